This is an optimization exercise on Yosys and OpenROAD, whose aim is a short achievable clock period and few clock cycles, not a production implementation. At most, simulation tests tie the RTL to the original design; equivalence was not proved. Order is by start time. A run may have started before the one above it ended, and the first run may already hold edits. Some runs may be left out. An edit can pass the tests and still lose a function that they never use. Function not checked in run 2: the RTL went through the layout flow alone. Power figures rest on the tool's default switching activity, not on a simulated workload.

File: flow/config.mk
export PLATFORM = sky130hd
export DESIGN_NAME = zpc_mips
export DESIGN_NICKNAME = zpc_mips
export VERILOG_FILES = /design/flow/design.v
export SDC_FILE = /design/flow/constraint.sdc
export NUM_CORES = 4
export LEC_CHECK = 0
export CAP_MARGIN = 20
export CORE_MARGIN = 2
export CORE_UTILIZATION = 40
export SLEW_MARGIN = 20
File: flow/constraint.sdc
create_clock -name core_clock -period 11.0 [get_ports {clk}]
set_input_delay 2.2000 -clock core_clock [delete_from_list [all_inputs] [get_ports {clk}]]
set_output_delay 2.2000 -clock core_clock [all_outputs]
set_load 0.01 [all_outputs]
File: flow/design.v
module GND(output G);
  assign G = 1'b0;
endmodule
module VCC(output P);
  assign P = 1'b1;
endmodule
module INV(input I, output O);
  assign O = ~I;
endmodule
module AND2(input I0, input I1, output O);
  assign O = I0 & I1;
endmodule
module OR2(input I0, input I1, output O);
  assign O = I0 | I1;
endmodule
module XOR2(input I0, input I1, output O);
  assign O = I0 ^ I1;
endmodule
`timescale 1ns / 1ps
module ADC32(
	input [31:0] A,
	input [31:0] B,
	input C0,
	output [32:0] S
    );
	assign S = A + B + C0;
endmodule
`timescale 1ns / 1ps
module xor32(
input [31:0]A,
input [31:0]B,
output [31:0]res 
    );
assign res = A^B;
endmodule
`timescale 1ns / 1ps
module nor32(
input [31:0]A,
input [31:0]B,
output [31:0]res 
    );
assign res = ~(A|B);
endmodule
`timescale 1ns / 1ps
module srl32(
input [31:0]A,
input [31:0]B,
output [31:0]res 
    );
	 assign res = A >> 1;
endmodule
`timescale 1ns / 1ps
module or_bit_32(
	input [31:0] A,
	output o
    );
	assign o = ~|A;
endmodule
`timescale 1ns / 1ps
module   SignalExt_32 (input S, 
							  output [31:0]So 
							  ); 
			assign So = {32{S}}; 
endmodule
`timescale 1ns / 1ps
module or32(
input [31:0]A,
input [31:0]B,
output [31:0]res 
    );
assign res = A | B;
endmodule
`timescale 1ns / 1ps
module and32(
input [31:0]A,
input [31:0]B,
output [31:0]res    );
assign	 res = A & B;
endmodule
`timescale 1ns / 1ps
module mux8to1_32(
 input [31:0] x0,
 input [31:0] x1,
 input [31:0] x2,
 input [31:0] x3,
 input [31:0] x4,
 input [31:0] x5,
 input [31:0] x6,
 input [31:0] x7,
 input [2:0] sel,
 output reg [31:0] o 
    );
	always @(*)
		case(sel)
		3'h0: o = x0;
		3'h1: o = x1;
		3'h2: o = x2;
		3'h3: o = x3;
		3'h4: o = x4;
		3'h5: o = x5;
		3'h6: o = x6;
		3'h7: o = x7;
		endcase
endmodule
`timescale 1ns / 1ps
module mux4to1_5(
	input [1:0] sel,
	input [4:0] a,
	input [4:0] b,
	input [4:0] c,
	input [4:0] d,
	output reg [4:0] o
    );
	 always @(*) begin
	 case (sel)
	 2'b00: o = a;
	 2'b01: o = b;
	 2'b10: o = c;
	 2'b11: o = d;
	 endcase
	 end
endmodule
`timescale 1ns / 1ps
module mux4to1_32(
	input [1:0] sel,
	input [31:0] a,
	input [31:0] b,
	input [31:0] c,
	input [31:0] d,
	output reg [31:0] o
    );
	 always @(*) begin
	 case (sel)
	 2'b00: o = a;
	 2'b01: o = b;
	 2'b10: o = c;
	 2'b11: o = d;
	 endcase
	 end
endmodule
`timescale 1ns / 1ps
module mux2to1_32(
	input [31:0] a,
	input [31:0] b,
	input sel,
	output [31:0] o
    );
	 assign o = sel ? b : a;
endmodule
`timescale 1ns / 1ps
module Ext_32(imm_16, Imm_32);
input [15:0] imm_16;
output [31:0] Imm_32;
assign Imm_32 = {{16{imm_16[15]}}, imm_16};
endmodule
`timescale 1ns / 1ps
module Ext_32_Unsigned(imm_16,imm_32);
input [15:0] imm_16;
output [31:0] imm_32;
assign imm_32 = {{16{1'b0}}, imm_16};
endmodule
`timescale 1ns / 1ps
module PC_Minus_4(input [31:0] PC_Next, output [31:0] PC_Previous
    );
assign PC_Previous=PC_Next-32'h4;
endmodule
`timescale 1ns / 1ps
module REG32(input clk,
             input rst,
             input CE,
				 input [31:0]D,
             output reg[31:0]Q
);
  always @(posedge clk or posedge rst)
   if (rst==1) Q<=0;
   else if (CE) Q<=D;
endmodule
`timescale 1ns / 1ps
module Regs(input clk, rst, L_S,
input [4:0] R_addr_A, R_addr_B, Wt_addr,
input [31:0] Wt_data,
output [31:0] rdata_A, rdata_B
);
reg[31:0] register [1:31];  
integer i;
assign rdata_A= (R_addr_A== 0) ? 0 : register[R_addr_A]; 
assign rdata_B= (R_addr_B== 0) ? 0 : register[R_addr_B];  
always @(posedge clk or posedge rst)
begin if (rst==1) for (i=1; i<32; i=i+1) register[i] <= 0; 
else if ((Wt_addr!= 0) && (L_S == 1))
register[Wt_addr] <= Wt_data;  
end
endmodule
`timescale 1ns / 1ps
module CoPorcessor0(input clk, rst, we,
input [4:0] R_addr,Wt_addr,
input [31:0] Wt_data,
output [31:0] rdata
);
reg[31:0] register [0:31];  
integer i;
assign rdata=register[R_addr]; 
always @(posedge clk or posedge rst)
begin if (rst==1) for (i=0; i<32; i=i+1) register[i] <= 0; 
else if (we == 1)
register[Wt_addr] <= Wt_data;  
end
endmodule
`timescale 1ns / 1ps
module ctrl(input INT_KBD,
				input INT_CNT,
				input clk,
            input reset,
				input zero,
				input overflow,
				input MIO_ready,
				input [31:0] Inst_in,
				output reg MemRead,
				output reg MemWrite,
				output reg CPU_MIO,
				output reg IorD,
				output reg IRWrite,
				output reg RegWrite,
				output reg ALUSrcA,
				output reg PCWrite,
				output reg PCWriteCond,
				output reg Branch,
				output reg Unsigned,
				output reg CP0Write,
				output reg [1:0] CP0Dst,
				output reg [2:0] Cause,
				output reg [2:0] DatatoCP0,
				output reg [1:0] RegDst,
				output reg [2:0] MemtoReg,
				output reg [1:0] ALUSrcB,
				output reg [1:0] CP0Src,
				output reg [2:0] PCSource,
				output reg [2:0] ALU_operation,
				output reg [4:0] state_out,
				output reg Intr,
				output reg Int_status
    );
	 parameter IF = 5'b00000, ID=5'b00001, EX_R= 5'b00010, EX_Mem=5'b00011, EX_I= 5'b00100,
    WB_Lui=5'b00101, EX_beq=5'b00110, EX_bne= 5'b00111, EX_jr= 5'b01000, EX_jal=5'b01001,
    EX_j= 5'b01010, MEM_RD=5'b01011, MEM_WD= 5'b01100, WB_R= 5'b01101, WB_I=5'b01110, WB_LW=5'b01111, 
	 CP0_RD=5'b10000,CP0_WD=5'b10001,INT_WEPC=5'b10010,INT_WCAUSE=5'b10011,INT_WSHIFT=5'b10100,INT_JHANDLER=5'b10101,INT_RET=5'b10110,Error=5'b11111;
    parameter AND=3'b000, OR=3'b001, ADD=3'b010, SUB=3'b110, NOR=3'b100, SLT=3'b111, XOR=3'b011, SRL=3'b101;
    wire [5:0] opcode;
	 wire [4:0] rs;
	 wire [5:0] funct;
	 reg INT_SYS;
	 reg INT_UNIMPL;
	 assign opcode[5:0]=Inst_in[31:26];
	 assign rs[4:0]=Inst_in[25:21];
	 assign funct[5:0]=Inst_in[5:0];
    always @ (posedge clk or posedge reset)
    if (reset==1) 
	  begin  
		{PCWrite, PCWriteCond, IorD, MemRead, MemWrite, IRWrite, MemtoReg, PCSource, ALUSrcB, ALUSrcA, RegWrite, RegDst, CPU_MIO}<=19'h4A021; {CP0Write, CP0Dst, Cause, DatatoCP0}<=9'h000; Branch<=0; Unsigned<=0; ALU_operation<=ADD; state_out<= IF; Int_status=0; INT_SYS<=0; INT_UNIMPL<=0; Intr<=1;
	  end 
    else if((INT_KBD|INT_CNT)&&state_out==IF&&Int_status==0)
	  begin
		 {PCWrite, PCWriteCond, IorD, MemRead, MemWrite, IRWrite, MemtoReg, PCSource, ALUSrcB, ALUSrcA, RegWrite, RegDst, CPU_MIO}<=19'h00000; {CP0Write, CP0Dst, Cause, DatatoCP0}<=9'h145; Branch<=0; Unsigned<=0; ALU_operation<=ADD; state_out<=INT_WEPC; Int_status=1; Intr<=1; 
	  end
	 else
     case(state_out)
      IF: begin 
		     if(MIO_ready) 
			   begin
             {PCWrite, PCWriteCond, IorD, MemRead, MemWrite, IRWrite, MemtoReg, PCSource, ALUSrcB, ALUSrcA, RegWrite, RegDst, CPU_MIO}<=19'h00060; {CP0Write, CP0Dst, Cause, DatatoCP0}<=9'h000; Branch<=0; Unsigned<=0; ALU_operation<=ADD; state_out<= ID; INT_SYS<=1'b0; INT_UNIMPL<=1'b0; Intr<=1;end
           else 
			   begin 
				 {PCWrite, PCWriteCond, IorD, MemRead, MemWrite, IRWrite, MemtoReg, PCSource, ALUSrcB, ALUSrcA, RegWrite, RegDst, CPU_MIO}<=19'h4A021; {CP0Write, CP0Dst, Cause, DatatoCP0}<=9'h000; Branch<=0; Unsigned<=0; ALU_operation<=ADD; state_out<=IF; Intr<=1;
				end
          end
      ID: begin
				   case(opcode)
					  6'h0: 
					   begin 
					    case(funct)
							6'h8: begin {PCWrite, PCWriteCond, IorD, MemRead, MemWrite, IRWrite, MemtoReg, PCSource, ALUSrcB, ALUSrcA, RegWrite, RegDst, CPU_MIO}<=19'h40010; {CP0Write, CP0Dst, Cause, DatatoCP0}<=9'h000; Branch<=0; Unsigned<=0; ALU_operation<=ADD;state_out<=EX_jr; end  
							6'hc: begin {PCWrite, PCWriteCond, IorD, MemRead, MemWrite, IRWrite, MemtoReg, PCSource, ALUSrcB, ALUSrcA, RegWrite, RegDst, CPU_MIO}<=19'h00000; {CP0Write, CP0Dst, Cause, DatatoCP0}<=9'h144; Branch<=0; Unsigned<=0; ALU_operation<=ADD;state_out<=INT_WEPC; Int_status=1;INT_SYS<=1'b1; end  
						   default:
							 begin
							 {PCWrite, PCWriteCond, IorD, MemRead, MemWrite, IRWrite, MemtoReg, PCSource, ALUSrcB, ALUSrcA, RegWrite, RegDst, CPU_MIO}<=19'h00010; {CP0Write, CP0Dst, Cause, DatatoCP0}<=9'h000; Unsigned<=0; Branch<=0; 
							   case(funct)
							    6'b100000:	 ALU_operation<= ADD; 
                         6'b100010:  ALU_operation<= SUB; 
                         6'b100100:  ALU_operation<= AND; 
                         6'b100101:  ALU_operation<= OR; 
                         6'b101010:  ALU_operation<= SLT; 
                         6'b100111:  ALU_operation<= NOR; 
                         6'b000010:  ALU_operation<= SRL; 
                         6'b010110:  ALU_operation<= XOR; 
							  endcase
							  state_out<=EX_R;    
							 end
						 endcase
						end
					  6'h23: begin
							{PCWrite, PCWriteCond, IorD, MemRead, MemWrite, IRWrite, MemtoReg, PCSource, ALUSrcB, ALUSrcA, RegWrite, RegDst, CPU_MIO}<=19'h00050; {CP0Write, CP0Dst, Cause, DatatoCP0}<=9'h000; Branch<=0; Unsigned<=0; ALU_operation<=ADD;state_out<=EX_Mem; 
								end
					  6'h2b: begin
							{PCWrite, PCWriteCond, IorD, MemRead, MemWrite, IRWrite, MemtoReg, PCSource, ALUSrcB, ALUSrcA, RegWrite, RegDst, CPU_MIO}<=19'h00050; {CP0Write, CP0Dst, Cause, DatatoCP0}<=9'h000; Branch<=0; Unsigned<=0; ALU_operation<=ADD;state_out<=EX_Mem; 
								end
					  6'h4: begin 
							{PCWrite, PCWriteCond, IorD, MemRead, MemWrite, IRWrite, MemtoReg, PCSource, ALUSrcB, ALUSrcA, RegWrite, RegDst, CPU_MIO}<=19'h20090; {CP0Write, CP0Dst, Cause, DatatoCP0}<=9'h000; Branch<=1; Unsigned<=0; ALU_operation<=SUB;state_out<=EX_beq;  
								end
					  6'h5: begin 
							{PCWrite, PCWriteCond, IorD, MemRead, MemWrite, IRWrite, MemtoReg, PCSource, ALUSrcB, ALUSrcA, RegWrite, RegDst, CPU_MIO}<=19'h20090; {CP0Write, CP0Dst, Cause, DatatoCP0}<=9'h000; Branch<=0; Unsigned<=0; ALU_operation<=SUB;state_out<=EX_bne;  
								end
					  6'h2: begin 
							{PCWrite, PCWriteCond, IorD, MemRead, MemWrite, IRWrite, MemtoReg, PCSource, ALUSrcB, ALUSrcA, RegWrite, RegDst, CPU_MIO}<=19'h40160; {CP0Write, CP0Dst, Cause, DatatoCP0}<=9'h000; Branch<=0; Unsigned<=0; ALU_operation<=ADD; state_out<=EX_j;   
								end
					  6'h3:  begin 
							{PCWrite, PCWriteCond, IorD, MemRead, MemWrite, IRWrite, MemtoReg, PCSource, ALUSrcB, ALUSrcA, RegWrite, RegDst, CPU_MIO}<=19'h40d6c; {CP0Write, CP0Dst, Cause, DatatoCP0}<=9'h000; Branch<=0; Unsigned<=0; ALU_operation<=ADD;state_out<=EX_jal;  
								end
					  6'ha: begin 
							{PCWrite, PCWriteCond, IorD, MemRead, MemWrite, IRWrite, MemtoReg, PCSource, ALUSrcB, ALUSrcA, RegWrite, RegDst, CPU_MIO}<=19'h00050; {CP0Write, CP0Dst, Cause, DatatoCP0}<=9'h000; Branch<=0; Unsigned<=0; ALU_operation<= SLT;state_out<=EX_I;    
								end
					  6'h8:  begin 
							{PCWrite, PCWriteCond, IorD, MemRead, MemWrite, IRWrite, MemtoReg, PCSource, ALUSrcB, ALUSrcA, RegWrite, RegDst, CPU_MIO}<=19'h00050; {CP0Write, CP0Dst, Cause, DatatoCP0}<=9'h000; Branch<=0; Unsigned<=0; ALU_operation<= ADD;state_out<=EX_I;    
								end
					  6'h9:  begin 
							{PCWrite, PCWriteCond, IorD, MemRead, MemWrite, IRWrite, MemtoReg, PCSource, ALUSrcB, ALUSrcA, RegWrite, RegDst, CPU_MIO}<=19'h00050; {CP0Write, CP0Dst, Cause, DatatoCP0}<=9'h000; Branch<=0; Unsigned<=1; ALU_operation<= ADD;state_out<=EX_I;    
								end
					  6'h10: case(rs)
									5'h0:begin 
										{PCWrite, PCWriteCond, IorD, MemRead, MemWrite, IRWrite, MemtoReg, PCSource, ALUSrcB, ALUSrcA, RegWrite, RegDst, CPU_MIO}<=19'h01008; {CP0Write, CP0Dst, Cause, DatatoCP0}<=9'h000; Unsigned<=0; Branch<=0; ALU_operation<= ADD;state_out<=CP0_RD;  
											end
									5'h4:begin 
										{PCWrite, PCWriteCond, IorD, MemRead, MemWrite, IRWrite, MemtoReg, PCSource, ALUSrcB, ALUSrcA, RegWrite, RegDst, CPU_MIO}<=19'h00000; {CP0Write, CP0Dst, Cause, DatatoCP0}<=9'h100; Unsigned<=0; Branch<=0; ALU_operation<= ADD;state_out<=CP0_WD;  
											end
									default:
									   case(funct)
											6'h18:begin
											{PCWrite, PCWriteCond, IorD, MemRead, MemWrite, IRWrite, MemtoReg, PCSource, ALUSrcB, ALUSrcA, RegWrite, RegDst, CPU_MIO}<=19'h40200; {CP0Write, CP0Dst, Cause, DatatoCP0}<=9'h040; Unsigned<=0; Branch<=0; ALU_operation<= ADD;state_out<=INT_RET; Intr<=0;  
													 end
											default:begin
											{PCWrite, PCWriteCond, IorD, MemRead, MemWrite, IRWrite, MemtoReg, PCSource, ALUSrcB, ALUSrcA, RegWrite, RegDst, CPU_MIO}<=19'h00000; {CP0Write, CP0Dst, Cause, DatatoCP0}<=9'h144; Branch<=0; Unsigned<=0; ALU_operation<=ADD;state_out<=INT_WEPC; INT_UNIMPL<=1'b1;
														end
										endcase							
								endcase
					  6'hc: begin 
							{PCWrite, PCWriteCond, IorD, MemRead, MemWrite, IRWrite, MemtoReg, PCSource, ALUSrcB, ALUSrcA, RegWrite, RegDst, CPU_MIO}<=19'h00050; {CP0Write, CP0Dst, Cause, DatatoCP0}<=9'h000; Branch<=0; Unsigned<=0; ALU_operation<= AND;state_out<=EX_I;    
								end
					  6'hd: begin 
							{PCWrite, PCWriteCond, IorD, MemRead, MemWrite, IRWrite, MemtoReg, PCSource, ALUSrcB, ALUSrcA, RegWrite, RegDst, CPU_MIO}<=19'h00050; {CP0Write, CP0Dst, Cause, DatatoCP0}<=9'h000; Branch<=0; Unsigned<=0; ALU_operation<= OR;state_out<=EX_I;    
								end
					  6'he: begin 
							{PCWrite, PCWriteCond, IorD, MemRead, MemWrite, IRWrite, MemtoReg, PCSource, ALUSrcB, ALUSrcA, RegWrite, RegDst, CPU_MIO}<=19'h00050; {CP0Write, CP0Dst, Cause, DatatoCP0}<=9'h000; Branch<=0; Unsigned<=0; ALU_operation<= XOR;state_out<=EX_I;    
								end
					  6'hf: begin 
							{PCWrite, PCWriteCond, IorD, MemRead, MemWrite, IRWrite, MemtoReg, PCSource, ALUSrcB, ALUSrcA, RegWrite, RegDst, CPU_MIO}<=19'h00050; {CP0Write, CP0Dst, Cause, DatatoCP0}<=9'h000; Branch<=0; Unsigned<=0; ALU_operation<= ADD;state_out<=EX_I; 
								end
					  default: state_out<=IF;  
					  endcase        						
		    end
		EX_R: begin
				   {PCWrite, PCWriteCond, IorD, MemRead, MemWrite, IRWrite, MemtoReg, PCSource, ALUSrcB, ALUSrcA, RegWrite, RegDst, CPU_MIO}<=19'h0001a; {CP0Write, CP0Dst, Cause, DatatoCP0}<=9'h000; Branch<=0; Unsigned<=0; ALU_operation<=ADD; state_out<=WB_R;
		      end
	   EX_Mem: begin
					 case(opcode)
					 6'h23:  begin 
								{PCWrite, PCWriteCond, IorD, MemRead, MemWrite, IRWrite, MemtoReg, PCSource, ALUSrcB, ALUSrcA, RegWrite, RegDst, CPU_MIO}<=19'h18051; {CP0Write, CP0Dst, Cause, DatatoCP0}<=9'h000; Branch<=0; Unsigned<=0; ALU_operation<=ADD;state_out<=MEM_RD; 
								end
					 6'h2b:  begin
								{PCWrite, PCWriteCond, IorD, MemRead, MemWrite, IRWrite, MemtoReg, PCSource, ALUSrcB, ALUSrcA, RegWrite, RegDst, CPU_MIO}<=19'h14051; {CP0Write, CP0Dst, Cause, DatatoCP0}<=9'h000; Branch<=0; Unsigned<=0; ALU_operation<=ADD;state_out<=MEM_WD; 
								end
					 endcase
					end
		EX_I: begin 
		       case(opcode)
				 6'hf:begin {PCWrite, PCWriteCond, IorD, MemRead, MemWrite, IRWrite, MemtoReg, PCSource, ALUSrcB, ALUSrcA, RegWrite, RegDst, CPU_MIO}<=19'h00868; {CP0Write, CP0Dst, Cause, DatatoCP0}<=9'h000; Branch<=0; Unsigned<=0; ALU_operation<= ADD;state_out<=WB_Lui; end
				 default:begin{PCWrite, PCWriteCond, IorD, MemRead, MemWrite, IRWrite, MemtoReg, PCSource, ALUSrcB, ALUSrcA, RegWrite, RegDst, CPU_MIO}<=19'h00058; {CP0Write, CP0Dst, Cause, DatatoCP0}<=9'h000; Branch<=0; Unsigned<=0; ALU_operation<=ADD;state_out<=WB_I; end
				 endcase
				end
	   EX_beq: begin {PCWrite, PCWriteCond, IorD, MemRead, MemWrite, IRWrite, MemtoReg, PCSource, ALUSrcB, ALUSrcA, RegWrite, RegDst, CPU_MIO}<=19'h4A021; {CP0Write, CP0Dst, Cause, DatatoCP0}<=9'h000; Branch<=0; Unsigned<=0; ALU_operation<=ADD; state_out<=IF; end
		EX_bne: begin {PCWrite, PCWriteCond, IorD, MemRead, MemWrite, IRWrite, MemtoReg, PCSource, ALUSrcB, ALUSrcA, RegWrite, RegDst, CPU_MIO}<=19'h4A021; {CP0Write, CP0Dst, Cause, DatatoCP0}<=9'h000; Branch<=0; Unsigned<=0; ALU_operation<=ADD; state_out<=IF; end
		EX_jr: begin {PCWrite, PCWriteCond, IorD, MemRead, MemWrite, IRWrite, MemtoReg, PCSource, ALUSrcB, ALUSrcA, RegWrite, RegDst, CPU_MIO}<=19'h4A021; {CP0Write, CP0Dst, Cause, DatatoCP0}<=9'h000; Branch<=0; Unsigned<=0; ALU_operation<=ADD; state_out<=IF; end
		EX_jal: begin {PCWrite, PCWriteCond, IorD, MemRead, MemWrite, IRWrite, MemtoReg, PCSource, ALUSrcB, ALUSrcA, RegWrite, RegDst, CPU_MIO}<=19'h4A021; {CP0Write, CP0Dst, Cause, DatatoCP0}<=9'h000; Branch<=0; Unsigned<=0; ALU_operation<=ADD; state_out<=IF; end
		EX_j: begin {PCWrite, PCWriteCond, IorD, MemRead, MemWrite, IRWrite, MemtoReg, PCSource, ALUSrcB, ALUSrcA, RegWrite, RegDst, CPU_MIO}<=19'h4A021; {CP0Write, CP0Dst, Cause, DatatoCP0}<=9'h000; Branch<=0; Unsigned<=0; ALU_operation<=ADD; state_out<=IF; end
		MEM_RD: begin {PCWrite, PCWriteCond, IorD, MemRead, MemWrite, IRWrite, MemtoReg, PCSource, ALUSrcB, ALUSrcA, RegWrite, RegDst, CPU_MIO}<=19'h00408; {CP0Write, CP0Dst, Cause, DatatoCP0}<=9'h000; Branch<=0; Unsigned<=0; ALU_operation<=ADD; state_out<=WB_LW; end 
		MEM_WD: begin {PCWrite, PCWriteCond, IorD, MemRead, MemWrite, IRWrite, MemtoReg, PCSource, ALUSrcB, ALUSrcA, RegWrite, RegDst, CPU_MIO}<=19'h4A021; {CP0Write, CP0Dst, Cause, DatatoCP0}<=9'h000; Branch<=0; Unsigned<=0; ALU_operation<=ADD; state_out<=IF; end
		CP0_RD: begin {PCWrite, PCWriteCond, IorD, MemRead, MemWrite, IRWrite, MemtoReg, PCSource, ALUSrcB, ALUSrcA, RegWrite, RegDst, CPU_MIO}<=19'h4A021; {CP0Write, CP0Dst, Cause, DatatoCP0}<=9'h000; Branch<=0; Unsigned<=0; ALU_operation<=ADD; state_out<=IF; end
		CP0_WD: begin {PCWrite, PCWriteCond, IorD, MemRead, MemWrite, IRWrite, MemtoReg, PCSource, ALUSrcB, ALUSrcA, RegWrite, RegDst, CPU_MIO}<=19'h4A021; {CP0Write, CP0Dst, Cause, DatatoCP0}<=9'h000; Branch<=0; Unsigned<=0; ALU_operation<=ADD; state_out<=IF; end
		WB_LW: begin {PCWrite, PCWriteCond, IorD, MemRead, MemWrite, IRWrite, MemtoReg, PCSource, ALUSrcB, ALUSrcA, RegWrite, RegDst, CPU_MIO}<=19'h4A021; {CP0Write, CP0Dst, Cause, DatatoCP0}<=9'h000; Branch<=0; Unsigned<=0; ALU_operation<=ADD; state_out<=IF; end
		WB_R: begin {PCWrite, PCWriteCond, IorD, MemRead, MemWrite, IRWrite, MemtoReg, PCSource, ALUSrcB, ALUSrcA, RegWrite, RegDst, CPU_MIO}<=19'h4A021; {CP0Write, CP0Dst, Cause, DatatoCP0}<=9'h000; Branch<=0; Unsigned<=0; ALU_operation<=ADD; state_out<=IF; end
		WB_I: begin {PCWrite, PCWriteCond, IorD, MemRead, MemWrite, IRWrite, MemtoReg, PCSource, ALUSrcB, ALUSrcA, RegWrite, RegDst, CPU_MIO}<=19'h4A021; {CP0Write, CP0Dst, Cause, DatatoCP0}<=9'h000; Branch<=0; Unsigned<=0; ALU_operation<=ADD; state_out<=IF; end
		WB_Lui: begin {PCWrite, PCWriteCond, IorD, MemRead, MemWrite, IRWrite, MemtoReg, PCSource, ALUSrcB, ALUSrcA, RegWrite, RegDst, CPU_MIO}<=19'h4A021; {CP0Write, CP0Dst, Cause, DatatoCP0}<=9'h000; Branch<=0; Unsigned<=0; ALU_operation<=ADD; state_out<=IF; end
		INT_WEPC: begin 
						{PCWrite, PCWriteCond, IorD, MemRead, MemWrite, IRWrite, MemtoReg, PCSource, ALUSrcB, ALUSrcA, RegWrite, RegDst, CPU_MIO}<=19'h00000; state_out<=INT_WCAUSE;
						if(INT_KBD) {CP0Write, CP0Dst, Cause, DatatoCP0}<=9'h181;
						else if(INT_CNT) {CP0Write, CP0Dst, Cause, DatatoCP0}<=9'h1a1;
						else if(INT_SYS) begin {CP0Write, CP0Dst, Cause, DatatoCP0}<=9'h189; INT_SYS<=1'b0; end 
						else if(INT_UNIMPL) begin {CP0Write, CP0Dst, Cause, DatatoCP0}<=9'h191; INT_UNIMPL<=1'b0; end
						else if(overflow) {CP0Write, CP0Dst, Cause, DatatoCP0}<=9'h199;
						else {CP0Write, CP0Dst, Cause, DatatoCP0}<=9'h000;
				    end
		INT_WCAUSE: begin {PCWrite, PCWriteCond, IorD, MemRead, MemWrite, IRWrite, MemtoReg, PCSource, ALUSrcB, ALUSrcA, RegWrite, RegDst, CPU_MIO}<=19'h00000; {CP0Write, CP0Dst, Cause, DatatoCP0}<=9'h1c1; state_out<=INT_WSHIFT;end
		INT_WSHIFT: begin {PCWrite, PCWriteCond, IorD, MemRead, MemWrite, IRWrite, MemtoReg, PCSource, ALUSrcB, ALUSrcA, RegWrite, RegDst, CPU_MIO}<=19'h40280; {CP0Write, CP0Dst, Cause, DatatoCP0}<=9'h000; state_out<=INT_JHANDLER;end
		INT_JHANDLER: begin {PCWrite, PCWriteCond, IorD, MemRead, MemWrite, IRWrite, MemtoReg, PCSource, ALUSrcB, ALUSrcA, RegWrite, RegDst, CPU_MIO}<=19'h4A021; {CP0Write, CP0Dst, Cause, DatatoCP0}<=9'h000; Branch<=0; Unsigned<=0; ALU_operation<=ADD; state_out<=IF;end
		INT_RET: begin {PCWrite, PCWriteCond, IorD, MemRead, MemWrite, IRWrite, MemtoReg, PCSource, ALUSrcB, ALUSrcA, RegWrite, RegDst, CPU_MIO}<=19'h4A021; {CP0Write, CP0Dst, Cause, DatatoCP0}<=9'h000; Branch<=0; Unsigned<=0; ALU_operation<=ADD; state_out<=IF; Int_status=0; Intr<=1;end
		Error: begin {PCWrite, PCWriteCond, IorD, MemRead, MemWrite, IRWrite, MemtoReg, PCSource, ALUSrcB, ALUSrcA, RegWrite, RegDst, CPU_MIO}<=19'h00000; {CP0Write, CP0Dst, Cause, DatatoCP0}<=9'h144; Branch<=0; Unsigned<=0; ALU_operation<=ADD;state_out<=INT_WEPC; INT_UNIMPL<=1'b1; Intr<=1; end 
		endcase
endmodule
`timescale 1ns / 1ps
module alu_MUSER_Muliti_CPU(A, 
                            ALU_operation, 
                            B, 
                            overflow, 
                            res, 
                            zero);
    input [31:0] A;
    input [2:0] ALU_operation;
    input [31:0] B;
   output overflow;
   assign overflow = 1'b0;
   output [31:0] res;
   output zero;
   wire N0;
   wire [32:0] S;
   wire [31:0] XLXN;
   wire [31:0] XLXN_11;
   wire [31:0] XLXN_19;
   wire [31:0] XLXN_21;
   wire [31:0] XLXN_22;
   wire [31:0] XLXN_28;
   wire [31:0] XLXN_30;
   wire [31:0] res_DUMMY;
   assign res[31:0] = res_DUMMY[31:0];
   ADC32  XLXI_4 (.A(A[31:0]), 
                 .B(XLXN_11[31:0]), 
                 .C0(ALU_operation[2]), 
                 .S(S[32:0]));
   xor32  XLXI_5 (.A(A[31:0]), 
                 .B(B[31:0]), 
                 .res(XLXN_28[31:0]));
   nor32  XLXI_6 (.A(A[31:0]), 
                 .B(B[31:0]), 
                 .res(XLXN[31:0]));
   srl32  XLXI_7 (.A(A[31:0]), 
                 .B(B[31:0]), 
                 .res(XLXN_30[31:0]));
   or_bit_32  XLXI_8 (.A(res_DUMMY[31:0]), 
                     .o(zero));
   xor32  XLXI_9 (.A(XLXN_19[31:0]), 
                 .B(B[31:0]), 
                 .res(XLXN_11[31:0]));
   SignalExt_32  XLXI_10 (.S(ALU_operation[2]), 
                         .So(XLXN_19[31:0]));
   or32  XLXI_18 (.A(A[31:0]), 
                 .B(B[31:0]), 
                 .res(XLXN_22[31:0]));
   and32  XLXI_19 (.A(A[31:0]), 
                  .B(B[31:0]), 
                  .res(XLXN_21[31:0]));
   mux8to1_32  XLXI_20 (.sel(ALU_operation[2:0]), 
                       .x0(XLXN_21[31:0]), 
                       .x1(XLXN_22[31:0]), 
                       .x2(S[31:0]), 
                       .x3(XLXN_28[31:0]), 
                       .x4(XLXN[31:0]), 
                       .x5(XLXN_30[31:0]), 
                       .x6(S[31:0]), 
                       .x7({N0, N0, N0, N0, N0, N0, N0, N0, N0, N0, N0, N0, N0, 
         N0, N0, N0, N0, N0, N0, N0, N0, N0, N0, N0, N0, N0, N0, N0, N0, N0, 
         N0, S[32]}), 
                       .o(res_DUMMY[31:0]));
   GND  XLXI_21 (.G(N0));
endmodule
`timescale 1ns / 1ps
module Data_path_MUSER_Muliti_CPU(ALUSrcA, 
                                  ALUSrcB, 
                                  ALU_operation, 
                                  Branch, 
                                  Cause, 
                                  clk, 
                                  CP0Dst, 
                                  CP0Write, 
                                  DatatoCP0, 
                                  data2CPU, 
                                  IorD, 
                                  IRWrite, 
                                  MemtoReg, 
                                  MIO_ready, 
                                  PCSource, 
                                  PCWrite, 
                                  PCWriteCond, 
                                  RegDst, 
                                  RegWrite, 
                                  reset, 
                                  Unsigned, 
                                  data_out, 
                                  Inst, 
                                  M_addr, 
                                  overflow, 
                                  PC_Current, 
                                  zero);
    input ALUSrcA;
    input [1:0] ALUSrcB;
    input [2:0] ALU_operation;
    input Branch;
    input [2:0] Cause;
    input clk;
    input [1:0] CP0Dst;
    input CP0Write;
    input [2:0] DatatoCP0;
    input [31:0] data2CPU;
    input IorD;
    input IRWrite;
    input [2:0] MemtoReg;
    input MIO_ready;
    input [2:0] PCSource;
    input PCWrite;
    input PCWriteCond;
    input [1:0] RegDst;
    input RegWrite;
    input reset;
    input Unsigned;
   output [31:0] data_out;
   output [31:0] Inst;
   output [31:0] M_addr;
   output overflow;
   output [31:0] PC_Current;
   output zero;
   wire [31:0] ALU_Out;
   wire [4:0] CP0_addr;
   wire [31:0] CP0_out;
   wire [31:0] CP0_WData;
   wire [31:0] Data_in;
   wire [31:0] Imm_32;
   wire N0;
   wire [31:0] PC_Previous;
   wire V5;
   wire [4:0] Wt_addr;
   wire [31:0] Wt_data;
   wire [31:0] XLXN_41;
   wire [31:0] XLXN_42;
   wire [31:0] XLXN_48;
   wire [31:0] XLXN_49;
   wire XLXN_56;
   wire XLXN_61;
   wire XLXN_62;
   wire XLXN_65;
   wire XLXN_70;
   wire [31:0] XLXN_75;
   wire [31:0] XLXN_103;
   wire [31:0] XLXN_104;
   wire [31:0] PC_Current_DUMMY;
   wire zero_DUMMY;
   wire [31:0] Inst_DUMMY;
   wire [31:0] data_out_DUMMY;
   assign data_out[31:0] = data_out_DUMMY[31:0];
   assign Inst[31:0] = Inst_DUMMY[31:0];
   assign PC_Current[31:0] = PC_Current_DUMMY[31:0];
   assign zero = zero_DUMMY;
   REG32  ALUOut (.CE(V5), 
                 .clk(clk), 
                 .D(XLXN_42[31:0]), 
                 .rst(N0), 
                 .Q(ALU_Out[31:0]));
   Ext_32  EXT (.imm_16(Inst_DUMMY[15:0]), 
               .Imm_32(XLXN_104[31:0]));
   REG32  IR (.CE(IRWrite), 
             .clk(clk), 
             .D(data2CPU[31:0]), 
             .rst(N0), 
             .Q(Inst_DUMMY[31:0]));
   REG32  MDR (.CE(V5), 
              .clk(clk), 
              .D(data2CPU[31:0]), 
              .rst(N0), 
              .Q(Data_in[31:0]));
   mux4to1_5  mux2 (.a(Inst_DUMMY[20:16]), 
                   .b(Inst_DUMMY[15:11]), 
                   .c({V5, V5, V5, V5, V5}), 
                   .d({N0, N0, N0, N0, N0}), 
                   .sel(RegDst[1:0]), 
                   .o(Wt_addr[4:0]));
   mux4to1_32  mux3 (.a(data_out_DUMMY[31:0]), 
                    .b({N0, N0, N0, N0, N0, N0, N0, N0, N0, N0, N0, N0, N0, N0, 
         N0, N0, N0, N0, N0, N0, N0, N0, N0, N0, N0, N0, N0, N0, N0, V5, N0, 
         N0}), 
                    .c(Imm_32[31:0]), 
                    .d({Imm_32[29:0], N0, N0}), 
                    .sel(ALUSrcB[1:0]), 
                    .o(XLXN_41[31:0]));
   mux2to1_32  mux4 (.a(PC_Current_DUMMY[31:0]), 
                    .b(XLXN_48[31:0]), 
                    .sel(ALUSrcA), 
                    .o(XLXN_49[31:0]));
   mux2to1_32  mux6 (.a(PC_Current_DUMMY[31:0]), 
                    .b(ALU_Out[31:0]), 
                    .sel(IorD), 
                    .o(M_addr[31:0]));
   REG32  PC (.CE(XLXN_70), 
             .clk(clk), 
             .D(XLXN_75[31:0]), 
             .rst(reset), 
             .Q(PC_Current_DUMMY[31:0]));
   alu_MUSER_Muliti_CPU  U1 (.A(XLXN_49[31:0]), 
                            .ALU_operation(ALU_operation[2:0]), 
                            .B(XLXN_41[31:0]), 
                            .overflow(overflow), 
                            .res(XLXN_42[31:0]), 
                            .zero(zero_DUMMY));
   Regs  U2 (.clk(clk), 
            .L_S(RegWrite), 
            .rst(reset), 
            .R_addr_A(Inst_DUMMY[25:21]), 
            .R_addr_B(Inst_DUMMY[20:16]), 
            .Wt_addr(Wt_addr[4:0]), 
            .Wt_data(Wt_data[31:0]), 
            .rdata_A(XLXN_48[31:0]), 
            .rdata_B(data_out_DUMMY[31:0]));
   XOR2  XLXI_21 (.I0(zero_DUMMY), 
                 .I1(Branch), 
                 .O(XLXN_56));
   INV  XLXI_22 (.I(XLXN_56), 
                .O(XLXN_61));
   AND2  XLXI_23 (.I0(XLXN_61), 
                 .I1(PCWriteCond), 
                 .O(XLXN_62));
   OR2  XLXI_24 (.I0(XLXN_62), 
                .I1(PCWrite), 
                .O(XLXN_65));
   AND2  XLXI_25 (.I0(XLXN_65), 
                 .I1(MIO_ready), 
                 .O(XLXN_70));
   GND  XLXI_26 (.G(N0));
   VCC  XLXI_27 (.P(V5));
   Ext_32_Unsigned  XLXI_29 (.imm_16(Inst_DUMMY[15:0]), 
                            .imm_32(XLXN_103[31:0]));
   mux2to1_32  XLXI_30 (.a(XLXN_104[31:0]), 
                       .b(XLXN_103[31:0]), 
                       .sel(Unsigned), 
                       .o(Imm_32[31:0]));
   mux8to1_32  XLXI_33 (.sel(MemtoReg[2:0]), 
                       .x0(ALU_Out[31:0]), 
                       .x1(Data_in[31:0]), 
                       .x2({Inst_DUMMY[15:0], N0, N0, N0, N0, N0, N0, N0, N0, 
         N0, N0, N0, N0, N0, N0, N0, N0}), 
                       .x3(PC_Current_DUMMY[31:0]), 
                       .x4(CP0_out[31:0]), 
                       .x5(32'h0),
                       .x6(32'h0),
                       .x7(32'h0),
                       .o(Wt_data[31:0]));
   mux8to1_32  XLXI_35 (.sel(PCSource[2:0]), 
                       .x0(XLXN_42[31:0]), 
                       .x1(ALU_Out[31:0]), 
                       .x2({PC_Current_DUMMY[31:28], Inst_DUMMY[25:0], N0, 
         N0}), 
                       .x3(ALU_Out[31:0]), 
                       .x4(CP0_out[31:0]), 
                       .x5({N0, N0, N0, N0, N0, N0, N0, N0, N0, N0, N0, N0, N0, 
         N0, N0, N0, N0, N0, N0, N0, N0, N0, N0, N0, N0, N0, V5, N0, V5, N0, 
         N0, N0}), 
                       .x6(32'h0),
                       .x7(32'h0),
                       .o(XLXN_75[31:0]));
   mux4to1_5  XLXI_42 (.a(Inst_DUMMY[15:11]), 
                      .b({N0, V5, V5, N0, N0}), 
                      .c({N0, V5, V5, N0, V5}), 
                      .d({N0, V5, V5, V5, N0}), 
                      .sel(CP0Dst[1:0]), 
                      .o(CP0_addr[4:0]));
   CoPorcessor0  XLXI_57 (.clk(clk), 
                         .rst(reset), 
                         .R_addr(CP0_addr[4:0]), 
                         .we(CP0Write), 
                         .Wt_addr(CP0_addr[4:0]), 
                         .Wt_data(CP0_WData[31:0]), 
                         .rdata(CP0_out[31:0]));
   mux8to1_32  XLXI_61 (.sel(DatatoCP0[2:0]), 
                       .x0(data_out_DUMMY[31:0]), 
                       .x1({N0, N0, N0, N0, N0, N0, N0, N0, N0, N0, N0, N0, N0, 
         N0, N0, N0, N0, N0, N0, N0, N0, N0, N0, N0, N0, N0, N0, N0, N0, 
         Cause[2:0]}), 
                       .x2({CP0_out[31:1], V5}), 
                       .x3({N0, N0, N0, N0, CP0_out[31:4]}), 
                       .x4(PC_Current_DUMMY[31:0]), 
                       .x5(PC_Previous[31:0]), 
                       .x6(32'h0),
                       .x7(32'h0),
                       .o(CP0_WData[31:0]));
   PC_Minus_4  XLXI_62 (.PC_Next(PC_Current_DUMMY[31:0]), 
                       .PC_Previous(PC_Previous[31:0]));
endmodule
`timescale 1ns / 1ps
module Muliti_CPU(clk, 
                  Data_in, 
                  INT_CNT, 
                  INT_KBD, 
                  MIO_ready, 
                  reset, 
                  Addr_out, 
                  CPU_MIO, 
                  Data_out, 
                  inst_out, 
                  Intr, 
                  INT_STATE, 
                  mem_w, 
                  PC_out, 
                  state);
    input clk;
    input [31:0] Data_in;
    input INT_CNT;
    input INT_KBD;
    input MIO_ready;
    input reset;
   output [31:0] Addr_out;
   output CPU_MIO;
   output [31:0] Data_out;
   output [31:0] inst_out;
   output Intr;
   output INT_STATE;
   output mem_w;
   output [31:0] PC_out;
   output [4:0] state;
   wire ALUSrcA;
   wire [1:0] ALUSrcB;
   wire [2:0] ALU_operation;
   wire Branch;
   wire [2:0] Cause;
   wire [1:0] CP0Dst;
   wire CP0Write;
   wire [2:0] DatatoCP0;
   wire IorD;
   wire IRWrite;
   wire MemRead;
   wire [2:0] MemtoReg;
   wire MemWrite;
   wire neg_MemRead;
   wire overflow;
   wire PCWrite;
   wire PCWriteCond;
   wire [2:0] PC_Source;
   wire [1:0] RegDst;
   wire RegWrite;
   wire Unsigned;
   wire zero;
   wire [31:0] inst_out_DUMMY;
   assign inst_out[31:0] = inst_out_DUMMY[31:0];
   ctrl  U1_1 (.clk(clk), 
              .Inst_in(inst_out_DUMMY[31:0]), 
              .INT_CNT(INT_CNT), 
              .INT_KBD(INT_KBD), 
              .MIO_ready(MIO_ready), 
              .overflow(overflow), 
              .reset(reset), 
              .zero(zero), 
              .ALUSrcA(ALUSrcA), 
              .ALUSrcB(ALUSrcB[1:0]), 
              .ALU_operation(ALU_operation[2:0]), 
              .Branch(Branch), 
              .Cause(Cause[2:0]), 
              .CPU_MIO(CPU_MIO), 
              .CP0Dst(CP0Dst[1:0]), 
              .CP0Write(CP0Write), 
              .DatatoCP0(DatatoCP0[2:0]), 
              .Intr(Intr), 
              .Int_status(INT_STATE), 
              .IorD(IorD), 
              .IRWrite(IRWrite), 
              .MemRead(MemRead), 
              .MemtoReg(MemtoReg[2:0]), 
              .MemWrite(MemWrite), 
              .PCSource(PC_Source[2:0]), 
              .PCWrite(PCWrite), 
              .PCWriteCond(PCWriteCond), 
              .RegDst(RegDst[1:0]), 
              .RegWrite(RegWrite), 
              .state_out(state[4:0]), 
              .Unsigned(Unsigned));
   Data_path_MUSER_Muliti_CPU  U1_2 (.ALUSrcA(ALUSrcA), 
                   .ALUSrcB(ALUSrcB[1:0]), 
                   .ALU_operation(ALU_operation[2:0]), 
                   .Branch(Branch), 
                   .Cause(Cause[2:0]), 
                   .clk(clk), 
                   .CP0Dst(CP0Dst[1:0]), 
                   .CP0Write(CP0Write), 
                   .DatatoCP0(DatatoCP0[2:0]), 
                   .data2CPU(Data_in[31:0]), 
                   .IorD(IorD), 
                   .IRWrite(IRWrite), 
                   .MemtoReg(MemtoReg[2:0]), 
                   .MIO_ready(MIO_ready), 
                   .PCSource(PC_Source[2:0]), 
                   .PCWrite(PCWrite), 
                   .PCWriteCond(PCWriteCond), 
                   .RegDst(RegDst[1:0]), 
                   .RegWrite(RegWrite), 
                   .reset(reset), 
                   .Unsigned(Unsigned), 
                   .data_out(Data_out[31:0]), 
                   .Inst(inst_out_DUMMY[31:0]), 
                   .M_addr(Addr_out[31:0]), 
                   .overflow(overflow), 
                   .PC_Current(PC_out[31:0]), 
                   .zero(zero));
   INV  XLXI_4 (.I(MemRead), 
               .O(neg_MemRead));
   AND2  XLXI_5 (.I0(MemWrite), 
                .I1(neg_MemRead), 
                .O(mem_w));
endmodule
`timescale 1ns / 1ps
module zpc_mips(
    input         clk,
    input         reset,
    input  [31:0] Data_in,
    input         INT_KBD,
    input         INT_CNT,
    output [31:0] Addr_out,
    output [31:0] Data_out,
    output        mem_w
);
  wire [31:0] pc_unused;
  wire [31:0] inst_unused;
  wire [4:0]  state_unused;
  wire        mio_unused;
  wire        intr_unused;
  wire        ints_unused;
  Muliti_CPU core (
    .clk(clk),
    .Data_in(Data_in),
    .INT_CNT(INT_CNT),
    .INT_KBD(INT_KBD),
    .MIO_ready(1'b1),
    .reset(reset),
    .Addr_out(Addr_out),
    .CPU_MIO(mio_unused),
    .Data_out(Data_out),
    .inst_out(inst_unused),
    .Intr(intr_unused),
    .INT_STATE(ints_unused),
    .mem_w(mem_w),
    .PC_out(pc_unused),
    .state(state_unused)
  );
endmodule
File: flow/run.sh
#!/bin/bash
# synth_recipe.tcl (not shown) runs the flow's synth.tcl, then flattens the netlist and writes it again
# the make line also repeats each setting of config.mk as NAME=value (left out here)
make -C /OpenROAD-flow-scripts/flow DESIGN_CONFIG=/design/flow/config.mk WORK_HOME=/design/flow/orfs CLKGATE_MAP_FILE= SYNTH_SCRIPT=/design/flow/synth_recipe.tcl finish
==> results of run 1 <==
[power groups by stage]
stage | registers [µW] | clock network, µW | logic (µW)
5_1_grt | 12200 | 8960 | 15300
2_1_floorplan | 11000 | 0 | 7820
6_report | 12100 | 8600 | 14800
3_5_place_dp | 12100 | 0 | 14100
4_1_cts | 12000 | 8640 | 14200
3_3_place_gp | 12100 | 0 | 14000
[state kept, by name, summed over array words and instances (netlist names), 2 cells and up]
signal and cells:
core.U1_1.ALU_operation 3, core.U1_1.state_out 5, core.U1_1.RegDst 2, core.U1_2.PC.Q 32, core.U1_1.Cause 3, core.U1_1.ALUSrcB 2, core.U1_1.MemtoReg 3, core.U1_2.MDR.Q 32
core.U1_1.PCSource 3, core.U1_2.U2.register 992, core.U1_1.DatatoCP0 2, core.U1_1.CP0Dst 2, core.U1_2.XLXI_57.register 1024, core.U1_2.IR.Q 32, core.U1_2.ALUOut.Q 32
[final timing paths]
check,from,to,depth (start not counted)
worst max-delay path,core.U1_2.IR.Q[18]$_DFFE_PP_,core.U1_2.PC.Q[16]$_DFFE_PP0P_,28
worst min-delay path,core.U1_2.XLXI_57.register[0][1]$_DFFE_PP0P_,core.U1_2.XLXI_57.register[0][1]$_DFFE_PP0P_,2
worst max register to register,core.U1_2.IR.Q[18]$_DFFE_PP_,core.U1_2.PC.Q[16]$_DFFE_PP0P_,28
worst min register to register,core.U1_2.XLXI_57.register[0][1]$_DFFE_PP0P_,core.U1_2.XLXI_57.register[0][1]$_DFFE_PP0P_,2
max in group asynchronous,reset,core.U1_2.XLXI_57.register[20][3]$_DFFE_PP0P_,5
min in group asynchronous,reset,core.U1_1.state_out[4]$_DFFE_PP0P_,2
[routing by layer]
layer / vias to the layer above / share of wire
li1: 39460 / -
met1: 49230 / 0.36
met2: 7282 / 0.43
met3: 2567 / 0.11
met4: 20 / 0.10
met5: - / 0.00029
[worst min-delay path: stages (launching register included)]
cell and delay, ps:
sky130_fd_sc_hd__dfrtp_1 330, sky130_fd_sc_hd__nand2_1 40, sky130_fd_sc_hd__o21ai_0 60
[stage by stage]
step | setup slack [ps] | hold slack [ps] | area [µm²] | instances | power, µW
3_3_place_gp | 1225 | 456.8 | 114000 | 13960 | 26160
3_5_place_dp | 1133 | 465.4 | 114000 | 13960 | 26230
6_report | 489.2 | 477.0 | 122400 | 14420 | 35580
2_1_floorplan | -20180 | 442.2 | 107700 | 10870 | 18820
4_1_cts | 1089 | 478.6 | 122300 | 14390 | 34810
5_1_grt | 551.9 | 494.8 | 122400 | 14400 | 36440
[logic make-up (layout without fill, tap and decap cells)]
family          after synthesis  in the layout  share of synthesized area
xor+xnor                     75             75                   0.006100
flops                      2183           2183                     0.5059
simple gates               2918           2918                     0.1207
fa+ha+maj                    98             98                    0.01143
mux                        1018           1018                     0.1054
buf+inv                    1166           1144                    0.04239
compound gates             3409           3409                     0.2081
other cells                   0             24                          0
[cells in the mapped netlist, types with 14 or more instances]
| cell | number | area share |
|---|---|---|
| sky130_fd_sc_hd__mux2_2 | 895 | 0.094 |
| sky130_fd_sc_hd__nor2_1 | 381 | 0.013 |
| sky130_fd_sc_hd__or3_1 | 19 | 0.0011 |
| sky130_fd_sc_hd__clkbuf_1 | 899 | 0.031 |
| sky130_fd_sc_hd__o31ai_1 | 125 | 0.0087 |
| sky130_fd_sc_hd__nor3_1 | 117 | 0.0054 |
| sky130_fd_sc_hd__xor2_1 | 19 | 0.0015 |
| sky130_fd_sc_hd__and3_1 | 112 | 0.0065 |
| sky130_fd_sc_hd__a221oi_1 | 236 | 0.019 |
| sky130_fd_sc_hd__nor4_1 | 47 | 0.0027 |
| sky130_fd_sc_hd__a21o_1 | 34 | 0.0024 |
| sky130_fd_sc_hd__buf_6 | 15 | 0.0016 |
| sky130_fd_sc_hd__xnor2_1 | 56 | 0.0046 |
| sky130_fd_sc_hd__a21oi_1 | 433 | 0.020 |
| sky130_fd_sc_hd__buf_1 | 72 | 0.0025 |
| sky130_fd_sc_hd__a211oi_1 | 36 | 0.0025 |
| sky130_fd_sc_hd__o21ai_0 | 1247 | 0.058 |
| sky130_fd_sc_hd__nand3_1 | 186 | 0.0086 |
| sky130_fd_sc_hd__o22ai_1 | 53 | 0.0031 |
| sky130_fd_sc_hd__nor2b_1 | 27 | 0.0016 |
| sky130_fd_sc_hd__nand2_1 | 1674 | 0.058 |
| sky130_fd_sc_hd__ha_1 | 96 | 0.011 |
| sky130_fd_sc_hd__a2111oi_0 | 36 | 0.0029 |
| sky130_fd_sc_hd__dfxtp_1 | 64 | 0.012 |
| sky130_fd_sc_hd__buf_2 | 22 | 0.0010 |
| sky130_fd_sc_hd__o211ai_1 | 24 | 0.0017 |
| sky130_fd_sc_hd__inv_1 | 137 | 0.0048 |
| sky130_fd_sc_hd__and2_1 | 15 | 0.00087 |
| sky130_fd_sc_hd__edfxtp_1 | 32 | 0.0089 |
| sky130_fd_sc_hd__a22oi_1 | 633 | 0.044 |
| sky130_fd_sc_hd__nand4_1 | 195 | 0.011 |
| sky130_fd_sc_hd__a222oi_1 | 106 | 0.0099 |
| sky130_fd_sc_hd__dfrtp_1 | 2082 | 0.48 |
| sky130_fd_sc_hd__nand2b_1 | 30 | 0.0017 |
| sky130_fd_sc_hd__or2_2 | 20 | 0.0012 |
| sky130_fd_sc_hd__mux2i_1 | 110 | 0.010 |
| sky130_fd_sc_hd__o21a_1 | 25 | 0.0017 |
| sky130_fd_sc_hd__a31oi_1 | 46 | 0.0027 |
| sky130_fd_sc_hd__o221ai_1 | 14 | 0.0011 |
| sky130_fd_sc_hd__a22o_1 | 198 | 0.016 |
[cell type report]
class	instances	area (µm²)
diodes	24	60.06
clock buffers	342	7003
clock inverters	97	1294
fillers	25020	145500
inverters	146	551.8
multi-input cells	7518	49830
flip-flops and latches	2183	54480
well taps	3552	4444
repair buffers	559	4773
==> metrics.md, run 1 <==
| Metric | Value |
|---|---|
| Library cells used by synthesis | 115 |
| Utilization after layout | 0.4570 |
| Sum of buffers and inverters on the critical path | 4 |
| Initial antenna violation count | 32 |
| Nets in the synthesized netlist | 11,000 |
| Number of enable flip-flop cells after synthesis | 32 |
| Max transition margin | 0.1406 |
| Clock latency at the later pin of the worst-skew pair | 970 ps |
| Wire length of the first global-routing pass | 779,600 µm |
| Detailed Routing Iterations Pass 1 | 10 |
| Dpl hpwl | 367,000 µm |
| Post-Synthesis Cells | 10,870 |
| Most frequently used flop master after synthesis | sky130_fd_sc_hd__dfrtp_1 |
| Register-to-register path setup slack | 490 ps |
| Setup fix buffers added after clock tree synthesis | 0 |
| Final wirelength | 568,600 µm |
| Leading cell type in the layout, fill and taps excluded | sky130_fd_sc_hd__dfrtp_1 |
| Die Span Y | 522.8 µm |
| Kind of capture point of the worst setup path | flip-flop |
| Post-detailed-route wirelength per cell | 39.43 µm |
| Count of pins over their slew limit | 0 |
| Clock-pin slew on the worst setup and hold paths | 70 ps |
| Number of nets with antenna violations after detailed routing | 0 |
| Total routing usage reported by global routing | 0.4072 |
| Proportion of power drawn by flip-flops and latches | 0.341 |
| Met1 usage | 0.4872 |
| Peak VDD IR | 0.0002044 V |
| LEAKAGE | 0.05329 µW |
| Via count | 98,560 |
| Clock tree sinks | 2,183 |
| Fin. Hold Viols | 0 |
| GR Util met2 | 0.6047 |
| Comb pwr share | 0.417 |
| Count of hold buffers inserted by post-cts repair | 0 |
| Post-CTS resize count | 0 |
| Congestion Overflow GR | 0 |
| Final TNS setup | 0 ps |
| Chip Width | 522.8 µm |
| Average via count per standard cell | 6.834 |
| Floorplan Core Area | 0.2679 mm² |
| Most frequent CP cell | sky130_fd_sc_hd__a21oi_1 |
| Count of buffers from port buffering | 100 |
| Status | no timing/DRC/antenna violations |
| RSZ-0062 raised after global routing | false |
| Pin count of the biggest net entering global routing | 170 |
| Cell family contributing the most delay on the critical path | compound AO/OA/AOI/OAI gates |
| Tcrit/Tclk final | 0.9555 |
| Clock network power share | 0.242 |
| H-tree Lvls | 4 |
| Int Pwr | 19,290 µW |
| Commonest cells after routing, fill and taps aside | sky130_fd_sc_hd__dfrtp_1, sky130_fd_sc_hd__nand2_1, sky130_fd_sc_hd__o21ai_0 |
| Min Tclk post-route | 10,510 ps |
| Maximum fanout count along the critical path | 25 |
| Area of the mapped netlist | 0.1077 mm² |
| Number of global-route vias before repair | 94,420 |
| Slew of the pin with the lowest slew margin | 1279 ps |
| Number of DRC markers after the initial detailed-route iteration | 14,240 |
| Syn avg cell area | 9.909 µm² |
| Post-layout nets | 10,780 |
| Switch Pwr | 16,290 µW |
| Data required, critical path | 11,810 ps |
| Share of layout cells above drive strength 1 | 0.1904 |
| Total CTS buffers | 242 |
| Async SR Flop Fraction | 0.9560 |
| Sequential area share after synthesis | 0.5059 |
| Flip-flop and latch count after synthesis | 2,183 |
| Cell at the root of the clock tree | sky130_fd_sc_hd__clkbuf_16 |
| I/O pin total | 101 |
| Startpoint Class | flip-flop |
| Switching portion of total power | 0.4578 |
| CP Data Arrival Time | 11,320 ps |
| Maximum count of clock buffers along a single path | 4 |
| Starting density of the core | 0.4019 |
| TritonCTS clock tree | done |
| Die Outline Area | 0.2734 mm² |
| Total setup violations reported at the end of the flow | 0 |
| Gpl congestion | 1.055 |
| Yosys warns | 9 |
| Largest clock skew in the final design | 66.34 ps |
| Busiest grt layer | met2 |
| Floorplan row count | 190 |
| Area growth from synthesis to layout | 13.71% |
| Met3 track utilization from global routing | 0.1261 |
| Critical path class | flip-flop to flip-flop |
| Residual DRC | 0 |
| Max Cap Viol | 0 |
| Stage delay of the slowest cell on the critical path | 920 ps |
| Cell area power density | 290.6 mW/mm² |
| Cell with the biggest individual delay on the critical path | sky130_fd_sc_hd__edfxtp_1 |
| Path class of the lowest-slack min-delay path | flip-flop to flip-flop |
| Fmax | 95.14 MHz |
Testbench counts, summed over its fixed seeds: cycles 98,509.
==> inputs of run 2 (changes only) <==
--- a/flow/design.v
+++ b/flow/design.v
@@ -818,27 +818,214 @@
     output [31:0] Data_out,
     output        mem_w
 );
-  wire [31:0] pc_unused;
-  wire [31:0] inst_unused;
-  wire [4:0]  state_unused;
-  wire        mio_unused;
-  wire        intr_unused;
-  wire        ints_unused;
-  Muliti_CPU core (
-    .clk(clk),
-    .Data_in(Data_in),
-    .INT_CNT(INT_CNT),
-    .INT_KBD(INT_KBD),
-    .MIO_ready(1'b1),
-    .reset(reset),
-    .Addr_out(Addr_out),
-    .CPU_MIO(mio_unused),
-    .Data_out(Data_out),
-    .inst_out(inst_unused),
-    .Intr(intr_unused),
-    .INT_STATE(ints_unused),
-    .mem_w(mem_w),
-    .PC_out(pc_unused),
-    .state(state_unused)
-  );
+  integer k;
+  reg  [31:0] A;         
+  reg  [31:0] Dout;      
+  reg         wr;        
+  reg         bfetch;    
+  reg         bload;     
+  reg  [4:0]  ld_rd;     
+  reg  [31:0] nf;        
+  assign Addr_out = A;
+  assign Data_out = Dout;
+  assign mem_w    = wr;
+  reg  [31:0] rf   [1:31];
+  reg  [31:1] rf_ok;      
+  reg  [31:0] cp0  [0:31];
+  reg  [31:0] c0_ok;      
+  reg         inh;        
+  reg         kbd_r, cnt_r;
+  reg         vd;
+  reg  [31:0] IRd;
+  reg  [31:0] pc4d;
+  wire [5:0]  op  = IRd[31:26];
+  wire [4:0]  rs  = IRd[25:21];
+  wire [4:0]  rt  = IRd[20:16];
+  wire [4:0]  rd  = IRd[15:11];
+  wire [5:0]  fn  = IRd[5:0];
+  wire [15:0] imm = IRd[15:0];
+  wire [31:0] simm = {{16{imm[15]}}, imm};
+  wire [31:0] zimm = {16'h0, imm};
+  wire d_r     = op == 6'h00;
+  wire d_jr    = d_r && fn == 6'h08;
+  wire d_sys   = d_r && fn == 6'h0c;
+  wire d_alur  = d_r && !d_jr && !d_sys;
+  wire d_lw    = op == 6'h23;
+  wire d_sw    = op == 6'h2b;
+  wire d_beq   = op == 6'h04;
+  wire d_bne   = op == 6'h05;
+  wire d_jal   = op == 6'h03;
+  wire d_addi  = op == 6'h08;
+  wire d_addiu = op == 6'h09;
+  wire d_slti  = op == 6'h0a;
+  wire d_andi  = op == 6'h0c;
+  wire d_ori   = op == 6'h0d;
+  wire d_xori  = op == 6'h0e;
+  wire d_lui   = op == 6'h0f;
+  wire d_c0    = op == 6'h10;
+  wire d_mfc0  = d_c0 && rs == 5'd0;
+  wire d_mtc0  = d_c0 && rs == 5'd4;
+  wire d_eret  = d_c0 && rs != 5'd0 && rs != 5'd4 && fn == 6'h18;
+  wire d_unimp = d_c0 && rs != 5'd0 && rs != 5'd4 && fn != 6'h18;
+  wire        d_we = d_alur | d_addi | d_addiu | d_slti | d_andi | d_ori |
+                     d_xori | d_lui | d_mfc0 | d_jal;
+  wire [4:0]  d_wa = d_jal ? 5'd31 : (d_alur ? rd : rt);
+  wire d_s_sub = d_alur && fn == 6'h22;
+  wire d_s_and = (d_alur && fn == 6'h24) || d_andi;
+  wire d_s_or  = (d_alur && fn == 6'h25) || d_ori;
+  wire d_s_nor = d_alur && fn == 6'h27;
+  wire d_s_xor = (d_alur && fn == 6'h16) || d_xori;
+  wire d_s_slt = (d_alur && fn == 6'h2a) || d_slti;
+  wire d_s_srl = d_alur && fn == 6'h02;
+  wire d_s_x   = d_lui || d_jal || d_mfc0;
+  wire d_s_add = !(d_s_sub | d_s_and | d_s_or | d_s_nor | d_s_xor | d_s_slt |
+                   d_s_srl | d_s_x);
+  wire d_br   = d_beq | d_bne;
+  wire d_pred = d_br && (rs == rt ? d_beq : d_bne);
+  wire [31:0] d_btgt = pc4d + {simm[29:0], 2'b00};
+  reg         ve;
+  reg  [31:0] pc4e, opA, opB, opX, btgt;
+  reg  [4:0]  e_rs, e_rt, e_wa, e_rd;
+  reg         e_we, e_xr;
+  reg         e_lw, e_sw, e_mem, e_br, e_beq, e_pred, e_jr, e_sys, e_exc, e_eret, e_mtc0;
+  reg         s_add, s_sub, s_and, s_or, s_nor, s_xor, s_slt, s_srl, s_x;
+  wire stallE   = bload && ld_rd != 5'd0 && (ld_rd == e_rs || ld_rd == e_rt);
+  wire take_int = ve && (kbd_r | cnt_r) && !inh;
+  wire goE      = ve && !stallE && !take_int;
+  wire [31:0] sum  = opA + opX;
+  wire [31:0] diff = opA - opX;
+  wire        ge   = opA >= opX;
+  wire [31:0] ewd  = ({32{s_add}} & sum) |
+                     ({32{s_sub}} & diff) |
+                     ({32{s_and}} & (opA & opX)) |
+                     ({32{s_or }} & (opA | opX)) |
+                     ({32{s_nor}} & ~(opA | opX)) |
+                     ({32{s_xor}} & (opA ^ opX)) |
+                     ({32{s_slt}} & {31'h0, ge}) |
+                     ({32{s_srl}} & {1'b0, opA[31:1]}) |
+                     ({32{s_x  }} & opX);
+  wire        ewe  = goE && e_we;
+  wire eq     = opA == opB;
+  wire taken  = e_beq ? eq : !eq;
+  wire mispr  = goE && e_br && (taken != e_pred);
+  wire selSum = goE && (e_mem || e_jr);           
+  wire redirO = take_int || (goE && (e_exc || e_eret));
+  wire redirE = redirO || mispr || (goE && e_jr);
+  wire memE   = goE && e_mem;
+  wire [31:0] cp0_12 = c0_ok[12] ? cp0[12] : 32'h0;
+  wire advD   = vd && (!ve || goE);               
+  wire redirD = advD && d_pred;
+  wire takeF  = bfetch && (!vd || advD);          
+  wire accF   = takeF && !redirE && !redirD;
+  wire [31:0] a4 = A + 32'd4;
+  wire        fj = Data_in[31:27] == 5'b00001;    
+  wire [31:0] fnext = fj ? {a4[31:28], Data_in[25:0], 2'b00} : a4;
+  wire [31:0] rfA = (rs != 5'd0 && rf_ok[rs]) ? rf[rs] : 32'h0;
+  wire [31:0] rfB = (rt != 5'd0 && rf_ok[rt]) ? rf[rt] : 32'h0;
+  wire        eA  = ewe && e_wa != 5'd0 && e_wa == rs;
+  wire        eB  = ewe && e_wa != 5'd0 && e_wa == rt;
+  wire        lA  = bload && ld_rd != 5'd0 && ld_rd == rs;
+  wire        lB  = bload && ld_rd != 5'd0 && ld_rd == rt;
+  wire [31:0] vA0 = lA ? Data_in : rfA;
+  wire [31:0] vB0 = lB ? Data_in : rfB;
+  wire [31:0] vA  = eA ? ewd : vA0;
+  wire [31:0] vB  = eB ? ewd : vB0;
+  wire [31:0] c0r = (goE && e_mtc0 && e_rd == rd) ? opB :
+                    (c0_ok[rd] ? cp0[rd] : 32'h0);
+  wire [31:0] vX0 = d_r    ? vB0 :
+                    d_lui  ? {imm, 16'h0} :
+                    d_jal  ? pc4d :
+                    d_mfc0 ? c0r :
+                    d_addiu ? zimm : simm;
+  wire [31:0] vX  = (d_r && eB) ? ewd : vX0;
+  reg [31:0] nextA;
+  always @(*) begin
+    if (selSum)                   nextA = sum;
+    else if (mispr)               nextA = taken ? btgt : pc4e;
+    else if (take_int || (goE && e_exc)) nextA = 32'h28;
+    else if (goE && e_eret)       nextA = cp0_12;
+    else if (redirD)              nextA = d_btgt;
+    else if (bfetch)              nextA = takeF ? fnext : A;
+    else                          nextA = nf;
+  end
+  always @(posedge clk or posedge reset) begin
+    if (reset) begin
+      A <= 32'h0; wr <= 1'b0; bfetch <= 1'b1; bload <= 1'b0;
+      vd <= 1'b0; ve <= 1'b0;
+    end else begin
+      A <= nextA;
+      wr <= memE && e_sw;
+      bload <= memE && e_lw;
+      bfetch <= !memE;
+      vd <= !redirE && (accF || (vd && !advD));
+      ve <= !redirE && (advD || (ve && !goE));
+    end
+  end
+  always @(posedge clk) begin
+    if (memE) begin
+      ld_rd <= e_rt; Dout <= opB;
+      if (!redirD && !takeF && bfetch) nf <= A;
+      else if (redirD) nf <= d_btgt;
+      else if (bfetch) nf <= fnext;
+    end else if (!bfetch && redirD) begin
+      nf <= d_btgt;
+    end
+    if (takeF) begin IRd <= Data_in; pc4d <= a4; end
+    if (advD) begin
+      pc4e <= pc4d; opA <= vA; opB <= vB; opX <= vX; btgt <= d_btgt;
+      e_rs <= rs; e_rt <= rt; e_wa <= d_wa; e_rd <= rd; e_we <= d_we; e_xr <= d_r;
+      e_lw <= d_lw; e_sw <= d_sw; e_mem <= d_lw | d_sw; e_br <= d_br; e_beq <= d_beq;
+      e_pred <= d_pred; e_jr <= d_jr; e_sys <= d_sys; e_exc <= d_sys | d_unimp;
+      e_eret <= d_eret; e_mtc0 <= d_mtc0;
+      s_add <= d_s_add; s_sub <= d_s_sub; s_and <= d_s_and; s_or <= d_s_or;
+      s_nor <= d_s_nor; s_xor <= d_s_xor; s_slt <= d_s_slt; s_srl <= d_s_srl;
+      s_x <= d_s_x;
+    end else if (stallE) begin
+      if (ld_rd == e_rs) opA <= Data_in;
+      if (ld_rd == e_rt) opB <= Data_in;
+      if (ld_rd == e_rt && e_xr) opX <= Data_in;
+    end
+  end
+  always @(posedge clk) begin
+    for (k = 1; k < 32; k = k + 1)
+      if (ewe && e_wa == k) rf[k] <= ewd;
+      else if (bload && ld_rd == k) rf[k] <= Data_in;
+  end
+  always @(posedge clk or posedge reset) begin
+    if (reset) rf_ok <= 31'h0;
+    else
+      for (k = 1; k < 32; k = k + 1)
+        if ((ewe && e_wa == k) || (bload && ld_rd == k)) rf_ok[k] <= 1'b1;
+  end
+  wire c0exc = take_int || (goE && e_exc);
+  reg  [2:0] cause;
+  always @(*) begin
+    if (kbd_r)      cause = 3'd0;
+    else if (cnt_r) cause = 3'd4;
+    else if (e_sys) cause = 3'd1;
+    else            cause = 3'd2;
+  end
+  always @(posedge clk) begin
+    if (c0exc) begin
+      cp0[12] <= take_int ? pc4e - 32'd4 : pc4e;
+      cp0[13] <= {29'h0, cause};
+      cp0[14] <= 32'h0;
+    end else if (goE && e_mtc0) begin
+      cp0[e_rd] <= opB;
+    end
+  end
+  always @(posedge clk or posedge reset) begin
+    if (reset) begin
+      c0_ok <= 32'h0; inh <= 1'b0; kbd_r <= 1'b0; cnt_r <= 1'b0;
+    end else begin
+      kbd_r <= INT_KBD; cnt_r <= INT_CNT;
+      if (c0exc) begin
+        c0_ok[12] <= 1'b1; c0_ok[13] <= 1'b1; c0_ok[14] <= 1'b1;
+      end else if (goE && e_mtc0) begin
+        c0_ok[e_rd] <= 1'b1;
+      end
+      if (take_int || (goE && e_sys)) inh <= 1'b1;
+      else if (goE && e_eret) inh <= 1'b0;
+    end
+  end
 endmodule
==> flow/flow/run.sh (new file) <==
#!/bin/bash
# Standard layout (standard.sh, unchanged synthesis), with a larger
# setup margin for ORFS's timing repair so that it keeps improving the
# critical paths beyond the 11 ns constraint.
set -uo pipefail
MARGIN=$(cat flow/margin.txt 2>/dev/null || echo 7)
bash standard.sh SETUP_SLACK_MARGIN=$MARGIN finish > make_finish.log 2>&1
status=$?
cp -r orfs/logs orfs_logs_copy 2>/dev/null || true
exit $status
==> flow/flow/margin.txt (new file) <==
7.5
==> flow/standard.sh (new file) <==
#!/bin/bash
# synth_recipe.tcl (not shown) runs the flow's synth.tcl, then flattens the netlist and writes it again
# the make line also repeats each setting of config.mk as NAME=value (left out here)
make -C /OpenROAD-flow-scripts/flow DESIGN_CONFIG=/design/flow/config.mk WORK_HOME=/design/flow/orfs CLKGATE_MAP_FILE= SYNTH_SCRIPT=/design/flow/synth_recipe.tcl "${@:-finish}"
--- a/flow/config.mk
+++ b/flow/config.mk
@@ -5,6 +5,7 @@
 export SDC_FILE = /design/flow/constraint.sdc
 export NUM_CORES = 4
 export LEC_CHECK = 0
+export ABC_CLOCK_PERIOD_IN_PS = 3000
 export CAP_MARGIN = 20
 export CORE_MARGIN = 2
 export CORE_UTILIZATION = 40
removed: flow/run.sh
==> metrics.md, run 2 <==
| Metric | Value |
|---|---|
| Area contributors post-synth | sky130_fd_sc_hd__edfxtp_1, sky130_fd_sc_hd__mux4_2, sky130_fd_sc_hd__a21oi_1 |
| Area share of the largest cell type after synthesis | 0.5766 |
| Chip Width | 557.0 µm |
| Total routing usage reported by global routing | 0.4842 |
| Post-Synthesis Cells | 10,040 |
| Count of buffers from port buffering | 100 |
| Most used standard cell by instance count after synthesis | sky130_fd_sc_hd__edfxtp_1 |
| Dpl hpwl | 361,000 µm |
| Gpl congestion | 1.047 |
| Total CTS buffers | 282 |
| Cell accounting for the most synthesized area | sky130_fd_sc_hd__edfxtp_1 |
| I/O pin total | 101 |
| Syn avg cell area | 12.18 µm² |
| Commonest cells in the synthesized netlist | sky130_fd_sc_hd__edfxtp_1, sky130_fd_sc_hd__nor2_1, sky130_fd_sc_hd__a21oi_1 |
| Cell at the root of the clock tree | sky130_fd_sc_hd__clkbuf_16 |
| Maximum count of clock buffers along a single path | 4 |
| Sequential area share after synthesis | 0.5985 |
| Floorplan row count | 203 |
| Congestion Overflow GR | 1 |
| Number of enable flip-flop cells after synthesis | 2,349 |
| Die Span Y | 557.0 µm |
| Count of hold buffers inserted by post-cts repair | 0 |
| Yosys warns | 34 |
| H-tree Lvls | 5 |
| Area of the mapped netlist | 0.1223 mm² |
| Async SR Flop Fraction | 0.04192 |
| Library cells used by synthesis | 102 |
| Nets in the synthesized netlist | 10,220 |
| Starting density of the core | 0.4010 |
| Flip-flop and latch count after synthesis | 2,457 |
| Clock tree sinks | 2,457 |
| Error that halted the flow | [ERROR GRT-0232] Routing congestion too high. Check the congestion heatmap in the GUI. |
| Stage reached | global routing |
| Pin count of the biggest net entering global routing | 70 |
| Most frequently used flop master after synthesis | sky130_fd_sc_hd__edfxtp_1 |
| Status | did not finish |
-- run 2: cell count changes after synthesis, moves of 151 or more --
cell and change:
sky130_fd_sc_hd__dfrtp_1 -1980, sky130_fd_sc_hd__a22oi_1 -330, sky130_fd_sc_hd__clkbuf_1 -151, sky130_fd_sc_hd__o21ai_0 -765, sky130_fd_sc_hd__nand2_1 -1014, sky130_fd_sc_hd__a21oi_1 +581
sky130_fd_sc_hd__mux4_2 +308, sky130_fd_sc_hd__mux2_2 -827, sky130_fd_sc_hd__nor2_1 +712, sky130_fd_sc_hd__edfxtp_1 +2317
-- run 2: cell families after synthesis --
family,Yosys count,share of synthesized area
buffers and inverters,1120,0.03585
XOR/XNOR,204,0.01461
AO/OA/AOI/OAI,3046,0.1665
AND/OR/NAND/NOR,2507,0.09116
flip-flops,2457,0.5985
adder cells (fa/ha/maj),144,0.01491
multiplexers,566,0.07851
-- run 2: metrics by stage --
stage / util / instance area (µm²) / power [µW] / cells / worst slack (ps)
floorplan: - / 122800 / 24080 / 10040 / 6795
CTS: 0.5100 / 155600 / 52320 / 14960 / 6889
global placement: 0.4239 / 129300 / 33280 / 13660 / 4473
detailed placement: 0.4244 / 129500 / 33480 / 13670 / 4224
-- run 2: timing repair --
item                                    4_1_cts
gates cloned                                147
endpoints found under the setup margin     3781
gates resized for setup                    2193
endpoints found under the hold margin         0
pin swaps                                   349
setup buffers                               634
-- run 2: metal layers --
metal  GRT overflow  track usage
met1              0       0.5185
met2              1       0.5979
met3              0       0.3499
met4              0       0.4244
met5              0       0.2507
-- run 2: how the worst max path moves through the flow --
stage | cells past startpoint | end | from
after floorplan | 8 | rf[20][0]$_DFFE_PP_ | ld_rd[2]$_DFFE_PP_
after global placement | 11 | opA[23]$_DFFE_PP_ | ld_rd[2]$_DFFE_PP_
after CTS | 15 | opX[29]$_DFFE_PP_ | opA[4]$_DFFE_PP_
after detailed placement | 11 | opA[23]$_DFFE_PP_ | ld_rd[2]$_DFFE_PP_
-- run 2: power groups by stage --
stage	Clock (µW)	Combinational, µW	Sequential [µW]
after CTS	9370	29500	13500
after detailed placement	0	19500	14000
after global placement	0	19300	14000
after floorplan	0	10700	13400
==> inputs of run 3 (changes only) <==
--- a/flow/design.v
+++ b/flow/design.v
@@ -826,6 +826,9 @@
   reg         bload;     
   reg  [4:0]  ld_rd;     
   reg  [31:0] nf;        
+  reg         w_we;      
+  reg  [4:0]  w_wa;
+  reg  [31:0] w_d;
   assign Addr_out = A;
   assign Data_out = Dout;
   assign mem_w    = wr;
@@ -895,8 +898,7 @@
   wire [31:0] sum  = opA + opX;
   wire [31:0] diff = opA - opX;
   wire        ge   = opA >= opX;
-  wire [31:0] ewd  = ({32{s_add}} & sum) |
-                     ({32{s_sub}} & diff) |
+  wire [31:0] ewo  = ({32{s_sub}} & diff) |
                      ({32{s_and}} & (opA & opX)) |
                      ({32{s_or }} & (opA | opX)) |
                      ({32{s_nor}} & ~(opA | opX)) |
@@ -904,6 +906,7 @@
                      ({32{s_slt}} & {31'h0, ge}) |
                      ({32{s_srl}} & {1'b0, opA[31:1]}) |
                      ({32{s_x  }} & opX);
+  wire [31:0] ewd  = s_add ? sum : ewo;
   wire        ewe  = goE && e_we;
   wire eq     = opA == opB;
   wire taken  = e_beq ? eq : !eq;
@@ -920,41 +923,59 @@
   wire [31:0] a4 = A + 32'd4;
   wire        fj = Data_in[31:27] == 5'b00001;    
   wire [31:0] fnext = fj ? {a4[31:28], Data_in[25:0], 2'b00} : a4;
-  wire [31:0] rfA = (rs != 5'd0 && rf_ok[rs]) ? rf[rs] : 32'h0;
-  wire [31:0] rfB = (rt != 5'd0 && rf_ok[rt]) ? rf[rt] : 32'h0;
+  reg  [31:0] rsOH, rtOH, rdOH;
+  reg  [31:0] rfA, rfB, c0v;
+  always @(*) begin
+    rfA = 32'h0; rfB = 32'h0; c0v = 32'h0;
+    for (k = 1; k < 32; k = k + 1) begin
+      rfA = rfA | ({32{rsOH[k] & rf_ok[k]}} & rf[k]);
+      rfB = rfB | ({32{rtOH[k] & rf_ok[k]}} & rf[k]);
+    end
+    for (k = 0; k < 32; k = k + 1)
+      c0v = c0v | ({32{rdOH[k] & c0_ok[k]}} & cp0[k]);
+  end
   wire        eA  = ewe && e_wa != 5'd0 && e_wa == rs;
   wire        eB  = ewe && e_wa != 5'd0 && e_wa == rt;
   wire        lA  = bload && ld_rd != 5'd0 && ld_rd == rs;
   wire        lB  = bload && ld_rd != 5'd0 && ld_rd == rt;
-  wire [31:0] vA0 = lA ? Data_in : rfA;
-  wire [31:0] vB0 = lB ? Data_in : rfB;
+  wire        wA  = w_we && w_wa == rs;
+  wire        wB  = w_we && w_wa == rt;
+  wire [31:0] vA0 = lA ? Data_in : (wA ? w_d : rfA);
+  wire [31:0] vB0 = lB ? Data_in : (wB ? w_d : rfB);
   wire [31:0] vA  = eA ? ewd : vA0;
   wire [31:0] vB  = eB ? ewd : vB0;
   wire [31:0] c0r = (goE && e_mtc0 && e_rd == rd) ? opB :
-                    (c0_ok[rd] ? cp0[rd] : 32'h0);
+                    c0v;
   wire [31:0] vX0 = d_r    ? vB0 :
                     d_lui  ? {imm, 16'h0} :
                     d_jal  ? pc4d :
                     d_mfc0 ? c0r :
                     d_addiu ? zimm : simm;
   wire [31:0] vX  = (d_r && eB) ? ewd : vX0;
-  reg [31:0] nextA;
+  wire        excE  = take_int || (goE && e_exc);
+  wire        eretE = goE && e_eret;
+  reg  [31:0] restA;
   always @(*) begin
-    if (selSum)                   nextA = sum;
-    else if (mispr)               nextA = taken ? btgt : pc4e;
-    else if (take_int || (goE && e_exc)) nextA = 32'h28;
-    else if (goE && e_eret)       nextA = cp0_12;
-    else if (redirD)              nextA = d_btgt;
-    else if (bfetch)              nextA = takeF ? fnext : A;
-    else                          nextA = nf;
+    if (excE)         restA = 32'h28;
+    else if (eretE)   restA = cp0_12;
+    else if (redirD)  restA = d_btgt;
+    else if (bfetch)  restA = takeF ? a4 : A;
+    else              restA = nf;
+  end
+  wire        useJ  = bfetch && takeF && !excE && !eretE && !redirD && fj;
+  wire [31:0] fA    = useJ ? {a4[31:28], Data_in[25:0], 2'b00} : restA;
+  wire [31:0] mtgt  = taken ? btgt : pc4e;
+  wire [31:0] nextA = selSum ? sum : (mispr ? mtgt : fA);
+  always @(posedge clk) begin
+    A  <= reset ? 32'h0 : nextA;
+    wr <= !reset && memE && e_sw;
+    Dout <= opB; ld_rd <= e_rt;
   end
   always @(posedge clk or posedge reset) begin
     if (reset) begin
-      A <= 32'h0; wr <= 1'b0; bfetch <= 1'b1; bload <= 1'b0;
+      bfetch <= 1'b1; bload <= 1'b0;
       vd <= 1'b0; ve <= 1'b0;
     end else begin
-      A <= nextA;
-      wr <= memE && e_sw;
       bload <= memE && e_lw;
       bfetch <= !memE;
       vd <= !redirE && (accF || (vd && !advD));
@@ -963,14 +984,18 @@
   end
   always @(posedge clk) begin
     if (memE) begin
-      ld_rd <= e_rt; Dout <= opB;
       if (!redirD && !takeF && bfetch) nf <= A;
       else if (redirD) nf <= d_btgt;
       else if (bfetch) nf <= fnext;
     end else if (!bfetch && redirD) begin
       nf <= d_btgt;
     end
-    if (takeF) begin IRd <= Data_in; pc4d <= a4; end
+    if (takeF) begin
+      IRd <= Data_in; pc4d <= a4;
+      rsOH <= 32'h1 << Data_in[25:21];
+      rtOH <= 32'h1 << Data_in[20:16];
+      rdOH <= 32'h1 << Data_in[15:11];
+    end
     if (advD) begin
       pc4e <= pc4d; opA <= vA; opB <= vB; opX <= vX; btgt <= d_btgt;
       e_rs <= rs; e_rt <= rt; e_wa <= d_wa; e_rd <= rd; e_we <= d_we; e_xr <= d_r;
@@ -986,16 +1011,22 @@
       if (ld_rd == e_rt && e_xr) opX <= Data_in;
     end
   end
+  wire        rwe = bload || w_we;
+  wire [4:0]  rwa = bload ? ld_rd : w_wa;
+  wire [31:0] rwd = bload ? Data_in : w_d;
   always @(posedge clk) begin
+    w_d <= ewd; w_wa <= e_wa;
     for (k = 1; k < 32; k = k + 1)
-      if (ewe && e_wa == k) rf[k] <= ewd;
-      else if (bload && ld_rd == k) rf[k] <= Data_in;
+      if (rwe && rwa == k) rf[k] <= rwd;
   end
   always @(posedge clk or posedge reset) begin
-    if (reset) rf_ok <= 31'h0;
-    else
+    if (reset) begin
+      rf_ok <= 31'h0; w_we <= 1'b0;
+    end else begin
+      w_we <= ewe && e_wa != 5'd0;
       for (k = 1; k < 32; k = k + 1)
-        if ((ewe && e_wa == k) || (bload && ld_rd == k)) rf_ok[k] <= 1'b1;
+        if (rwe && rwa == k) rf_ok[k] <= 1'b1;
+    end
   end
   wire c0exc = take_int || (goE && e_exc);
   reg  [2:0] cause;
==> metrics.md, run 3 <==
| Metric | Value |
|---|---|
| Status | no timing/DRC/antenna violations |
| Commonest cells after routing, fill and taps aside | sky130_fd_sc_hd__edfxtp_1, sky130_fd_sc_hd__a22oi_1, sky130_fd_sc_hd__buf_4 |
| Die Outline Area | 0.2863 mm² |
| Gpl congestion | 1.010 |
| Cell area power density | 309.5 mW/mm² |
| Sequential area share after synthesis | 0.6751 |
| H-tree Lvls | 5 |
| Area of the mapped netlist | 0.1128 mm² |
| Starting density of the core | 0.4031 |
| Max Cap Viol | 0 |
| Floorplan row count | 194 |
| Dpl hpwl | 304,800 µm |
| Most frequently used flop master after synthesis | sky130_fd_sc_hd__edfxtp_1 |
| Final TNS setup | 0 ps |
| Via count | 89,570 |
| Critical path class | flip-flop to flip-flop |
| FF-to-FF Start | opA[0]$_DFFE_PP_ |
| Share of layout cells above drive strength 1 | 0.2081 |
| Crit. Startpoint | opA[0]$_DFFE_PP_ |
| Average via count per standard cell | 7.155 |
| Commonest cells in the synthesized netlist | sky130_fd_sc_hd__edfxtp_1, sky130_fd_sc_hd__a22oi_1, sky130_fd_sc_hd__clkbuf_1 |
| CP Data Arrival Time | 4440 ps |
| Final-layout worst hold slack | 391.9 ps |
| RSZ-0062 raised after global routing | true |
| Fin. Hold Viols | 0 |
| Sum of buffers and inverters on the critical path | 5 |
| Largest clock skew in the final design | 58.04 ps |
| Post-Synthesis Cells | 8,200 |
| Area growth from synthesis to layout | 18.57% |
| Nets in the synthesized netlist | 8,370 |
| Maximum fanout count along the critical path | 3 |
| Detailed Routing Iterations Pass 1 | 11 |
| Kind of capture point of the worst setup path | flip-flop |
| Total routing usage reported by global routing | 0.3613 |
| Chip Width | 535.1 µm |
| Register ranked first by flip-flop count | cp0 |
| Path class of the lowest-slack min-delay path | flip-flop to flip-flop |
| Data required, critical path | 11,600 ps |
| Tcrit/Tclk final | 0.3484 |
| Count of hold buffers inserted by post-cts repair | 0 |
| Startpoint Class | flip-flop |
| Area share of the largest cell type after synthesis | 0.6403 |
| Utilization after layout | 0.4780 |
| Launch point of the worst hold path | e_rt[4]$_DFFE_PP_ |
| Number of DRC markers after the initial detailed-route iteration | 17,590 |
| Post-layout nets | 8,725 |
| Cell accounting for the most synthesized area | sky130_fd_sc_hd__edfxtp_1 |
| Initial antenna violation count | 28 |
| Total setup violations reported at the end of the flow | 0 |
| Floorplan Core Area | 0.2799 mm² |
| Clock latency at the later pin of the worst-skew pair | 910 ps |
| Total CTS buffers | 279 |
| Library cells used by synthesis | 113 |
| I/O pin total | 101 |
| Pwr Total | 41,410 µW |
| Clock tree sinks | 2,584 |
| Fmax | 260.9 MHz |
| Maximum count of clock buffers along a single path | 4 |
| Peak VDD IR | 0.0001904 V |
| Max transition margin | 0.1753 |
| Count of pins over their slew limit | 0 |
| Stage delay of the slowest cell on the critical path | 490 ps |
| Top Registers | cp0 (1024), rf (992) |
| Post-detailed-route wirelength per cell | 42.86 µm |
| Slew of the pin with the lowest slew margin | 1237 ps |
| Residual DRC | 0 |
| Syn avg cell area | 13.76 µm² |
| Area contributors post-synth | sky130_fd_sc_hd__edfxtp_1, sky130_fd_sc_hd__a22oi_1, sky130_fd_sc_hd__a221oi_1 |
| Congestion Overflow GR | 0 |
| Cell family contributing the most delay on the critical path | compound AO/OA/AOI/OAI gates |
| Cells traversed along the worst timing path | inv_2, ha_4, fa_2, or2_4, a221oi_2, buf_4, buf_6, o21ai_4, a21oi_2, a211o_1, o22ai_1, a211oi_4, buf_12, o211ai_1, buf_4, o211ai_1 |
| Async SR Flop Fraction | 0.02748 |
| Pin count of the biggest net entering global routing | 72 |
| Number of enable flip-flop cells after synthesis | 2,406 |
| Number of global-route vias before repair | 83,620 |
| Cell at the root of the clock tree | sky130_fd_sc_hd__clkbuf_16 |
| LEAKAGE | 0.04506 µW |
| Leading cell type in the layout, fill and taps excluded | sky130_fd_sc_hd__edfxtp_1 |
| Number of nets with antenna violations after detailed routing | 0 |
| Most used standard cell by instance count after synthesis | sky130_fd_sc_hd__edfxtp_1 |
| Min Tclk post-route | 3833 ps |
| Wire length of the first global-routing pass | 713,600 µm |
| Flip-flop and latch count after synthesis | 2,584 |
| Final wirelength | 536,600 µm |
| Clock-pin slew on the worst setup and hold paths | 70 ps |
| Die Span Y | 535.1 µm |
| Count of buffers from port buffering | 100 |
| TritonCTS clock tree | done |
| Max reg flops | 1,024 |
| Yosys warns | 2 |
| Cell with the biggest individual delay on the critical path | sky130_fd_sc_hd__o211ai_1 |
run 3: cell types whose count changed after synthesis, moves of 268 or more:
cell                      previous run  this run
sky130_fd_sc_hd__a21oi_1          1014       290
sky130_fd_sc_hd__nor2_1           1093       419
sky130_fd_sc_hd__a22oi_1           303       771
sky130_fd_sc_hd__nand2_1           660       303
sky130_fd_sc_hd__mux4_2            308         0
sky130_fd_sc_hd__o21ai_0           482       214
run 3: report_power, final:
group	switching (µW)	internal, µW	leakage [µW]
registers	1230	13600	0.0241
logic	11800	5390	0.0166
clock network	3990	5400	0.00437
total	17000	24400	0.0451
run 3: cell type report:
class / count / area (µm²)
flip-flops and latches: 2584 / 76350
diodes: 20 / 50.05
well taps: 3724 / 4659
repair buffers: 698 / 6350
fillers: 24110 / 146100
multi-input cells: 4821 / 36820
inverters: 171 / 661.9
clock buffers: 369 / 7690
clock inverters: 131 / 1195
run 3: per-layer routing:
layer,part of all wire,vias up,GRT usage
li1,-,33920,-
met1,0.33,44580,0.4296
met4,0.10,19,0.2833
met5,0.00042,-,0.001499
met2,0.43,8498,0.5497
met3,0.14,2559,0.1062
run 3: kinds of logic (layout without fill, tap and decap cells):
| kind of cell | after synthesis | count (layout) | share of synthesized area |
|---|---|---|---|
| xor+xnor | 198 | 198 | 0.01544 |
| other cells | 0 | 20 | 0 |
| fa+ha+maj | 134 | 134 | 0.01506 |
| compound gates | 2505 | 2508 | 0.1680 |
| simple gates | 1796 | 1799 | 0.08162 |
| buf+inv | 801 | 1369 | 0.02793 |
| mux | 182 | 182 | 0.01690 |
| flops | 2584 | 2584 | 0.6751 |
run 3: worst paths after layout:
check | endpoint | slack (ps) | cells after the start
worst max-delay path | opX[12]$_DFFE_PP_ | 7170 | 16
worst min-delay path | ld_rd[4]$_DFF_P_ | 390 | 0
worst max register to register | opX[12]$_DFFE_PP_ | 7170 | 16
worst min register to register | ld_rd[4]$_DFF_P_ | 390 | 0
max in group asynchronous | c0_ok[20]$_DFFE_PP0P_ | 8320 | 4
min in group asynchronous | rf_ok[17]$_DFFE_PP0P_ | 1970 | 3
run 3: metrics by stage:
| stage | setup slack, ps | cells | area [µm²] |
|---|---|---|---|
| finish | 7167 | 12520 | 133800 |
| global route | 7173 | 12500 | 133700 |
| CTS | 7263 | 12410 | 131900 |
| detailed placement | 4905 | 11700 | 119200 |
| global placement | 4972 | 11700 | 119200 |
| floorplan | 5864 | 8200 | 112900 |
run 3: what timing repair did:
action                      CTS  global route
buffers inserted            194            89
pin swaps                   118           126
setup endpoints to repair  1655          1047
gates cloned                  9             2
resized for setup           892           266
Testbench counts for the RTL of run 3, summed over its fixed seeds: cycles 35,998.
==> inputs of run 4 (changes only) <==
--- a/flow/design.v
+++ b/flow/design.v
@@ -820,6 +820,7 @@
 );
   integer k;
   reg  [31:0] A;         
+  reg  [31:0] Aout;      
   reg  [31:0] Dout;      
   reg         wr;        
   reg         bfetch;    
@@ -829,7 +830,7 @@
   reg         w_we;      
   reg  [4:0]  w_wa;
   reg  [31:0] w_d;
-  assign Addr_out = A;
+  assign Addr_out = Aout;
   assign Data_out = Dout;
   assign mem_w    = wr;
   reg  [31:0] rf   [1:31];
@@ -839,6 +840,9 @@
   reg         inh;        
   reg         kbd_r, cnt_r;
   reg         vd;
+  reg  [31:0] rap;       
+  reg  [31:0] pcd, d_bt;
+  reg         d_bh;
   reg  [31:0] IRd;
   reg  [31:0] pc4d;
   wire [5:0]  op  = IRd[31:26];
@@ -884,10 +888,11 @@
   wire d_s_add = !(d_s_sub | d_s_and | d_s_or | d_s_nor | d_s_xor | d_s_slt |
                    d_s_srl | d_s_x);
   wire d_br   = d_beq | d_bne;
-  wire d_pred = d_br && (rs == rt ? d_beq : d_bne);
+  reg  d_pred, d_jrp, d_jmp;
   wire [31:0] d_btgt = pc4d + {simm[29:0], 2'b00};
   reg         ve;
   reg  [31:0] pc4e, opA, opB, opX, btgt;
+  reg  [31:0] cA, cB, cX;    
   reg  [4:0]  e_rs, e_rt, e_wa, e_rd;
   reg         e_we, e_xr;
   reg         e_lw, e_sw, e_mem, e_br, e_beq, e_pred, e_jr, e_sys, e_exc, e_eret, e_mtc0;
@@ -895,9 +900,11 @@
   wire stallE   = bload && ld_rd != 5'd0 && (ld_rd == e_rs || ld_rd == e_rt);
   wire take_int = ve && (kbd_r | cnt_r) && !inh;
   wire goE      = ve && !stallE && !take_int;
-  wire [31:0] sum  = opA + opX;
-  wire [31:0] diff = opA - opX;
-  wire        ge   = opA >= opX;
+  wire [31:0] sum, diff;
+  wire        ge;                                 
+  wire        sum_co;
+  ks_add32 u_sum  (.a(opA), .b(opX),  .cin(1'b0), .s(sum),  .cout(sum_co));
+  ks_add32 u_diff (.a(opA), .b(~opX), .cin(1'b1), .s(diff), .cout(ge));
   wire [31:0] ewo  = ({32{s_sub}} & diff) |
                      ({32{s_and}} & (opA & opX)) |
                      ({32{s_or }} & (opA | opX)) |
@@ -911,16 +918,37 @@
   wire eq     = opA == opB;
   wire taken  = e_beq ? eq : !eq;
   wire mispr  = goE && e_br && (taken != e_pred);
-  wire selSum = goE && (e_mem || e_jr);           
+  wire jrok   = opA == btgt && opX == 32'h0;
+  wire jrbad  = goE && e_jr && !jrok;
+  wire selSum = goE && e_mem || jrbad;            
   wire redirO = take_int || (goE && (e_exc || e_eret));
-  wire redirE = redirO || mispr || (goE && e_jr);
+  wire redirE = redirO || mispr || jrbad;
   wire memE   = goE && e_mem;
   wire [31:0] cp0_12 = c0_ok[12] ? cp0[12] : 32'h0;
   wire advD   = vd && (!ve || goE);               
-  wire redirD = advD && d_pred;
+  wire d_redir  = d_pred || d_jrp;
+  wire wrongBTB = d_bh && !d_redir;
+  wire redirD   = advD && (d_redir ? !d_bh : wrongBTB);
+  wire [31:0] d_jtgt = {pc4d[31:28], IRd[25:0], 2'b00};
+  wire [31:0] tgtD = wrongBTB ? (d_jmp ? d_jtgt : pc4d) : (d_jrp ? rap : d_btgt);
   wire takeF  = bfetch && (!vd || advD);          
   wire accF   = takeF && !redirE && !redirD;
   wire [31:0] a4 = A + 32'd4;
+  localparam NB = 8;
+  reg  [NB-1:0] bv, bjr;
+  reg  [31:2]   btag [0:NB-1];
+  reg  [31:2]   btt  [0:NB-1];
+  reg  [2:0]    bptr;
+  reg           bhit, bhjr;
+  reg  [31:2]   bt;
+  always @(*) begin
+    bhit = 1'b0; bhjr = 1'b0; bt = 30'h0;
+    for (k = 0; k < NB; k = k + 1)
+      if (bv[k] && btag[k] == A[31:2]) begin
+        bhit = 1'b1; bhjr = bhjr | bjr[k]; bt = bt | btt[k];
+      end
+  end
+  wire [31:0] bpred = bhjr ? rap : {bt, 2'b00};
   wire        fj = Data_in[31:27] == 5'b00001;    
   wire [31:0] fnext = fj ? {a4[31:28], Data_in[25:0], 2'b00} : a4;
   reg  [31:0] rsOH, rtOH, rdOH;
@@ -958,24 +986,31 @@
   always @(*) begin
     if (excE)         restA = 32'h28;
     else if (eretE)   restA = cp0_12;
-    else if (redirD)  restA = d_btgt;
+    else if (redirD)  restA = tgtD;
     else if (bfetch)  restA = takeF ? a4 : A;
     else              restA = nf;
   end
-  wire        useJ  = bfetch && takeF && !excE && !eretE && !redirD && fj;
-  wire [31:0] fA    = useJ ? {a4[31:28], Data_in[25:0], 2'b00} : restA;
+  wire        useF  = bfetch && takeF && !excE && !eretE && !redirD;
+  wire        useB  = useF && bhit;
+  wire        useJ  = useF && !bhit && fj;
+  wire [31:0] fA    = useJ ? {a4[31:28], Data_in[25:0], 2'b00} : (useB ? bpred : restA);
   wire [31:0] mtgt  = taken ? btgt : pc4e;
   wire [31:0] nextA = selSum ? sum : (mispr ? mtgt : fA);
   always @(posedge clk) begin
-    A  <= reset ? 32'h0 : nextA;
+    Aout <= reset ? 32'h0 : nextA;
     wr <= !reset && memE && e_sw;
     Dout <= opB; ld_rd <= e_rt;
   end
   always @(posedge clk or posedge reset) begin
     if (reset) begin
-      bfetch <= 1'b1; bload <= 1'b0;
-      vd <= 1'b0; ve <= 1'b0;
+      A <= 32'h0; bfetch <= 1'b1; bload <= 1'b0;
+      vd <= 1'b0; ve <= 1'b0; rap <= 32'h0; bv <= {NB{1'b0}}; bptr <= 3'd0;
     end else begin
+      if (redirD && d_redir) begin
+        bv[bptr] <= 1'b1; bv[bptr + 3'd1] <= 1'b0; bptr <= bptr + 3'd1;
+      end
+      if (advD && d_jal) rap <= pc4d;
+      A <= nextA;
       bload <= memE && e_lw;
       bfetch <= !memE;
       vd <= !redirE && (accF || (vd && !advD));
@@ -983,21 +1018,28 @@
     end
   end
   always @(posedge clk) begin
+    btag[bptr] <= pcd[31:2]; btt[bptr] <= d_btgt[31:2]; bjr[bptr] <= d_jrp;
+  end
+  always @(posedge clk) begin
     if (memE) begin
       if (!redirD && !takeF && bfetch) nf <= A;
-      else if (redirD) nf <= d_btgt;
-      else if (bfetch) nf <= fnext;
+      else if (redirD) nf <= tgtD;
+      else if (bfetch) nf <= bhit ? bpred : fnext;
     end else if (!bfetch && redirD) begin
-      nf <= d_btgt;
+      nf <= tgtD;
     end
     if (takeF) begin
-      IRd <= Data_in; pc4d <= a4;
+      IRd <= Data_in; pc4d <= a4; pcd <= A; d_bh <= bhit; d_bt <= bpred;
+      d_jrp  <= Data_in[31:26] == 6'h00 && Data_in[5:0] == 6'h08;
+      d_jmp  <= Data_in[31:27] == 5'b00001;
+      d_pred <= Data_in[31:27] == 5'b00010 &&
+                (Data_in[25:21] == Data_in[20:16] ? !Data_in[26] : Data_in[26]);
       rsOH <= 32'h1 << Data_in[25:21];
       rtOH <= 32'h1 << Data_in[20:16];
       rdOH <= 32'h1 << Data_in[15:11];
     end
     if (advD) begin
-      pc4e <= pc4d; opA <= vA; opB <= vB; opX <= vX; btgt <= d_btgt;
+      pc4e <= pc4d; cA <= vA; cB <= vB; cX <= vX; btgt <= d_jrp ? (d_bh ? d_bt : rap) : d_btgt;
       e_rs <= rs; e_rt <= rt; e_wa <= d_wa; e_rd <= rd; e_we <= d_we; e_xr <= d_r;
       e_lw <= d_lw; e_sw <= d_sw; e_mem <= d_lw | d_sw; e_br <= d_br; e_beq <= d_beq;
       e_pred <= d_pred; e_jr <= d_jr; e_sys <= d_sys; e_exc <= d_sys | d_unimp;
@@ -1005,11 +1047,10 @@
       s_add <= d_s_add; s_sub <= d_s_sub; s_and <= d_s_and; s_or <= d_s_or;
       s_nor <= d_s_nor; s_xor <= d_s_xor; s_slt <= d_s_slt; s_srl <= d_s_srl;
       s_x <= d_s_x;
-    end else if (stallE) begin
-      if (ld_rd == e_rs) opA <= Data_in;
-      if (ld_rd == e_rt) opB <= Data_in;
-      if (ld_rd == e_rt && e_xr) opX <= Data_in;
     end
+    opA <= !(stallE && ve) ? vA : (ld_rd == e_rs ? Data_in : cA);
+    opB <= !(stallE && ve) ? vB : (ld_rd == e_rt ? Data_in : cB);
+    opX <= !(stallE && ve) ? vX : (ld_rd == e_rt && e_xr ? Data_in : cX);
   end
   wire        rwe = bload || w_we;
   wire [4:0]  rwa = bload ? ld_rd : w_wa;
@@ -1060,3 +1101,31 @@
     end
   end
 endmodule
+module ks_add32(
+    input  [31:0] a,
+    input  [31:0] b,
+    input         cin,
+    output [31:0] s,
+    output        cout
+);
+  wire [31:0]  p0 = a ^ b;
+  wire [191:0] G, P;
+  assign G[31:0] = (a & b) | {31'h0, p0[0] & cin};
+  assign P[31:0] = p0;
+  genvar l, i;
+  generate
+    for (l = 0; l < 5; l = l + 1) begin : lvl
+      for (i = 0; i < 32; i = i + 1) begin : bt
+        if (i >= (1 << l)) begin : pg
+          assign G[32*(l+1)+i] = G[32*l+i] | (P[32*l+i] & G[32*l+i-(1<<l)]);
+          assign P[32*(l+1)+i] = P[32*l+i] & P[32*l+i-(1<<l)];
+        end else begin : pt
+          assign G[32*(l+1)+i] = G[32*l+i];
+          assign P[32*(l+1)+i] = P[32*l+i];
+        end
+      end
+    end
+  endgenerate
+  assign s    = p0 ^ {G[190:160], cin};
+  assign cout = G[191];
+endmodule
--- a/flow/config.mk
+++ b/flow/config.mk
@@ -8,5 +8,5 @@
 export ABC_CLOCK_PERIOD_IN_PS = 3000
 export CAP_MARGIN = 20
 export CORE_MARGIN = 2
-export CORE_UTILIZATION = 40
+export CORE_UTILIZATION = 55
 export SLEW_MARGIN = 20
==> metrics.md, run 4 <==
| Metric | Value |
|---|---|
| Share of layout cells above drive strength 1 | 0.2312 |
| Async SR Flop Fraction | 0.04410 |
| Commonest cells after routing, fill and taps aside | sky130_fd_sc_hd__edfxtp_1, sky130_fd_sc_hd__a22oi_1, sky130_fd_sc_hd__buf_4 |
| Most used standard cell by instance count after synthesis | sky130_fd_sc_hd__edfxtp_1 |
| Number of global-route vias before repair | 105,700 |
| Via count | 114,500 |
| Post-layout nets | 11,210 |
| Total setup violations reported at the end of the flow | 0 |
| RSZ-0062 raised after global routing | true |
| Multiplexer area fraction after synthesis | 0.02517 |
| Final wirelength | 672,000 µm |
| Fmax | 261.3 MHz |
| Compound-Gate Fraction of Synth Area | 0.1522 |
| Fin area | 0.1725 mm² |
| Floorplan Core Area | 0.2616 mm² |
| FF-to-FF Start | opA[0]$_DFF_P_ |
| Floorplan row count | 188 |
| Area contributors post-synth | sky130_fd_sc_hd__edfxtp_1, sky130_fd_sc_hd__a22oi_1, sky130_fd_sc_hd__dfxtp_1 |
| Library cells used by synthesis | 97 |
| Pin count of the biggest net entering global routing | 78 |
| Starting density of the core | 0.5514 |
| Kind of capture point of the worst setup path | flip-flop |
| LEAKAGE | 0.05972 µW |
| Congestion Overflow GR | 0 |
| Max Cap Viol | 0 |
| Commonest cells in the synthesized netlist | sky130_fd_sc_hd__edfxtp_1, sky130_fd_sc_hd__a22oi_1, sky130_fd_sc_hd__clkbuf_1 |
| Max reg flops | 1,024 |
| Post-Synthesis Cells | 10,570 |
| Chip Width | 516.1 µm |
| Simple-gate share of the synthesized area | 0.08448 |
| Path class of the lowest-slack min-delay path | flip-flop to flip-flop |
| Data required, critical path | 11,780 ps |
| Area of the mapped netlist | 0.1442 mm² |
| Launch point of the worst hold path | e_rt[0]$_DFFE_PP_ |
| DP Worst Slack | 5572 ps |
| Largest family of logic cells by synthesized area | compound AO/OA/AOI/OAI gates |
| Worst min-delay path endpoint | ld_rd[0]$_DFF_P_ |
| Worst reg2reg endpoint | cX[30]$_DFFE_PP_ |
| Residual DRC | 0 |
| Post-Synth XOR/XNOR Area | 0.02977 |
| Clock-pin slew on the worst setup and hold paths | 60 ps |
| Dpl hpwl | 406,600 µm |
| Peak VDD IR | 0.0002332 V |
| Number of DRC markers after the initial detailed-route iteration | 24,950 |
| Cell accounting for the most synthesized area | sky130_fd_sc_hd__edfxtp_1 |
| Number of nets with antenna violations after detailed routing | 0 |
| H-tree Lvls | 5 |
| Adder and majority cell fraction of the synthesized area | 0.01230 |
| Nets in the synthesized netlist | 10,740 |
| Register-to-register path setup slack | 7170 ps |
| Syn avg cell area | 13.65 µm² |
| Average via count per standard cell | 7.706 |
| Count of pins over their slew limit | 0 |
| Final TNS setup | 0 ps |
| Initial antenna violation count | 56 |
| Sequential area share after synthesis | 0.6696 |
| Leading cell type in the layout, fill and taps excluded | sky130_fd_sc_hd__edfxtp_1 |
| I/O pin total | 101 |
| CP Data Arrival Time | 4610 ps |
| Hold path depth | 0 |
| Yosys warns | 2 |
| Clock tree sinks | 3,311 |
| Die Span Y | 516.1 µm |
| Flip-flop and latch count after synthesis | 3,311 |
| Startpoint Class | flip-flop |
| Count of buffers from port buffering | 100 |
| Maximum count of clock buffers along a single path | 4 |
| Utilization after layout | 0.6597 |
| Register ranked first by flip-flop count | cp0 |
| Status | no timing/DRC/antenna violations |
| Area growth from synthesis to layout | 19.63% |
| Post-detailed-route wirelength per cell | 45.22 µm |
| # fillers | 18,820 |
| Cell area power density | 326.4 mW/mm² |
| Fin. Hold Viols | 0 |
| Most frequently used flop master after synthesis | sky130_fd_sc_hd__edfxtp_1 |
| Top Registers | cp0 (1024), rf (992) |
| Max transition margin | 0.1765 |
| Detailed Routing Iterations Pass 1 | 13 |
| Maximum fanout count along the critical path | 7 |
| Cell at the root of the clock tree | sky130_fd_sc_hd__clkbuf_16 |
| Slew of the pin with the lowest slew margin | 1235 ps |
| Gpl congestion | 1.060 |
| Final-layout worst hold slack | 388.3 ps |
| Largest clock skew in the final design | 83.94 ps |
| Depth of the worst register-to-register path | 13 |
| Min Tclk post-route | 3827 ps |
| Post-place instance area | 0.1506 mm² |
| TritonCTS clock tree | done |
| Number of enable flip-flop cells after synthesis | 2,954 |
| Total routing usage reported by global routing | 0.4900 |
| Tcrit/Tclk final | 0.3479 |
| Fin worst setup slack | 7173 ps |
| Area share of the largest cell type after synthesis | 0.6150 |
| Critical path class | flip-flop to flip-flop |
| Wire length of the first global-routing pass | 891,600 µm |
| Total CTS buffers | 347 |
| Clock latency at the later pin of the worst-skew pair | 1010 ps |
| Die Outline Area | 0.2664 mm² |
==> run 4: critical path, stage by stage (launching register included) <==
cell	delay, ps
sky130_fd_sc_hd__dfxtp_4	370
sky130_fd_sc_hd__inv_4	40
sky130_fd_sc_hd__ha_4	150
sky130_fd_sc_hd__fa_2	360
sky130_fd_sc_hd__o21ba_4	220
sky130_fd_sc_hd__o311a_4	350
sky130_fd_sc_hd__a211oi_4	350
sky130_fd_sc_hd__o31a_1	280
sky130_fd_sc_hd__o21a_1	180
sky130_fd_sc_hd__o21ai_2	70
sky130_fd_sc_hd__nand3_2	110
sky130_fd_sc_hd__mux2_4	300
sky130_fd_sc_hd__or4b_4	640
sky130_fd_sc_hd__a31oi_1	200
==> run 4: how the worst max path moves through the flow <==
stage / startpoint / end / slack [ps] / depth (start not counted)
after floorplan: ld_rd[1]$_DFF_P_ / rap[10]$_DFFE_PP0P_ / 3450 / 10
after CTS: opA[20]$_DFF_P_ / opX[30]$_DFF_P_ / 7200 / 13
after detailed placement: Data_in[31] / Aout[8]$_SDFF_PP0_ / 5570 / 9
after global placement: Data_in[31] / Aout[30]$_SDFF_PP0_ / 5740 / 10
after global routing: opX[0]$_DFF_P_ / opX[30]$_DFF_P_ / 7140 / 16
final: opA[0]$_DFF_P_ / cX[30]$_DFFE_PP_ / 7170 / 13
==> run 4: what timing repair did <==
item / CTS / global route
endpoints found under the setup margin: 2185 / 1298
setup buffers: 249 / 130
pin swaps: 179 / 200
hold buffers: 0 / 0
cloned: 21 / 6
resized for setup: 1325 / 514
==> run 4: cell type report <==
class                      count  area (µm²)  area share
sequential                  3311       96850      0.5613
multi-input combinational   6273       49880      0.2891
clock buffer                 435        9228     0.05348
timing repair buffer         896        9025     0.05230
tap                         3515        4398     0.02549
clock inverter               203        2285     0.01324
inverter                     207       827.0    0.004793
antenna                       22       55.05   0.0003191
==> run 4: layer usage <==
metal / vias to the layer above / global-route usage / routed length [µm]
li1: 43210 / - / -
met1: 56270 / 0.6284 / 224800
met2: 11780 / 0.6964 / 277500
met3: 3218 / 0.1717 / 106900
met4: 54 / 0.3417 / 62410
met5: - / 0.001442 / 441
==> run 4: cells by family after synthesis <==
logic type	after synthesis
DFF	3311
AOI/OAI and AO/OA	2891
and+or+nand+nor	2404
buffers and inverters	989
xor gates and xnor gates	487
muxes	344
adders and majority gates	140
==> run 4: power breakdown <==
part	switching [µW]	total, µW	internal [µW]
Sequential	2130	20400	18300
Combinational	16200	23800	7560
Clock	5210	12100	6890
Total	23600	56300	32700
==> run 4: stage by stage <==
step,power [µW],cells
6_report,56310,14860
5_1_grt,57030,14840
4_1_cts,53450,14700
3_5_place_dp,39110,13800
3_3_place_gp,38930,13790
2_1_floorplan,29690,10570
Testbench counts for the RTL of run 4, summed over its fixed seeds: cycles 34,120.
==> inputs of run 5 (changes only) <==
--- a/flow/config.mk
+++ b/flow/config.mk
@@ -9,4 +9,6 @@
 export CAP_MARGIN = 20
 export CORE_MARGIN = 2
 export CORE_UTILIZATION = 55
+export CTS_CLUSTER_DIAMETER = 80
+export CTS_CLUSTER_SIZE = 20
 export SLEW_MARGIN = 20
==> metrics.md, run 5 <==
| Metric | Value |
|---|---|
| Status | no timing/DRC/antenna violations |
| Int Pwr | 29,340 µW |
| Critical path class | flip-flop to flip-flop |
| Min Tclk post-route | 3834 ps |
| Flip-flop and latch count after synthesis | 3,311 |
| Average via count per standard cell | 7.785 |
| Async SR Flop Fraction | 0.04410 |
| Library cells used by synthesis | 97 |
| Proportion of power drawn by flip-flops and latches | 0.392 |
| Post-layout nets | 11,020 |
| Clock network power share | 0.156 |
| Die Span Y | 516.1 µm |
| Leading cell type in the layout, fill and taps excluded | sky130_fd_sc_hd__edfxtp_1 |
| Clock tree sinks | 3,311 |
| Tcrit/Tclk final | 0.3486 |
| Commonest cells after routing, fill and taps aside | sky130_fd_sc_hd__edfxtp_1, sky130_fd_sc_hd__a22oi_1, sky130_fd_sc_hd__buf_4 |
| Post-Synthesis Cells | 10,570 |
| Number of enable flip-flop cells after synthesis | 2,954 |
| Maximum fanout count along the critical path | 7 |
| LEAKAGE | 0.05670 µW |
| Max reg flops | 1,024 |
| Cell at the root of the clock tree | sky130_fd_sc_hd__clkbuf_16 |
| Startpoint Class | flip-flop |
| Slew of the pin with the lowest slew margin | 1278 ps |
| Syn avg cell area | 13.65 µm² |
| Floorplan Core Area | 0.2616 mm² |
| Yosys warns | 2 |
| Commonest cells in the synthesized netlist | sky130_fd_sc_hd__edfxtp_1, sky130_fd_sc_hd__a22oi_1, sky130_fd_sc_hd__clkbuf_1 |
| Number of DRC markers after the initial detailed-route iteration | 24,750 |
| Area of the mapped netlist | 0.1442 mm² |
| Clock-pin slew on the worst setup and hold paths | 90 ps |
| Area growth from synthesis to layout | 15.45% |
| Final-layout worst hold slack | 395.2 ps |
| Cell accounting for the most synthesized area | sky130_fd_sc_hd__edfxtp_1 |
| Gpl congestion | 1.060 |
| Count of pins over their slew limit | 0 |
| Most used standard cell by instance count after synthesis | sky130_fd_sc_hd__edfxtp_1 |
| Kind of capture point of the worst setup path | flip-flop |
| Peak VDD IR | 0.0001846 V |
| Dpl hpwl | 406,600 µm |
| Count of buffers from port buffering | 100 |
| Most frequently used flop master after synthesis | sky130_fd_sc_hd__edfxtp_1 |
| Cell area power density | 312.7 mW/mm² |
| Share of layout cells above drive strength 1 | 0.2079 |
| I/O pin total | 101 |
| Fin. Hold Viols | 0 |
| H-tree Lvls | 4 |
| Wire length of the first global-routing pass | 883,400 µm |
| Max Cap Viol | 0 |
| Largest clock skew in the final design | 91.49 ps |
| Data required, critical path | 11,770 ps |
| Area contributors post-synth | sky130_fd_sc_hd__edfxtp_1, sky130_fd_sc_hd__a22oi_1, sky130_fd_sc_hd__dfxtp_1 |
| Path class of the lowest-slack min-delay path | flip-flop to flip-flop |
| Chip Width | 516.1 µm |
| Pwr Total | 52,070 µW |
| Final wirelength | 667,300 µm |
| Clock latency at the later pin of the worst-skew pair | 1010 ps |
| Total CTS buffers | 202 |
| Starting density of the core | 0.5514 |
| CP Data Arrival Time | 4610 ps |
| Detailed Routing Iterations Pass 1 | 13 |
| Sequential area share after synthesis | 0.6696 |
| Floorplan row count | 188 |
| Nets in the synthesized netlist | 10,740 |
| Maximum count of clock buffers along a single path | 4 |
| Post-detailed-route wirelength per cell | 45.88 µm |
| Pin count of the biggest net entering global routing | 78 |
| Area share of the largest cell type after synthesis | 0.6150 |
| RSZ-0062 raised after global routing | true |
| Initial antenna violation count | 58 |
| Via count | 113,200 |
| Total setup violations reported at the end of the flow | 0 |
| Switching portion of total power | 0.4365 |
| Comb pwr share | 0.452 |
| Switch Pwr | 22,730 µW |
| Register ranked first by flip-flop count | cp0 |
| Top Registers | cp0 (1024), rf (992) |
| Post-place instance area | 0.1506 mm² |
| Number of global-route vias before repair | 103,800 |
| Congestion Overflow GR | 0 |
| Fmax | 260.8 MHz |
| Total routing usage reported by global routing | 0.4863 |
| Max transition margin | 0.1393 |
| Final TNS setup | 0 ps |
| Residual DRC | 0 |
| TritonCTS clock tree | done |
| Die Outline Area | 0.2664 mm² |
| Number of nets with antenna violations after detailed routing | 0 |
| Fin area | 0.1665 mm² |
run 5: power by group through the flow:
stage	clock, µW	combinational, µW	sequential [µW]
6_report	8130	23500	20400
3_3_place_gp	0	18400	20600
4_1_cts	8050	20800	20300
3_5_place_dp	0	18500	20600
2_1_floorplan	0	9920	19800
5_1_grt	8460	23800	20500
run 5: routing by layer:
metal	wire length (µm)	track usage	share of wire
met2	277800	0.6952	0.42
met5	422	0	0.00063
met3	106700	0.1747	0.16
met4	58990	0.3220	0.088
met1	223300	0.6240	0.33
run 5: final cells by class:
cell class	count	area, µm²
well taps	3515	4398
clock inverters	44	595.6
flip-flops and latches	3311	96850
repair buffers	845	8422
fillers	19470	95050
multi-input cells	6274	49760
diodes	32	80.08
inverters	207	830.8
clock buffers	316	5585
run 5: logic make-up after synthesis:
| logic type | Yosys count | share of synthesized area |
|---|---|---|
| flip-flops | 3311 | 0.6696 |
| AO/OA/AOI/OAI | 2891 | 0.1522 |
| AND/OR/NAND/NOR | 2404 | 0.08448 |
| buffers and inverters | 989 | 0.02647 |
| XOR/XNOR | 487 | 0.02977 |
| multiplexers | 344 | 0.02517 |
| adder cells (fa/ha/maj) | 140 | 0.01230 |
run 5: critical path: stages, from the launching register on:
cell and delay [ps]:
sky130_fd_sc_hd__dfxtp_4 370, sky130_fd_sc_hd__inv_4 40, sky130_fd_sc_hd__ha_4 150, sky130_fd_sc_hd__fa_2 350, sky130_fd_sc_hd__o21ba_4 210, sky130_fd_sc_hd__o311a_4 350
sky130_fd_sc_hd__a211oi_4 350, sky130_fd_sc_hd__o31a_1 300, sky130_fd_sc_hd__o21a_1 180, sky130_fd_sc_hd__o21ai_2 60, sky130_fd_sc_hd__nand3_2 110, sky130_fd_sc_hd__mux2_4 300
sky130_fd_sc_hd__or4b_4 650, sky130_fd_sc_hd__a31oi_1 210
run 5: path summary, 6_finish.rpt:
kind | slack, ps | startpoint | depth (start not counted) | endpoint
max in group asynchronous | 8080 | reset | 4 | rf_ok[31]$_DFFE_PP0P_
min | 400 | e_rt[0]$_DFFE_PP_ | 0 | ld_rd[0]$_DFF_P_
min reg2reg | 400 | e_rt[0]$_DFFE_PP_ | 0 | ld_rd[0]$_DFF_P_
max | 7170 | opA[0]$_DFF_P_ | 13 | cX[30]$_DFFE_PP_
min in group asynchronous | 1900 | reset | 3 | A[5]$_DFF_PP0_
max reg2reg | 7170 | opA[0]$_DFF_P_ | 13 | cX[30]$_DFFE_PP_
run 5: stage by stage:
| step | worst slack [ps] | std cells | util |
|---|---|---|---|
| after floorplan | 3446 | 10570 | - |
| after global placement | 5739 | 13790 | 0.5755 |
| after detailed placement | 5572 | 13800 | 0.5758 |
| after CTS | 7190 | 14380 | 0.6221 |
| after global routing | 7133 | 14520 | 0.6364 |
| final | 7166 | 14540 | 0.6366 |
run 5: repair_timing:
action	in CTS	in global routing
endpoints found under the hold margin	0	0
gates resized for setup	1258	520
cloned	21	9
setup endpoints to repair	2195	1027
pin swaps	151	182
buffers inserted	200	126
hold buffers	0	0
==> inputs of run 6 (changes only) <==
--- a/flow/config.mk
+++ b/flow/config.mk
@@ -8,7 +8,5 @@
 export ABC_CLOCK_PERIOD_IN_PS = 3000
 export CAP_MARGIN = 20
 export CORE_MARGIN = 2
-export CORE_UTILIZATION = 55
-export CTS_CLUSTER_DIAMETER = 80
-export CTS_CLUSTER_SIZE = 20
+export CORE_UTILIZATION = 40
 export SLEW_MARGIN = 20
==> metrics.md, run 6 <==
| Metric | Value |
|---|---|
| Min Tclk post-route | 3780 ps |
| Die Outline Area | 0.3654 mm² |
| Fin area | 0.1729 mm² |
| Count of pins over their slew limit | 0 |
| Wire length of the first global-routing pass | 904,400 µm |
| Cell area power density | 323.1 mW/mm² |
| Post-layout nets | 11,160 |
| Leading cell type in the layout, fill and taps excluded | sky130_fd_sc_hd__edfxtp_1 |
| RSZ-0062 raised after global routing | true |
| Fin. Hold Viols | 0 |
| Largest clock skew in the final design | 57.07 ps |
| Via count | 113,100 |
| Path class of the lowest-slack min-delay path | flip-flop to flip-flop |
| Count of buffers from port buffering | 100 |
| Status | no timing/DRC/antenna violations |
| Area share of the largest cell type after synthesis | 0.6150 |
| Total CTS buffers | 348 |
| Share of layout cells above drive strength 1 | 0.2226 |
| Cell at the root of the clock tree | sky130_fd_sc_hd__clkbuf_16 |
| Syn avg cell area | 13.65 µm² |
| Clock-pin slew on the worst setup and hold paths | 60 ps |
| Commonest cells after routing, fill and taps aside | sky130_fd_sc_hd__edfxtp_1, sky130_fd_sc_hd__a22oi_1, sky130_fd_sc_hd__buf_4 |
| Pin count of the biggest net entering global routing | 130 |
| Floorplan Core Area | 0.3589 mm² |
| Residual DRC | 0 |
| Peak VDD IR | 0.0001921 V |
| Post-Synthesis Cells | 10,570 |
| Critical path class | flip-flop to flip-flop |
| Maximum fanout count along the critical path | 16 |
| Congestion Overflow GR | 0 |
| Max reg flops | 1,024 |
| Yosys warns | 2 |
| Maximum count of clock buffers along a single path | 4 |
| Depth of the worst register-to-register path | 13 |
| Number of nets with antenna violations after detailed routing | 0 |
| Number of enable flip-flop cells after synthesis | 2,954 |
| Tcrit/Tclk final | 0.3436 |
| Hold path depth | 0 |
| Post-detailed-route wirelength per cell | 42.16 µm |
| Most used standard cell by instance count after synthesis | sky130_fd_sc_hd__edfxtp_1 |
| H-tree Lvls | 5 |
| Total setup violations reported at the end of the flow | 0 |
| Library cells used by synthesis | 97 |
| Data required, critical path | 11,830 ps |
| Clock tree sinks | 3,311 |
| Final TNS setup | 0 ps |
| Commonest cells in the synthesized netlist | sky130_fd_sc_hd__edfxtp_1, sky130_fd_sc_hd__a22oi_1, sky130_fd_sc_hd__clkbuf_1 |
| Final wirelength | 678,200 µm |
| Async SR Flop Fraction | 0.04410 |
| CP Data Arrival Time | 4610 ps |
| Fmax | 264.6 MHz |
| Gpl congestion | 1.000 |
| Total routing usage reported by global routing | 0.3585 |
| Clock latency at the later pin of the worst-skew pair | 990 ps |
| Number of global-route vias before repair | 105,500 |
| Cell accounting for the most synthesized area | sky130_fd_sc_hd__edfxtp_1 |
| Average via count per standard cell | 7.028 |
| Register ranked first by flip-flop count | cp0 |
| Flip-flop and latch count after synthesis | 3,311 |
| Startpoint Class | flip-flop |
| Kind of capture point of the worst setup path | flip-flop |
| Area contributors post-synth | sky130_fd_sc_hd__edfxtp_1, sky130_fd_sc_hd__a22oi_1, sky130_fd_sc_hd__dfxtp_1 |
| Dpl hpwl | 398,800 µm |
| TritonCTS clock tree | done |
| Nets in the synthesized netlist | 10,740 |
| I/O pin total | 101 |
| Max transition margin | 0.2012 |
| Starting density of the core | 0.4018 |
| Detailed Routing Iterations Pass 1 | 9 |
| Area growth from synthesis to layout | 19.89% |
| Sequential area share after synthesis | 0.6696 |
| Floorplan row count | 220 |
| Max Cap Viol | 0 |
| Chip Width | 604.5 µm |
| Area of the mapped netlist | 0.1442 mm² |
| LEAKAGE | 0.05917 µW |
| Initial antenna violation count | 44 |
| Number of DRC markers after the initial detailed-route iteration | 23,200 |
| Slew of the pin with the lowest slew margin | 1190 ps |
| Top Registers | cp0 (1024), rf (992) |
| Post-place instance area | 0.1523 mm² |
| Die Span Y | 604.5 µm |
| Most frequently used flop master after synthesis | sky130_fd_sc_hd__edfxtp_1 |
==> run 6: where the power goes <==
group          switching, µW  internal (µW)
clock                   5250           6840
sequential              2090          18300
combinational          16100           7290
==> run 6: area by class of cell <==
class                   instances  area (µm²)
fillers                     30950      186000
flip-flops and latches       3311       96920
multi-input cells            6276       49340
clock buffers                 462        9577
repair buffers                842        8318
well taps                    4773        5972
clock inverters               184        1916
inverters                     207       812.0
diodes                         30       75.07
==> run 6: routing by layer <==
layer | up-vias | GRT usage | part of all wire
met4 | 21 | 0.2438 | 0.088
met5 | - | 0.003397 | 0.00059
met1 | 56480 | 0.4528 | 0.35
li1 | 43140 | - | -
met2 | 10580 | 0.5277 | 0.42
met3 | 2841 | 0.1109 | 0.14
==> run 6: critical path: stages (launching register included) <==
cell and delay, ps:
sky130_fd_sc_hd__dfrtp_4 560, sky130_fd_sc_hd__buf_12 160, sky130_fd_sc_hd__xnor2_1 360, sky130_fd_sc_hd__nand3_1 120, sky130_fd_sc_hd__nor2_1 340, sky130_fd_sc_hd__and3_4 270, sky130_fd_sc_hd__buf_12 190, sky130_fd_sc_hd__a22oi_1 130
sky130_fd_sc_hd__and3_4 240, sky130_fd_sc_hd__buf_12 180, sky130_fd_sc_hd__mux2_4 340, sky130_fd_sc_hd__a221oi_2 310, sky130_fd_sc_hd__o221ai_2 220, sky130_fd_sc_hd__and2_1 200
==> run 6: logic make-up after synthesis <==
| family | share of synthesized area |
|---|---|
| flip-flops | 0.6696 |
| AO/OA/AOI/OAI | 0.1522 |
| AND/OR/NAND/NOR | 0.08448 |
| buffers and inverters | 0.02647 |
| XOR/XNOR | 0.02977 |
| multiplexers | 0.02517 |
| adder cells (fa/ha/maj) | 0.01230 |
==> run 6: stage by stage <==
stage | cells | utilization | hold WS, ps | total power, µW | setup WS, ps
floorplan | 10570 | - | 367.3 | 29690 | 3446
global placement | 15060 | 0.4241 | 376.1 | 39210 | 5199
detailed placement | 15070 | 0.4243 | 377.9 | 39410 | 5231
CTS | 15940 | 0.4738 | 390.1 | 53560 | 7227
global route | 16060 | 0.4816 | 407.1 | 56840 | 7210
finish | 16090 | 0.4818 | 389.9 | 55860 | 7220
==> run 6: final timing paths <==
check,startpoint,endpoint,slack (ps)
max,A[13]$_DFF_PP0_,Aout[16]$_SDFF_PP0_,7220
min,e_rt[1]$_DFFE_PP_,ld_rd[1]$_DFF_P_,390
max reg2reg,A[13]$_DFF_PP0_,Aout[16]$_SDFF_PP0_,7220
min reg2reg,e_rt[1]$_DFFE_PP_,ld_rd[1]$_DFF_P_,390
max in group asynchronous,reset,rf_ok[10]$_DFFE_PP0P_,7890
min in group asynchronous,reset,cnt_r$_DFF_PP0_,1920
==> run 6: repair_timing <==
item                        CTS  global route
pin swaps                   131           125
setup endpoints to repair  2121           878
gates resized for setup    1294           376
gates cloned                 24             4
hold buffers                  0             0
setup buffers               206           107

[port drivers added, routing unchanged]
No port has a modelled driver above. Below, the same layouts with a new extraction and two added sets of constraints.
Step 1 assumes that a clkbuf_16 drives the clock port and a buf_2 every other input.
Step 2 moves the port delays by t, midway between the first and last clock arrival at a register: inputs arrive t later, outputs are due t later. That takes back most of the time a late clock gives input paths.
Three values: ideal ports, drivers, drivers and shift; two values: the first two.
run | shift t [ns] | setup WS [ns] | worst slew at a driven data input, ns
run 1 | 1.047 | 0.489 / 0.489 / 0.489 | 0.05
run 3 | 0.981 | 7.167 / 7.167 / 6.390 | 0.11
run 4 | 1.075 | 7.173 / 7.171 / 6.304 | 0.16
run 5 | 1.070 | 7.166 / 7.154 / 6.304 | 0.19
run 6 | 1.069 | 7.220 / 7.146 / 6.418 | 0.07
After both steps setup and hold are still met in every run listed. The setup slack of run 4, which loses most, moves by -0.002 ns with the drivers and by -0.869 ns with both steps.
